From an optimization exercise on the open Yosys and OpenROAD flow, aimed at small area; shortcuts taken in it are not production practice. At most, simulation tests tie the RTL to the original design; equivalence was not proved. Order is by start time. A run may have started before the one above it ended, and the first run may already hold edits. Not every run is shown, and edits may drop behaviour that the tests do not exercise. The RTL of run 2 was laid out without a check of its function. Power and IR drop assume default switching activity.

`design/flow/run.sh`:
```
#!/bin/bash
# synth_recipe.tcl (not shown) runs the flow's synth.tcl, then flattens the netlist and writes it again
# the make line also repeats each setting of config.mk as NAME=value (left out here)
make -C /OpenROAD-flow-scripts/flow DESIGN_CONFIG=/design/flow/config.mk WORK_HOME=/design/flow/orfs CLKGATE_MAP_FILE= SYNTH_SCRIPT=/design/flow/synth_recipe.tcl finish
```
`design/flow/config.mk`:
```
export PLATFORM = sky130hd
export DESIGN_NAME = Register_File
export DESIGN_NICKNAME = Register_File
export VERILOG_FILES = /design/flow/design.v
export SDC_FILE = /design/flow/constraint.sdc
export NUM_CORES = 4
export LEC_CHECK = 0
export CAP_MARGIN = 20
export CORE_MARGIN = 2
export CORE_UTILIZATION = 40
export SETUP_SLACK_MARGIN = 0.4
export SLEW_MARGIN = 20
```
`design/flow/constraint.sdc`:
```
create_clock -name core_clock -period 6.0 [get_ports {clk}]
set_input_delay 1.2000 -clock core_clock [delete_from_list [all_inputs] [get_ports {clk}]]
set_output_delay 1.2000 -clock core_clock [all_outputs]
set_load 0.01 [all_outputs]
```
`design/flow/design.v`:
```
 module Register
#(
	parameter WORD_LENGTH = 32
)
(
	input clk,
	input reset,
	input enable,
	input [WORD_LENGTH-1 : 0] Data_Input,
	output [WORD_LENGTH-1 : 0] Data_Output
);
reg  [WORD_LENGTH-1 : 0] Data_reg;
always@(posedge clk or negedge reset) begin
	if(reset == 1'b0) 
		Data_reg <= 32'd0;
	else begin
		if(enable ==1'b1)
			Data_reg <= Data_Input;
	end
end
assign Data_Output = Data_reg;
endmodule
module Mux32to1
#(
	parameter WORD_LENGTH = 32,
	parameter NBITS = CeilLog2(WORD_LENGTH)
)
(
	input [NBITS-1 : 0]Selector,
	input [WORD_LENGTH-1 : 0] Data_0,
	input [WORD_LENGTH-1 : 0] Data_1,
	input [WORD_LENGTH-1 : 0] Data_2,
	input [WORD_LENGTH-1 : 0] Data_3,
	input [WORD_LENGTH-1 : 0] Data_4,
	input [WORD_LENGTH-1 : 0] Data_5,
	input [WORD_LENGTH-1 : 0] Data_6,
	input [WORD_LENGTH-1 : 0] Data_7,
	input [WORD_LENGTH-1 : 0] Data_8,
	input [WORD_LENGTH-1 : 0] Data_9,
	input [WORD_LENGTH-1 : 0] Data_10,
	input [WORD_LENGTH-1 : 0] Data_11,
	input [WORD_LENGTH-1 : 0] Data_12,
	input [WORD_LENGTH-1 : 0] Data_13,
	input [WORD_LENGTH-1 : 0] Data_14,
	input [WORD_LENGTH-1 : 0] Data_15,
	input [WORD_LENGTH-1 : 0] Data_16,
	input [WORD_LENGTH-1 : 0] Data_17,
	input [WORD_LENGTH-1 : 0] Data_18,
	input [WORD_LENGTH-1 : 0] Data_19,
	input [WORD_LENGTH-1 : 0] Data_20,
	input [WORD_LENGTH-1 : 0] Data_21,
	input [WORD_LENGTH-1 : 0] Data_22,
	input [WORD_LENGTH-1 : 0] Data_23,
	input [WORD_LENGTH-1 : 0] Data_24,
	input [WORD_LENGTH-1 : 0] Data_25,
	input [WORD_LENGTH-1 : 0] Data_26,
	input [WORD_LENGTH-1 : 0] Data_27,
	input [WORD_LENGTH-1 : 0] Data_28,
	input [WORD_LENGTH-1 : 0] Data_29,
	input [WORD_LENGTH-1 : 0] Data_30,
	input [WORD_LENGTH-1 : 0] Data_31,
	output reg [WORD_LENGTH-1 : 0] Mux_Output
);
 always@(Selector, 
	 Data_0, 
	 Data_1, 
	 Data_2, 
	 Data_3, 
	 Data_4, 
	 Data_5,  
	 Data_6,
	 Data_7, 
	 Data_8,
	 Data_9, 
	 Data_10, 
	 Data_11, 
	 Data_12, 
	 Data_13, 
	 Data_14, 
	 Data_15,  
	 Data_16,
	 Data_17,
	 Data_18,
	 Data_19, 
	 Data_20, 
	 Data_21, 
	 Data_22, 
	 Data_23, 
	 Data_24, 
	 Data_25,  
	 Data_26,
	 Data_27,
	 Data_28,
	 Data_29, 
	 Data_30, 
	 Data_31 
 ) begin
	case(Selector)
		5'd0 : Mux_Output= Data_0;
		5'd1 : Mux_Output= Data_1;
		5'd2 : Mux_Output= Data_2;
		5'd3 : Mux_Output= Data_3;
		5'd4 : Mux_Output= Data_4;
		5'd5 : Mux_Output= Data_5;
		5'd6 : Mux_Output= Data_6;
		5'd7 : Mux_Output= Data_7;
		5'd8 : Mux_Output= Data_8;
		5'd9 : Mux_Output= Data_9;
		5'd10 : Mux_Output= Data_10;
		5'd11 : Mux_Output= Data_11;
		5'd12 : Mux_Output= Data_12;
		5'd13 : Mux_Output= Data_13;
		5'd14 : Mux_Output= Data_14;
		5'd15 : Mux_Output= Data_15;
		5'd16 : Mux_Output= Data_16;
		5'd17 : Mux_Output= Data_17;
		5'd18 : Mux_Output= Data_18;
		5'd19 : Mux_Output = Data_19;
		5'd20 : Mux_Output= Data_20;
		5'd21 : Mux_Output= Data_21;
		5'd22 : Mux_Output= Data_22;
		5'd23 : Mux_Output= Data_23;
		5'd24 : Mux_Output= Data_24;
		5'd25 : Mux_Output= Data_25;
		5'd26 : Mux_Output= Data_26;
		5'd27 : Mux_Output= Data_27;
		5'd28 : Mux_Output= Data_28;
		5'd29 : Mux_Output= Data_29;
		5'd30 : Mux_Output= Data_30;
		5'd31 : Mux_Output= Data_31;
	 default: Mux_Output= Data_0;
	endcase
 end
     function integer CeilLog2;
       input integer data;
       integer i,result;
       begin
          for(i=0; 2**i < data; i=i+1)
             result = i + 1;
          CeilLog2 = result;
       end
    endfunction
endmodule
module Register_File
#(
	parameter WORD_LENGTH =32,
	parameter NBITS = CeilLog2(WORD_LENGTH)
)
(
	input clk,
	input reset,
	input [NBITS-1 : 0]Read_Reg1,
	input [NBITS-1 : 0]Read_Reg2,
	input [NBITS-1 : 0]Write_Reg,
	input [WORD_LENGTH-1 : 0] Write_Data,
	input Write,
	output [WORD_LENGTH-1 : 0] Read_Data1,
	output [WORD_LENGTH-1 : 0] Read_Data2
);
wire [WORD_LENGTH-1 : 0]RegtoMux [WORD_LENGTH-1 : 0];
Mux32to1
#(
 .WORD_LENGTH(WORD_LENGTH)
)
Mux_Read_Register_Number1
(
 .Selector(Read_Reg1), 
 .Data_0(RegtoMux[0]),
 .Data_1(RegtoMux[1]),
 .Data_2(RegtoMux[2]),
 .Data_3(RegtoMux[3]),
 .Data_4(RegtoMux[4]),
 .Data_5(RegtoMux[5]),
 .Data_6(RegtoMux[6]),
 .Data_7(RegtoMux[7]),
 .Data_8(RegtoMux[8]),
 .Data_9(RegtoMux[9]),
 .Data_10(RegtoMux[10]),
 .Data_11(RegtoMux[11]),
 .Data_12(RegtoMux[12]),
 .Data_13(RegtoMux[13]),
 .Data_14(RegtoMux[14]),
 .Data_15(RegtoMux[15]),
 .Data_16(RegtoMux[16]),
 .Data_17(RegtoMux[17]),
 .Data_18(RegtoMux[18]),
 .Data_19(RegtoMux[19]),
 .Data_20(RegtoMux[20]),
 .Data_21(RegtoMux[21]),
 .Data_22(RegtoMux[22]),
 .Data_23(RegtoMux[23]),
 .Data_24(RegtoMux[24]),
 .Data_25(RegtoMux[25]),
 .Data_26(RegtoMux[26]),
 .Data_27(RegtoMux[27]),
 .Data_28(RegtoMux[28]),
 .Data_29(RegtoMux[29]),
 .Data_30(RegtoMux[30]),
 .Data_31(RegtoMux[31]),
 .Mux_Output(Read_Data1)
);
Mux32to1
#(
 .WORD_LENGTH(WORD_LENGTH)
)
Mux_Read_Register_Number2
(
 .Selector(Read_Reg2), 
 .Data_0(RegtoMux[0]),
 .Data_1(RegtoMux[1]),
 .Data_2(RegtoMux[2]),
 .Data_3(RegtoMux[3]),
 .Data_4(RegtoMux[4]),
 .Data_5(RegtoMux[5]),
 .Data_6(RegtoMux[6]),
 .Data_7(RegtoMux[7]),
 .Data_8(RegtoMux[8]),
 .Data_9(RegtoMux[9]),
 .Data_10(RegtoMux[10]),
 .Data_11(RegtoMux[11]),
 .Data_12(RegtoMux[12]),
 .Data_13(RegtoMux[13]),
 .Data_14(RegtoMux[14]),
 .Data_15(RegtoMux[15]),
 .Data_16(RegtoMux[16]),
 .Data_17(RegtoMux[17]),
 .Data_18(RegtoMux[18]),
 .Data_19(RegtoMux[19]),
 .Data_20(RegtoMux[20]),
 .Data_21(RegtoMux[21]),
 .Data_22(RegtoMux[22]),
 .Data_23(RegtoMux[23]),
 .Data_24(RegtoMux[24]),
 .Data_25(RegtoMux[25]),
 .Data_26(RegtoMux[26]),
 .Data_27(RegtoMux[27]),
 .Data_28(RegtoMux[28]),
 .Data_29(RegtoMux[29]),
 .Data_30(RegtoMux[30]),
 .Data_31(RegtoMux[31]),
 .Mux_Output(Read_Data2)
);
genvar i;  
generate
	for(i=0;i<=WORD_LENGTH-1; i = i + 1)begin:Register
		Register
		RegisterUnit
		(
			.clk(clk),
			.reset(reset),
			.enable(Write & (Write_Reg == i)),
			.Data_Input(Write_Data),
			.Data_Output(RegtoMux[i])
		);
	end
endgenerate
     function integer CeilLog2;
       input integer data;
       integer i,result;
       begin
          for(i=0; 2**i < data; i=i+1)
             result = i + 1;
          CeilLog2 = result;
       end
    endfunction
endmodule
```
==> results.toml, run 1 <==
[floorplanning]
dieArea_um2 = 133000
io_pins = 114
fp.dieH_um = 365
core_area_um2 = 129000
initial_core_util_pct = 40.3
die_w_um = 365
core.rowCount = 132

[clock_network]
cts_max_level = 3
cts_root_buf = "clkbuf_16"
clockBufferDepth = 3
cts_hold_buf = 0
clkSinkCount = 1024
clock_latency_ps = 770
clkTransAtPathRegs_ps = 50
numCtsBuffers = 115
cts_tree = "done"

[grt]
track_usage_pct = 41.9
antenna_found_initial = 24
grt_max_degree = 147
grt_pass1_wl_um = 383000
grt_overflow_total = 0
grt_pass1_vias = 45226

[worst_setup_path]
setup.worst_path.class = "input port to output port"
start_kind = "input port"
cp-end-kind = "output port"
crit_fanout = 10
arrival_ps = 4540
critPathRequiredTime_ps = 4800

[synth]
synth_edf_count = 0
syn_area_um2 = 52100
yosys_warnings = 3
synth_flop_cell = "dfrtp_1"
syn-num-nets = 4449
ys_ff_latch = 1024
async_flop_share_pct = 100
synth_cell_types = 73
syn_inst = 4399
seq_area_frac_synth_pct = 49.2
syn_area_per_cell_um2 = 11.8

[timing]
rsz0062_at_grt = "true"
maxSlewViolCount = 0
maxSlewHeadroom_pct = 20.0
timing.fmax_mhz = 174
final-setup-viol-count = 0
tightest_slew_ps = 1190
fin_worst_hold_slack_ps = 409
fin_tns_setup_ps = 0
period_needed_ps = 5740
period_share_pct = 95.7
hold_viol = 0
skew_ps = 0

[routing]
drtPass1Iterations = 9
via_per_inst = 7.34
wl_per_cell_um = 44.2
ant_nets = 0
drc = 0
vias = 47046
drt-initial-drc-count = 8349
wirelength_um = 283000

[layout]
drive_above_1_share_pct = 37.0
largest_reg_flops = 1024
fillers = 11733
final_nets = 4614
syn_to_final_growth_pct = 17.9

[power]
vdd_drop_max_mv = 0.237
p_leak_nw = 26.7
powerDensity_nw_per_um2 = 333

[place]
post-dp-hpwl_um = 180000
io_buffers = 113
gp_congestion = 1.03

[hold_path]
hold_class = "input port to async pin"

[status]
status = "complete, no violations"

[job]
drv_cap = 0
[through the flow]
step	std cells	setup WS [ps]	instance area, µm²	total power [mW]	utilization, %
4_1_cts	6382	411	61200	20.3	47.3
5_1_grt	6403	282	61400	21.0	47.5
3_5_place_dp	6167	314	57100	12.8	44.2
3_3_place_gp	6167	216	57200	12.7	44.2
6_report	6412	255	61400	20.5	47.5
2_1_floorplan	4399	2060	52100	11.0	-
[Yosys cell counts (28+ instances only)]
library cell,n,area share (%)
a21oi_1,91,0.87
a221oi_1,34,0.57
a22o_1,47,0.79
a22oi_1,740,11
buf_1,37,0.27
buf_2,157,1.5
buf_4,40,0.58
clkbuf_1,178,1.3
dfrtp_1,1024,49
mux2_2,999,22
mux2_4,30,0.87
mux2i_1,39,0.75
nand2_1,238,1.7
nand3_1,47,0.45
nand4_1,97,1.2
nor2_1,150,1.1
nor3_1,72,0.69
nor4_1,28,0.34
[per-layer routing]
layer  routed length [µm]  part of all wire, %  track usage, %  vias up
li1                     -                    -               -    17191
met2               110000                   39            56.7     4581
met1               105000                   37            54.0    23693
met4                25800                  9.1            29.0       20
met5                  106                0.037               0        -
met3                42500                   15            17.4     1561
[path summary, 6_finish.rpt]
kind	from	to	slack, ps	depth (start not counted)
hold reg to reg	Register[14].RegisterUnit.Data_reg[19]$_DFFE_PN0P_	Register[14].RegisterUnit.Data_reg[19]$_DFFE_PN0P_	520	1
setup reg to reg	Register[6].RegisterUnit.Data_reg[0]$_DFFE_PN0P_	Register[6].RegisterUnit.Data_reg[0]$_DFFE_PN0P_	5070	1
setup / recovery	Read_Reg1[0]	Read_Data1[12]	260	10
hold / removal	reset	Register[8].RegisterUnit.Data_reg[18]$_DFFE_PN0P_	410	1
min in group core_clock	Register[14].RegisterUnit.Data_reg[19]$_DFFE_PN0P_	Register[14].RegisterUnit.Data_reg[19]$_DFFE_PN0P_	520	1
max in group asynchronous	reset	Register[28].RegisterUnit.Data_reg[26]$_DFFE_PN0P_	4090	2
[critical path, cell delays in order]
cell and delay (ps):
buf_2 320, buf_4 230, nand3_2 90, buf_4 200, nor2_4 730, buf_4 390, a22o_1 170, nor3_1 40
a31oi_1 500, clkdlybuf4s50_1 650
[cells in the final DEF, fill, tap and decap left out, types with 25 or more instances in the layout]
cell	count
nor2_4	71
nor3_1	69
nand4_1	97
clkdlybuf4s50_1	93
a221oi_1	34
mux2_4	30
nand3_1	47
mux2i_1	39
buf_12	67
a21oi_1	88
nand2_1	226
nor4_1	28
mux2_2	999
clkbuf_8	25
nor2_1	101
buf_4	293
a22oi_1	740
clkbuf_16	117
a22o_1	47
dfrtp_1	1024
[cell type report]
type	instances	area [µm²]	share of cell area, %
Sequential cell	1024	25600	41.7
Multi-Input combinational cell	2939	24900	40.5
Timing Repair Buffer	477	4670	7.60
Clock buffer	165	3360	5.47
Tap cell	1742	2180	3.55
Clock inverter	46	629	1.02
Antenna cell	12	30.0	0.0489
Inverter	7	26.3	0.0428
[power by group]
part / switching [mW] / internal [mW] / leakage (nW) / total (mW)
combinational: 1.54 / 1.61 / 11.7 / 3.15
clock: 3.13 / 4.43 / 1.95 / 7.56
sequential: 1.49 / 8.26 / 13.1 / 9.75
[logic make-up (layout without fill, tap and decap cells)]
family | count (synthesis) | after routing | share of synthesized area (%)
flip-flops | 1024 | 1024 | 49.2
AND/OR/NAND/NOR | 774 | 774 | 7.62
AO/OA/AOI/OAI | 1076 | 1076 | 15.4
other | 0 | 12 | 0
buffers and inverters | 436 | 695 | 4.05
multiplexers | 1089 | 1089 | 23.7
[timing repair]
action / CTS / global route
hold endpoints to repair: 0 / 0
endpoints found under the setup margin: 6 / 14
pin swaps: 1 / 6
buffers inserted: 4 / 15
resized for setup: 3 / 10
cloned: 0 / 0
==> run 2, diff against run 1 <==
==> design/flow/design.v (replaced) <==
module Register
#(
	parameter WORD_LENGTH = 32
)
(
	input enable,
	input enable_n,
	input [WORD_LENGTH-1 : 0] Data_Input,
	input [WORD_LENGTH-1 : 0] Data_Current,
	output [WORD_LENGTH-1 : 0] Data_Next
);
assign Data_Next = (Data_Input & {WORD_LENGTH{enable}}) | (Data_Current & {WORD_LENGTH{enable_n}});
endmodule
module Mux32to1
#(
	parameter WORD_LENGTH = 32
)
(
	input [31:0] Select_n,
	input [32*WORD_LENGTH-1 : 0] Data_n,
	output [WORD_LENGTH-1 : 0] Mux_Output
);
genvar b, j;
generate
	for (b = 0; b < WORD_LENGTH; b = b + 1) begin : Bit
		wire [15:0] pair_n;
		wire [3:0] group;
		for (j = 0; j < 16; j = j + 1) begin : Pair
			OAI22 Gate (
				.A1(Data_n[(2*j)*WORD_LENGTH + b]), .A2(Select_n[2*j]),
				.B1(Data_n[(2*j+1)*WORD_LENGTH + b]), .B2(Select_n[2*j+1]),
				.Y(pair_n[j])
			);
		end
		for (j = 0; j < 4; j = j + 1) begin : Group
			NOR4 Gate (.A(pair_n[4*j]), .B(pair_n[4*j+1]), .C(pair_n[4*j+2]), .D(pair_n[4*j+3]), .Y(group[j]));
		end
		NAND4 Out (.A(group[0]), .B(group[1]), .C(group[2]), .D(group[3]), .Y(Mux_Output[b]));
	end
endgenerate
endmodule
module OAI22 (input A1, input A2, input B1, input B2, output Y);
assign Y = ~((A1 | A2) & (B1 | B2));
endmodule
module NOR4 (input A, input B, input C, input D, output Y);
assign Y = ~(A | B | C | D);
endmodule
module NAND4 (input A, input B, input C, input D, output Y);
assign Y = ~(A & B & C & D);
endmodule
module Register_File
#(
	parameter WORD_LENGTH = 32,
	parameter NBITS = 5
)
(
	input clk,
	input reset,
	input [NBITS-1 : 0] Read_Reg1,
	input [NBITS-1 : 0] Read_Reg2,
	input [NBITS-1 : 0] Write_Reg,
	input [WORD_LENGTH-1 : 0] Write_Data,
	input Write,
	output [WORD_LENGTH-1 : 0] Read_Data1,
	output [WORD_LENGTH-1 : 0] Read_Data2
);
wire [WORD_LENGTH-1 : 0] Write_Data_n = ~Write_Data;
wire [32*WORD_LENGTH-1 : 0] Words_n;
wire [31:0] Write_Enable;
wire [31:0] Write_Enable_n;
wire [31:0] Select1_n;
wire [31:0] Select2_n;
reg  [31:0] Valid;
genvar i;
generate
	for (i = 0; i < 32; i = i + 1) begin : Register
		reg  [WORD_LENGTH-1 : 0] Data_reg_n;
		wire [WORD_LENGTH-1 : 0] Data_next_n;
		assign Write_Enable[i]   = Write & (Write_Reg == i);
		assign Write_Enable_n[i] = ~Write_Enable[i];
		assign Select1_n[i] = ~(Valid[i] & (Read_Reg1 == i));
		assign Select2_n[i] = ~(Valid[i] & (Read_Reg2 == i));
		Register #(.WORD_LENGTH(WORD_LENGTH)) RegisterUnit (
			.enable(Write_Enable[i]),
			.enable_n(Write_Enable_n[i]),
			.Data_Input(Write_Data_n),
			.Data_Current(Data_reg_n),
			.Data_Next(Data_next_n)
		);
		always @(posedge clk)
			Data_reg_n <= Data_next_n;
		assign Words_n[i*WORD_LENGTH +: WORD_LENGTH] = Data_reg_n;
	end
endgenerate
always @(posedge clk or negedge reset) begin
	if (reset == 1'b0)
		Valid <= 32'd0;
	else
		Valid <= Valid | Write_Enable;
end
Mux32to1 #(.WORD_LENGTH(WORD_LENGTH)) Mux_Read_Register_Number1 (
	.Select_n(Select1_n),
	.Data_n(Words_n),
	.Mux_Output(Read_Data1)
);
Mux32to1 #(.WORD_LENGTH(WORD_LENGTH)) Mux_Read_Register_Number2 (
	.Select_n(Select2_n),
	.Data_n(Words_n),
	.Mux_Output(Read_Data2)
);
endmodule
--- a/design/flow/config.mk
+++ b/design/flow/config.mk
@@ -10,3 +10,4 @@
 export CORE_UTILIZATION = 40
 export SETUP_SLACK_MARGIN = 0.4
 export SLEW_MARGIN = 20
+export SYNTH_HIERARCHICAL = 1
==> results.toml, run 2 <==
[status]
status = "complete, no violations"

[worst_setup_path]
crit_path_start = "Read_Reg2[0]"
crit_fanout = 20
path_cells = "clkdlybuf4s50_1, nor2b_1, buf_4, nand3_2, buf_4, buf_4, o22ai_1, nor4_2, nand4_1, clkdlybuf4s50_1"
slowest_delay_ps = 600
cp_slowest_cell = "clkdlybuf4s50_1"
r2r_start = "Valid[5]$_DFF_PN0_"
cp-end-kind = "output port"
critPathRequiredTime_ps = 4800
start_kind = "input port"
critical_path.most_common_cell = "buf_4"
setup.worst_path.class = "input port to output port"
arrival_ps = 4550

[routing]
wl_per_cell_um = 35.4
vias = 41580
ant_nets = 0
drt-initial-drc-count = 6099
via_per_inst = 7.33
drtPass1Iterations = 7
drc = 0
wirelength_um = 201000

[synth]
synth_cell_types = 32
syn_inst = 3883
synth_area_leaders = "dfxtp_1, a22o_1, o22ai_1"
synth_commonest_cells = "dfxtp_1, o22ai_1, a22o_1"
ys_ff_latch = 1056
syn_area_per_cell_um2 = 11.3
synth_top_area_cell = "dfxtp_1"
synth_flop_cell = "dfxtp_1"
synth_edf_count = 0
synth_top_area_share_pct = 46.6
async_flop_share_pct = 3.03
syn-num-nets = 3933
syn_area_um2 = 44000
seq_area_frac_synth_pct = 48.4
yosys_warnings = 7

[clock_network]
clock_latency_ps = 700
cts_max_level = 3
clkTransAtPathRegs_ps = 60
numCtsBuffers = 111
clkSinkCount = 1056
cts_root_buf = "clkbuf_16"
cts_tree = "done"
clockBufferDepth = 3

[floorplanning]
core.rowCount = 121
die_w_um = 336
initial_core_util_pct = 40.3
core_area_um2 = 109000
fp.dieH_um = 336
dieArea_um2 = 113000
io_pins = 114

[grt]
grt_pass1_wl_um = 284000
antenna_found_initial = 17
grt_max_degree = 33
track_usage_pct = 34.1
grt_overflow_total = 0
grt_pass1_vias = 38785

[power]
vdd_drop_max_mv = 0.265
p_leak_nw = 21.6
total_power_mw = 20.0
powerDensity_nw_per_um2 = 385

[layout]
final_nets = 4207
seq_area_um2 = 21300
drive_above_1_share_pct = 20.9
fin_util_pct = 47.8
largest_reg_flops = 1024
layout.cells.non_filler = 5672
final_cell_mix = "dfxtp_1, o22ai_1, a22o_1, nor4_2, buf_4"
fillers = 9819
syn_to_final_growth_pct = 18.5
multi_input_comb_area_um2 = 21000

[place]
gp_congestion = 0.949
io_buffers = 113
post-dp-hpwl_um = 121000
dpl.cell_count = 5450

[timing]
skew_ps = 0
fin_worst_hold_slack_ps = 498
maxSlewHeadroom_pct = 17.7
maxSlewViolCount = 0
timing.fmax_mhz = 174
period_share_pct = 95.8
hold_viol = 0
period_needed_ps = 5750
fin_tns_setup_ps = 0
tightest_slew_ps = 1230
final-setup-viol-count = 0
rsz0062_at_grt = "true"

[hold_path]
hold_start = "Register[24].Data_reg_n[21]$_DFF_P_"
hold_class = "flop to flop"

[job]
drv_cap = 0
-- run 2: cell types whose count changed after synthesis, sizes merged, moves of 740 or more --
cell,before,now
mux2,1050,0
dfxtp,0,1024
o22ai,10,1024
dfrtp,1024,32
a22o,47,1024
a22oi,740,0
-- run 2: critical path, delay by kind of cell --
| family | cells | cell delay, ps |
|---|---|---|
| buffers and inverters | 5 | 2070 |
| and+or+nand+nor | 4 | 1090 |
| AOI/OAI and AO/OA | 1 | 160 |
-- run 2: logic make-up after synthesis --
kind of cell,Yosys count,synth area share [%]
buf+inv,251,5.48
flops,1056,48.4
compound gates,2080,35.7
simple gates,496,10.4
-- run 2: layout make-up --
cell class | instances | area share (%)
Clock inverter | 52 | 1.34
Sequential cell | 1056 | 40.9
Antenna cell | 4 | 0.0192
Multi-Input combinational cell | 2576 | 40.3
Inverter | 32 | 0.231
Timing Repair Buffer | 380 | 7.63
Clock buffer | 158 | 6.17
Tap cell | 1414 | 3.40
-- run 2: metrics by stage --
step           worst slack [ps]  area (µm²)
3_3_place_gp               65.4       47700
6_report                    253       52100
5_1_grt                     327       52100
2_1_floorplan              2010       44000
4_1_cts                     412       51800
3_5_place_dp               64.1       47800
-- run 2: worst paths after layout --
path / endpoint / slack, ps / cells past startpoint
max in group asynchronous: Valid[8]$_DFF_PN0_ / 4710 / 2
setup reg to reg: Valid[5]$_DFF_PN0_ / 5250 / 1
hold / removal: Register[24].Data_reg_n[21]$_DFF_P_ / 500 / 1
hold reg to reg: Register[24].Data_reg_n[21]$_DFF_P_ / 500 / 1
setup / recovery: Read_Data2[12] / 250 / 10
min in group asynchronous: Valid[26]$_DFF_PN0_ / 930 / 2
-- run 2: layer usage --
metal / track usage [%] / routed length [µm]
met4: 18.4 / 12800
met3: 11.9 / 27200
met5: 0.695 / 274
met2: 48.9 / 82700
met1: 44.7 / 77700
-- run 2: power breakdown --
group	total [mW]	internal (mW)	switching, mW	leakage, nW
Sequential	9.59	8.43	1.16	8.89
Combinational	3.00	1.61	1.38	10.8
Clock	7.45	4.34	3.11	1.92
Total	20.0	14.4	5.66	21.6
-- run 2: modules after synthesis, one instance, submodules excluded, excerpt --
module / flops+latches / cell area, µm² / copies in the design / cells
OAI22: 0 / 6.26 / 1024 / 1
NAND4: 0 / 6.26 / 64 / 1
Register_File: 1056 / 22700 / 1 / 1323
NOR4: 0 / 12.5 / 256 / 1
-- run 2: what timing repair did --
action | CTS | global route
pin swaps | 0 | 1
buffers inserted | 0 | 3
gates resized for setup | 7 | 18
hold buffers | 0 | 0
endpoints found under the setup margin | 62 | 21
==> run 3, diff against run 2 <==
--- a/design/flow/design.v
+++ b/design/flow/design.v
@@ -23,30 +23,23 @@
 genvar b, j;
 generate
 	for (b = 0; b < WORD_LENGTH; b = b + 1) begin : Bit
-		wire [15:0] pair_n;
-		wire [3:0] group;
+		wire [15:0] pair;
 		for (j = 0; j < 16; j = j + 1) begin : Pair
 			OAI22 Gate (
 				.A1(Data_n[(2*j)*WORD_LENGTH + b]), .A2(Select_n[2*j]),
 				.B1(Data_n[(2*j+1)*WORD_LENGTH + b]), .B2(Select_n[2*j+1]),
-				.Y(pair_n[j])
+				.Y(pair[j])
 			);
 		end
-		for (j = 0; j < 4; j = j + 1) begin : Group
-			NOR4 Gate (.A(pair_n[4*j]), .B(pair_n[4*j+1]), .C(pair_n[4*j+2]), .D(pair_n[4*j+3]), .Y(group[j]));
-		end
-		NAND4 Out (.A(group[0]), .B(group[1]), .C(group[2]), .D(group[3]), .Y(Mux_Output[b]));
+		OR16 Out (.A(pair), .Y(Mux_Output[b]));
 	end
 endgenerate
 endmodule
 module OAI22 (input A1, input A2, input B1, input B2, output Y);
 assign Y = ~((A1 | A2) & (B1 | B2));
 endmodule
-module NOR4 (input A, input B, input C, input D, output Y);
-assign Y = ~(A | B | C | D);
-endmodule
-module NAND4 (input A, input B, input C, input D, output Y);
-assign Y = ~(A & B & C & D);
+module OR16 (input [15:0] A, output Y);
+assign Y = |A;
 endmodule
 module Register_File
 #(
==> results.toml, run 3 <==
[timing]
final-setup-viol-count = 0
tightest_slew_ps = 1250
fin_tns_setup_ps = 0
maxSlewViolCount = 0
period_needed_ps = 5670
hold_viol = 0
rsz0062_at_grt = "true"
final.setup.worst_slack_ps = 334
period_share_pct = 94.4
maxSlewHeadroom_pct = 16.6
fin_worst_hold_slack_ps = 495
skew_ps = 0
timing.fmax_mhz = 176

[synth]
synth_top_area_cell = "dfxtp_1"
syn_inst = 3883
async_flop_share_pct = 3.03
yosys_warnings = 7
syn_area_um2 = 42400
synth_top_area_share_pct = 48.4
syn_area_per_cell_um2 = 10.9
synth_xor_area_share_pct = 0
synth_edf_count = 0
synth_area_leaders = "dfxtp_1, a22o_1, o22ai_1"
synthMuxAreaShare_pct = 0
synth-compound-area-share_pct = 37.0
synth_top_family_by_area = "compound AO/OA/AOI/OAI gates"
synth_flop_cell = "dfxtp_1"
synth_cell_types = 32
syn-num-nets = 3933
synth_commonest_cells = "dfxtp_1, o22ai_1, a22o_1"
yosys.area_share.adder_pct = 0
synth-simple-area-share_pct = 6.99
ys_ff_latch = 1056
seq_area_frac_synth_pct = 50.3

[worst_setup_path]
setup.worst_path.class = "input port to output port"
slowest_delay_ps = 620
crit_fanout = 15
cp_slowest_cell = "clkdlybuf4s50_1"
start_kind = "input port"
cp-end-kind = "output port"
critical_path.most_common_cell = "clkdlybuf4s50_1"
cp_top_family = "simple AND/OR/NAND/NOR gates"
path_cells = "clkdlybuf4s50_1, and3b_1, nand3_2, buf_12, o22ai_1, nor4_1, nand4_1, buf_4, clkdlybuf4s50_1"
cp.depth = 9
worst-path-buf-inv = 4
critPathRequiredTime_ps = 4800
worst_r2r_path_depth = 1
arrival_ps = 4470

[layout]
drive_above_1_share_pct = 17.1
largest_reg_flops = 1024
fillers = 9546
final_cell_mix = "dfxtp_1, o22ai_1, a22o_1, buf_4, nor4_1"
syn_to_final_growth_pct = 20.4
final_nets = 4279

[place]
post-dp-hpwl_um = 113000
gp_congestion = 0.914
pre_cts_slack_ps = 116
io_buffers = 113

[grt]
grt_overflow_total = 0
antenna_found_initial = 11
grt_max_degree = 33
grt_pass1_wl_um = 278000
grt_pass1_vias = 38989
track_usage_pct = 34.4

[floorplanning]
fp.dieH_um = 329
io_pins = 114
dieArea_um2 = 109000
core.rowCount = 119
initial_core_util_pct = 40.3
core_area_um2 = 105000
die_w_um = 329

[clock_network]
cts_max_level = 3
cts_tree = "done"
cts_root_buf = "clkbuf_16"
clock_latency_ps = 710
numCtsBuffers = 109
clkTransAtPathRegs_ps = 60
cts_hold_buf = 0
clockBufferDepth = 3
clkSinkCount = 1056

[routing]
vias = 41938
drt-initial-drc-count = 6459
ant_nets = 0
via_per_inst = 7.34
wl_per_cell_um = 34.1
drtPass1Iterations = 6
wirelength_um = 195000
drc = 0

[power]
p_seq_share_pct = 48.1
p_comb_share_pct = 15.4
power_switching_share_pct = 28.1
pwr-share-clk_pct = 36.5
powerDensity_nw_per_um2 = 390
power_switching_mw = 5.59
p_leak_nw = 21.6
intPower_mw = 14.3
vdd_drop_max_mv = 0.256
total_power_mw = 19.9

[hold_path]
hold_class = "flop to flop"
min_path_cells = 1

[status]
status = "complete, no violations"

[job]
drv_cap = 0
## run 3: cell count changes in the layout (fill, tap and decap cells not counted), sizes merged
cell,before,now
clkinv,30,26
buf,267,340
clkbuf,158,153
bufinv,14,12
inv,33,37
diode,4,1
clkinvlp,7,8
## run 3: power by group through the flow
| stage | logic [mW] | registers, mW | clock network, mW |
|---|---|---|---|
| 4_1_cts | 2.96 | 9.52 | 7.24 |
| 2_1_floorplan | 1.70 | 9.36 | 0 |
| 6_report | 3.06 | 9.56 | 7.26 |
| 5_1_grt | 3.20 | 9.73 | 7.54 |
| 3_3_place_gp | 2.88 | 9.62 | 0 |
| 3_5_place_dp | 2.95 | 9.63 | 0 |
## run 3: path summary, 6_finish.rpt
kind | slack, ps | start | end
setup / recovery | 330 | Read_Reg1[4] | Read_Data1[31]
hold / removal | 490 | Register[13].Data_reg_n[20]$_DFF_P_ | Register[13].Data_reg_n[20]$_DFF_P_
setup reg to reg | 5250 | Valid[23]$_DFF_PN0_ | Valid[23]$_DFF_PN0_
hold reg to reg | 490 | Register[13].Data_reg_n[20]$_DFF_P_ | Register[13].Data_reg_n[20]$_DFF_P_
max in group asynchronous | 4750 | reset | Valid[31]$_DFF_PN0_
min in group asynchronous | 900 | reset | Valid[2]$_DFF_PN0_
## run 3: final cells by class
cell class / count / area [µm²] / area share (%)
Clock inverter: 51 / 657 / 1.29
Timing Repair Buffer: 454 / 4570 / 8.95
Sequential cell: 1056 / 21300 / 41.8
Tap cell: 1391 / 1740 / 3.41
Multi-Input combinational cell: 2576 / 19500 / 38.2
Clock buffer: 152 / 3140 / 6.16
Antenna cell: 1 / 2.50 / 0.00491
Inverter: 32 / 120 / 0.235
## run 3: through the flow
stage	instances	util [%]	instance area (µm²)
CTS	5710	48.3	50800
detailed placement	5507	44.7	46900
finish	5713	48.5	51000
global placement	5496	44.4	46700
floorplan	3883	-	42400
global route	5712	48.5	51000
## run 3: cells by family (layout without fill, tap and decap cells)
| logic type | Yosys count | count (layout) |
|---|---|---|
| buffers and inverters | 251 | 689 |
| DFF | 1056 | 1056 |
| and+or+nand+nor | 496 | 496 |
| other | 0 | 1 |
| AOI/OAI and AO/OA | 2080 | 2080 |
## run 3: per-layer routing
| metal | wire (µm) | part of all wire [%] | vias up | global-route usage (%) |
|---|---|---|---|---|
| met5 | 69 | 0.035 | - | 0 |
| li1 | - | - | 17247 | - |
| met3 | 28400 | 15 | 831 | 11.9 |
| met1 | 74300 | 38 | 20159 | 45.4 |
| met2 | 81000 | 42 | 3689 | 49.9 |
| met4 | 11000 | 5.6 | 12 | 17.0 |
## run 3: what timing repair did
| item | CTS | global route |
|---|---|---|
| resized for setup | 16 | 23 |
| pin swaps | 0 | 1 |
| setup endpoints to repair | 28 | 24 |
| buffers inserted | 0 | 0 |
| gates cloned | 0 | 0 |
## run 3: modules after synthesis, one instance, submodules excluded, a selection
module	flops+latches	times used	cells	area, µm²
OR16	0	64	5	31.3
OAI22	0	1024	1	6.26
Register_File	1056	1	1323	22700
==> run 4, diff against run 3 <==
==> design/flow/flow/run.sh (new file) <==
#!/bin/bash
# Own layout flow: the standard ORFS flow (standard.sh, unchanged synthesis,
# floorplan, power grid and tap cells) with these changes:
#  - ports are buffered with the smallest buffer (buf_1) instead of the
#    default choice;
#  - clock tree synthesis without dummy loads;
#  - power recovery (downsizing of gates with positive slack) after global
#    routing's timing repair.
# make's full output goes to flow.log in the work folder; each ORFS step also
# writes its own log under orfs/logs/.
set -euo pipefail
bash standard.sh \
  "BUFFER_PORTS_ARGS=-buffer_cell sky130_fd_sc_hd__buf_1" \
  "CTS_ARGS=-sink_clustering_enable -repair_clock_nets -root_buf sky130_fd_sc_hd__clkbuf_16 -buf_list {sky130_fd_sc_hd__clkbuf_8} -sink_clustering_size 16 -sink_clustering_max_diameter 45 -dont_use_dummy_load" \
  "RECOVER_POWER=100" \
  finish > flow.log 2>&1
==> design/flow/standard.sh (new file) <==
#!/bin/bash
# synth_recipe.tcl (not shown) runs the flow's synth.tcl, then flattens the netlist and writes it again
# the make line also repeats each setting of config.mk as NAME=value (left out here)
make -C /OpenROAD-flow-scripts/flow DESIGN_CONFIG=/design/flow/config.mk WORK_HOME=/design/flow/orfs CLKGATE_MAP_FILE= SYNTH_SCRIPT=/design/flow/synth_recipe.tcl "${@:-finish}"
--- a/design/flow/config.mk
+++ b/design/flow/config.mk
@@ -7,7 +7,10 @@
 export LEC_CHECK = 0
 export CAP_MARGIN = 20
 export CORE_MARGIN = 2
-export CORE_UTILIZATION = 40
-export SETUP_SLACK_MARGIN = 0.4
+export CORE_UTILIZATION = 55
+export CTS_BUF_LIST = sky130_fd_sc_hd__clkbuf_4 sky130_fd_sc_hd__clkbuf_8
+export CTS_CLUSTER_DIAMETER = 60
+export CTS_CLUSTER_SIZE = 30
+export SETUP_SLACK_MARGIN = 0.2
 export SLEW_MARGIN = 20
 export SYNTH_HIERARCHICAL = 1
removed: design/flow/run.sh
==> results.toml, run 4 <==
[layout]
largest_reg_flops = 1024
design_area_um2 = 45600
final_nets = 4180
drive_above_1_share_pct = 10.9
syn_to_final_growth_pct = 7.66
final_cell_mix = "dfxtp_1, o22ai_1, a22o_1, nor4_1, buf_4"

[worst_setup_path]
path_cells = "clkbuf_1, and2_1, nand3_2, clkbuf_2, o22ai_1, nor4_1, nand4_1, buf_1"
start_kind = "input port"
critPathRequiredTime_ps = 4800
cp-end-kind = "output port"
arrival_ps = 4500
crit_fanout = 20
setup.worst_path.class = "input port to output port"
cp_slowest_cell = "nor4_1"
slowest_delay_ps = 810

[power]
vdd_drop_max_mv = 0.244
powerDensity_nw_per_um2 = 366
p_leak_nw = 19.2

[status]
violations = "max-capacitance violations, max-slew violations"
status = "complete, but fails checks"

[timing]
maxSlewHeadroom_pct = -114
rsz0062_at_grt = "false"
maxSlewViolCount = 1058
final-setup-viol-count = 0
hold_viol = 0
fin_tns_setup_ps = 0
timing.fmax_mhz = 175
tightest_slew_ps = 3210
period_share_pct = 95.0
skew_ps = 0
period_needed_ps = 5700

[synth]
synth_area_leaders = "dfxtp_1, a22o_1, o22ai_1"
synth_edf_count = 0
async_flop_share_pct = 3.03
ys_ff_latch = 1056
syn_inst = 3883
syn_area_per_cell_um2 = 10.9
syn-num-nets = 3933
synth_top_area_share_pct = 48.4
synth_commonest_cells = "dfxtp_1, o22ai_1, a22o_1"
syn_area_um2 = 42400
synth_flop_cell = "dfxtp_1"
synth_top_area_cell = "dfxtp_1"
synth_cell_types = 32
seq_area_frac_synth_pct = 50.3
yosys_warnings = 7

[grt]
antenna_found_initial = 10
grt_overflow_total = 0
grt_max_degree = 33
grt_pass1_vias = 41608
track_usage_pct = 50.6
grt_pass1_wl_um = 292000

[floorplanning]
initial_core_util_pct = 55.7
io_pins = 114
die_w_um = 282
core_area_um2 = 76100
fp.dieH_um = 282
dieArea_um2 = 79300
core.rowCount = 101

[routing]
drtPass1Iterations = 9
drt-initial-drc-count = 7850
drc = 0
via_per_inst = 8.48
ant_nets = 0
wl_per_cell_um = 40.0
vias = 43778
wirelength_um = 207000

[place]
post_dp_cell_area_um2 = 44100
io_buffers = 113
post-dp-hpwl_um = 119000
gp_congestion = 0.991

[clock_network]
cts_tree = "done"
cts_setup_buffers = 0
cts_max_level = 4
cts_hold_buf = 0
clkSinkCount = 1056
clockBufferDepth = 3
ctsResizeCount = 0
numCtsBuffers = 131
cts_root_buf = "clkbuf_16"
clock_latency_ps = 650
clkTransAtPathRegs_ps = 50

[job]
drv_cap = 46

[hold_path]
hold_class = "flop to flop"
==> run 4: metrics by stage <==
| stage | hold WS (ps) | std cells | utilization, % | total power, mW | setup WS, ps |
|---|---|---|---|---|---|
| 2_1_floorplan | 448 | 3883 | - | 11.1 | 2040 |
| 3_3_place_gp | 463 | 5023 | 57.9 | 12.0 | 792 |
| 3_5_place_dp | 465 | 5027 | 58.0 | 12.2 | 850 |
| 4_1_cts | 478 | 5158 | 60.4 | 16.5 | 841 |
| 5_1_grt | 504 | 5160 | 59.9 | 17.2 | 379 |
| 6_report | 479 | 5165 | 60.0 | 16.7 | 298 |
==> run 4: layout make-up <==
type / instances / area [µm²]
clock buffer: 131 / 1810
timing repair buffer: 333 / 2070
multi-input combinational: 2576 / 19000
antenna: 7 / 17.5
inverter: 32 / 120
tap: 1030 / 1290
fill: 6504 / 30500
sequential: 1056 / 21300
==> run 4: cells by family after synthesis <==
| kind of cell | Yosys count | share of synthesized area (%) |
|---|---|---|
| AOI/OAI and AO/OA | 2080 | 37.0 |
| buffers and inverters | 251 | 5.69 |
| DFF | 1056 | 50.3 |
| and+or+nand+nor | 496 | 6.99 |
==> run 4: per-module statistics from Yosys (local to each module, per instance), excerpt <==
module,flops+latches,cells inside,copies in the design,area (µm²)
Register_File,1056,1323,1,22700
OAI22,0,1,1024,6.26
OR16,0,5,64,31.3
==> run 4: where the power goes <==
part / switching [mW] / internal [mW] / total (mW)
Sequential: 1.16 / 8.42 / 9.59
Combinational: 1.31 / 1.29 / 2.60
Clock: 2.55 / 1.96 / 4.51
==> run 4: worst max-delay path: cells and delay by family <==
| kind | cells | cell delay, ps |
|---|---|---|
| AO/OA/AOI/OAI | 1 | 180 |
| buffers and inverters | 3 | 960 |
| AND/OR/NAND/NOR | 4 | 2100 |
==> run 4: final timing paths <==
kind / slack (ps) / cells after the start / end / start
hold reg to reg: 480 / 1 / Valid[10]$_DFF_PN0_ / Valid[10]$_DFF_PN0_
hold / removal: 480 / 1 / Valid[10]$_DFF_PN0_ / Valid[10]$_DFF_PN0_
setup reg to reg: 5240 / 1 / Valid[20]$_DFF_PN0_ / Valid[20]$_DFF_PN0_
max in group asynchronous: 3900 / 1 / Valid[4]$_DFF_PN0_ / reset
min in group asynchronous: 1000 / 1 / Valid[16]$_DFF_PN0_ / reset
setup / recovery: 300 / 8 / Read_Data2[22] / Read_Reg2[1]
==> run 4: routing by layer <==
metal / global-route usage, % / wire [µm] / share of wire [%] / vias to the layer above
met5: 1.65 / 265 / 0.13 / -
met4: 31.4 / 17000 / 8.2 / 18
met3: 25.2 / 36100 / 17 / 1360
met2: 69.3 / 80600 / 39 / 4549
met1: 62.8 / 72700 / 35 / 20938
li1: - / - / - / 16913
==> run 5, diff against run 4 <==
--- a/design/flow/flow/run.sh
+++ b/design/flow/flow/run.sh
@@ -11,6 +11,6 @@
 set -euo pipefail
 bash standard.sh \
   "BUFFER_PORTS_ARGS=-buffer_cell sky130_fd_sc_hd__buf_1" \
-  "CTS_ARGS=-sink_clustering_enable -repair_clock_nets -root_buf sky130_fd_sc_hd__clkbuf_16 -buf_list {sky130_fd_sc_hd__clkbuf_8} -sink_clustering_size 16 -sink_clustering_max_diameter 45 -dont_use_dummy_load" \
+  "CTS_ARGS=-sink_clustering_enable -repair_clock_nets -buf_list {sky130_fd_sc_hd__clkbuf_16} -sink_clustering_size 24 -sink_clustering_max_diameter 60 -dont_use_dummy_load" \
   "RECOVER_POWER=100" \
   finish > flow.log 2>&1
==> results.toml, run 5 <==
[status]
status = "complete, but fails checks"
violations = "max-capacitance violations, max-slew violations"

[worst_setup_path]
setup.worst_path.class = "input port to output port"
start_kind = "input port"
path_cells = "clkbuf_1, and2_0, nand3_2, clkbuf_2, o22ai_1, nor4_1, nand4_1, buf_1"
arrival_ps = 4610
cp_slowest_cell = "nor4_1"
slowest_delay_ps = 730
crit_fanout = 17
critPathRequiredTime_ps = 4800
cp-end-kind = "output port"
cp_top_family = "simple AND/OR/NAND/NOR gates"
worst-path-buf-inv = 3

[synth]
synth_top_area_share_pct = 48.4
synth_commonest_cells = "dfxtp_1, o22ai_1, a22o_1"
ys_ff_latch = 1056
synth_cell_types = 32
synth_edf_count = 0
syn_area_um2 = 42400
syn-num-nets = 3933
async_flop_share_pct = 3.03
syn_area_per_cell_um2 = 10.9
synth_top_area_cell = "dfxtp_1"
yosys_warnings = 7
syn_inst = 3883
synth_flop_cell = "dfxtp_1"
synth_area_leaders = "dfxtp_1, a22o_1, o22ai_1"
seq_area_frac_synth_pct = 50.3

[timing]
fin_tns_setup_ps = 0
period_needed_ps = 5810
period_share_pct = 96.9
timing.fmax_mhz = 172
tightest_slew_ps = 3200
final-setup-viol-count = 0
skew_ps = 0
hold_viol = 0
rsz0062_at_grt = "false"
maxSlewHeadroom_pct = -114
fin_worst_hold_slack_ps = 485
final.setup.worst_slack_ps = 188
maxSlewViolCount = 1048

[layout]
drive_above_1_share_pct = 9.75
fillers = 6485
final_cell_mix = "dfxtp_1, o22ai_1, a22o_1, nor4_1, buf_4"
largest_reg_flops = 1024
final_nets = 4124
multi_input_comb_area_um2 = 19000
design_area_um2 = 45700
seq_area_um2 = 21300
fin_util_pct = 60.0
syn_to_final_growth_pct = 7.78
layout.cells.non_filler = 5106

[hold_path]
hold_class = "flop to flop"

[routing]
drc = 0
top_layer_used = "met5"
drtPass1Iterations = 9
wl_per_cell_um = 40.2
via_per_inst = 8.49
route.met2.wl_um = 80200
vias = 43367
drt-met1-wl_um = 72200
wirelength_um = 205000
ant_nets = 0
drt-initial-drc-count = 7706
dr_wl_met3_um = 36300

[clock_network]
cts_root_buf = "clkbuf_16"
cts_tree = "done"
cts_setup_buffers = 0
clockBufferDepth = 3
clock_latency_ps = 650
ctsResizeCount = 0
cts_hold_buf = 0
clkSinkCount = 1056
numCtsBuffers = 74
clkTransAtPathRegs_ps = 70
cts_max_level = 3

[grt]
grt_pass1_vias = 41316
antenna_found_initial = 15
grt_pass1_wl_um = 290000
grt_overflow_total = 0
grt_max_degree = 33
track_usage_pct = 50.2

[place]
pre_cts_slack_ps = 850
dpl.cell_count = 5027
post_dp_cell_area_um2 = 44100
io_buffers = 113
gp_congestion = 0.991
post-dp-hpwl_um = 119000

[floorplanning]
io_pins = 114
initial_core_util_pct = 55.7
core_area_um2 = 76100
fp.dieH_um = 282
dieArea_um2 = 79300
core.rowCount = 101
die_w_um = 282

[power]
vdd_drop_max_mv = 0.224
powerDensity_nw_per_um2 = 369
total_power_mw = 16.9
p_leak_nw = 19.2

[job]
drv_cap = 44
run 5: changes by cell type in the layout (fill, tap and decap cells not counted), sizes merged:
cell / delta
diode: -3
clkbuf: -57
inv: +1
buf: +1
clkinv: -1
run 5: cell type report:
cell class	count	share of cell area [%]
repair buffers	334	4.57
diodes	4	0.0219
inverters	32	0.263
multi-input cells	2576	41.6
clock buffers	74	4.06
flip-flops and latches	1056	46.6
well taps	1030	2.82
run 5: logic make-up after synthesis:
family / count (synthesis) / share of synthesized area, %
buf+inv: 251 / 5.69
simple gates: 496 / 6.99
compound gates: 2080 / 37.0
flops: 1056 / 50.3
run 5: final timing paths:
check                                          from             endpoint  slack [ps]  cells past startpoint
worst min register to register  Valid[10]$_DFF_PN0_  Valid[10]$_DFF_PN0_         480                      1
worst max-delay path                   Read_Reg2[1]       Read_Data2[11]         190                      8
worst min-delay path            Valid[10]$_DFF_PN0_  Valid[10]$_DFF_PN0_         480                      1
min in group asynchronous                     reset  Valid[11]$_DFF_PN0_        1030                      1
max in group asynchronous                     reset  Valid[13]$_DFF_PN0_        3880                      1
worst max register to register  Valid[20]$_DFF_PN0_  Valid[20]$_DFF_PN0_        5220                      1
run 5: per-module statistics from Yosys, one instance, submodules excluded, excerpt:
module / copies in the design / area, µm²
OAI22: 1024 / 6.26
Register_File: 1 / 22700
OR16: 64 / 31.3
run 5: power by group:
| part | internal (mW) | total (mW) | switching, mW |
|---|---|---|---|
| clock | 2.19 | 4.67 | 2.48 |
| combinational | 1.29 | 2.60 | 1.31 |
| sequential | 8.42 | 9.59 | 1.17 |
run 5: routing by layer:
metal / track usage [%] / vias up
met3: 24.4 / 1344
met5: 1.65 / -
met2: 68.8 / 4479
li1: - / 16830
met1: 62.5 / 20690
met4: 31.3 / 24
==> run 6, diff against run 5 <==
==> design/flow/flow/run.sh (replaced) <==
#!/bin/bash
# Own layout flow: the standard ORFS flow (standard.sh, unchanged synthesis,
# floorplan, power grid and tap cells) with these changes:
#  - ports are buffered with the smallest buffer (buf_1) instead of the
#    default choice;
#  - clock tree synthesis without dummy loads;


# make's full output goes to flow.log in the work folder; each ORFS step also
# writes its own log under orfs/logs/.
set -euo pipefail
bash standard.sh \
  "BUFFER_PORTS_ARGS=-buffer_cell sky130_fd_sc_hd__buf_1" \
  "CTS_ARGS=-sink_clustering_enable -repair_clock_nets -buf_list {sky130_fd_sc_hd__clkbuf_16} -sink_clustering_size 30 -sink_clustering_max_diameter 60 -dont_use_dummy_load" \
  finish > flow.log 2>&1
==> results.toml, run 6 <==
[floorplanning]
fp.dieH_um = 282
core.rowCount = 101
core_area_um2 = 76100
die_w_um = 282
dieArea_um2 = 79300
initial_core_util_pct = 55.7
io_pins = 114

[place]
io_buffers = 113
post-dp-hpwl_um = 119000
gp_congestion = 0.991
post_dp_cell_area_um2 = 44100

[timing]
tightest_slew_ps = 1290
period_needed_ps = 5580
maxSlewViolCount = 0
period_share_pct = 92.9
fin_worst_hold_slack_ps = 484
hold_viol = 0
fin_tns_setup_ps = 0
maxSlewHeadroom_pct = 13.5
timing.fmax_mhz = 179
final-setup-viol-count = 0
rsz0062_at_grt = "false"
skew_ps = 0

[clock_network]
ctsResizeCount = 0
cts_max_level = 3
cts_setup_buffers = 0
clock_latency_ps = 650
numCtsBuffers = 74
clkSinkCount = 1056
cts_hold_buf = 0
clkTransAtPathRegs_ps = 70
cts_tree = "done"
clockBufferDepth = 3
cts_root_buf = "clkbuf_16"

[synth]
syn_inst = 3883
syn_area_um2 = 42400
synth_flop_cell = "dfxtp_1"
syn-num-nets = 3933
ys_ff_latch = 1056
yosys_warnings = 7
synth_top_area_share_pct = 48.4
synth_cell_types = 32
syn_area_per_cell_um2 = 10.9
synth_edf_count = 0
seq_area_frac_synth_pct = 50.3
synth_top_area_cell = "dfxtp_1"
synth_commonest_cells = "dfxtp_1, o22ai_1, a22o_1"
async_flop_share_pct = 3.03
synth_area_leaders = "dfxtp_1, a22o_1, o22ai_1"

[grt]
track_usage_pct = 50.2
grt_max_degree = 33
grt_pass1_wl_um = 290000
grt_overflow_total = 0
antenna_found_initial = 13
grt_pass1_vias = 41248

[routing]
drc = 0
ant_nets = 0
wl_per_cell_um = 40.2
drt-initial-drc-count = 7803
vias = 43327
via_per_inst = 8.48
drtPass1Iterations = 9
wirelength_um = 205000

[layout]
largest_reg_flops = 1024
final_nets = 4124
design_area_um2 = 46000
syn_to_final_growth_pct = 8.63
final_cell_mix = "dfxtp_1, o22ai_1, a22o_1, nor4_1, buf_4"
fillers = 6407
drive_above_1_share_pct = 11.4

[worst_setup_path]
setup.worst_path.class = "input port to output port"
worst_r2r_path_depth = 1
critPathRequiredTime_ps = 4800
r2r_start = "Valid[20]$_DFF_PN0_"
arrival_ps = 4380
rr_endpoint = "Valid[20]$_DFF_PN0_"
crit_fanout = 19
start_kind = "input port"
cp-end-kind = "output port"
crit_path_start = "Read_Reg2[1]"
r2r_setup_slack_ps = 5230

[power]
total_power_mw = 16.9
p_leak_nw = 19.4
vdd_drop_max_mv = 0.225
powerDensity_nw_per_um2 = 367

[status]
status = "complete, no violations"

[hold_path]
hold_class = "flop to flop"
holdPathEnd = "Valid[10]$_DFF_PN0_"
min_path_cells = 1
hold_start = "Valid[10]$_DFF_PN0_"

[job]
drv_cap = 0
-- run 6: changes by cell type in the layout (fill, tap and decap cells not counted), sizes merged --
cell | before | now
buf | 269 | 333
clkbuf | 139 | 75
diode | 4 | 5
clkinv | 1 | 3
inv | 31 | 29
-- run 6: worst max-delay path, cell delays in order --
cell and delay (ps):
buf_1 180, and2_1 390, nand3_2 760, buf_4 430
o22ai_1 160, nor4_1 780, nand4_1 230, buf_1 220
-- run 6: worst max-delay path by stage --
stage / slack, ps / cells after the start / to
finish: 420 / 8 / Read_Data2[23]
detailed placement: 850 / 8 / Read_Data2[29]
floorplan: 2040 / 6 / Read_Data1[0]
CTS: 840 / 8 / Read_Data2[29]
global route: 560 / 8 / Read_Data2[23]
global placement: 790 / 8 / Read_Data2[6]
-- run 6: power breakdown --
group          switching [mW]  internal [mW]
Sequential               1.16           8.42
Clock                    2.50           2.19
Combinational            1.32           1.31
Total                    4.98           11.9
-- run 6: logic make-up (layout without fill, tap and decap cells) --
kind of cell | count (synthesis) | in the layout | share of synthesized area (%)
buffers and inverters | 251 | 440 | 5.69
other | 0 | 5 | 0
DFF | 1056 | 1056 | 50.3
and+or+nand+nor | 496 | 496 | 6.99
AOI/OAI and AO/OA | 2080 | 2080 | 37.0
-- run 6: Yosys stat by module (local to each module, per instance), a selection --
module / cells / area [µm²] / times used
OR16: 5 / 31.3 / 64
OAI22: 1 / 6.26 / 1024
Register_File: 1323 / 22700 / 1
-- run 6: layout make-up --
cell class              instances  area (µm²)  area share (%)
diodes                          5        12.5          0.0272
clock buffers                  74        1850            4.02
inverters                      32         120           0.261
multi-input cells            2576       19100            41.6
flip-flops and latches       1056       21300            46.3
well taps                    1030        1290            2.80
repair buffers                334        2320            5.04
-- run 6: layer usage --
metal	global-route usage [%]	vias up	share of wire, %
li1	-	16827	-
met1	62.7	20602	35
met2	68.8	4502	39
met3	24.9	1376	18
met4	30.3	20	8.1
met5	0.549	-	0.065
-- run 6: stage by stage --
step	setup slack [ps]	cells	util, %
after floorplan	2040	3883	-
after CTS	835	5101	60.4
after detailed placement	850	5027	58.0
final	425	5107	60.5
after global routing	563	5103	60.5
after global placement	792	5023	57.9
==> run 7, diff against run 6 <==
--- a/design/flow/flow/run.sh
+++ b/design/flow/flow/run.sh
@@ -11,5 +11,5 @@
 set -euo pipefail
 bash standard.sh \
   "BUFFER_PORTS_ARGS=-buffer_cell sky130_fd_sc_hd__buf_1" \
-  "CTS_ARGS=-sink_clustering_enable -repair_clock_nets -buf_list {sky130_fd_sc_hd__clkbuf_16} -sink_clustering_size 30 -sink_clustering_max_diameter 60 -dont_use_dummy_load" \
+  "CTS_ARGS=-sink_clustering_enable -repair_clock_nets -root_buf sky130_fd_sc_hd__clkbuf_16 -buf_list {sky130_fd_sc_hd__clkbuf_8} -sink_clustering_size 16 -sink_clustering_max_diameter 45 -dont_use_dummy_load" \
   finish > flow.log 2>&1
==> results.toml, run 7 <==
[grt]
grt_pass1_wl_um = 292000
antenna_found_initial = 11
track_usage_pct = 50.6
grt_pass1_vias = 41608
grt_max_degree = 33
grt_overflow_total = 0

[timing]
final-setup-viol-count = 0
maxSlewViolCount = 0
timing.fmax_mhz = 178
rsz0062_at_grt = "false"
fin_tns_setup_ps = 0
period_needed_ps = 5610
period_share_pct = 93.5
hold_viol = 0
maxSlewHeadroom_pct = 13.6
tightest_slew_ps = 1280
skew_ps = 0
final.setup.worst_slack_ps = 387

[place]
io_buffers = 113
post-dp-hpwl_um = 119000
gp_congestion = 0.991
pre_cts_slack_ps = 850

[synth]
syn-num-nets = 3933
synth_top_area_share_pct = 48.4
synth_edf_count = 0
syn_area_per_cell_um2 = 10.9
synth_commonest_cells = "dfxtp_1, o22ai_1, a22o_1"
synth_cell_types = 32
ys_ff_latch = 1056
yosys_warnings = 7
seq_area_frac_synth_pct = 50.3
synth_top_area_cell = "dfxtp_1"
syn_inst = 3883
synth_area_leaders = "dfxtp_1, a22o_1, o22ai_1"
synth_flop_cell = "dfxtp_1"
syn_area_um2 = 42400
async_flop_share_pct = 3.03

[routing]
wirelength_um = 206000
vias = 43542
via_per_inst = 8.44
ant_nets = 0
drt-initial-drc-count = 7810
drc = 0
drtPass1Iterations = 9
wl_per_cell_um = 40.0

[worst_setup_path]
slowest_delay_ps = 800
cp-end-kind = "output port"
arrival_ps = 4410
cp_top_family = "simple AND/OR/NAND/NOR gates"
setup.worst_path.class = "input port to output port"
worst_r2r_path_depth = 1
worst-path-buf-inv = 3
critical_path.most_common_cell = "buf_1"
r2r_setup_slack_ps = 5240
r2r_start = "Valid[20]$_DFF_PN0_"
start_kind = "input port"
cp_slowest_cell = "nor4_1"
crit_fanout = 19
critPathRequiredTime_ps = 4800
rr_endpoint = "Valid[20]$_DFF_PN0_"
path_cells = "buf_1, and2_1, nand3_2, buf_4, o22ai_1, nor4_1, nand4_1, buf_1"

[clock_network]
cts_hold_buf = 0
clkTransAtPathRegs_ps = 50
ctsResizeCount = 0
numCtsBuffers = 131
clockBufferDepth = 3
cts_setup_buffers = 0
cts_max_level = 4
clock_latency_ps = 650
clkSinkCount = 1056
cts_root_buf = "clkbuf_16"
cts_tree = "done"

[layout]
fillers = 6427
largest_reg_flops = 1024
final_cell_mix = "dfxtp_1, o22ai_1, a22o_1, nor4_1, buf_4"
syn_to_final_growth_pct = 8.46
final_nets = 4180
drive_above_1_share_pct = 12.6

[power]
vdd_drop_max_mv = 0.242
powerDensity_nw_per_um2 = 363
p_leak_nw = 19.4

[hold_path]
hold_start = "Valid[10]$_DFF_PN0_"
holdPathEnd = "Valid[10]$_DFF_PN0_"
min_path_cells = 1
hold_class = "flop to flop"

[floorplanning]
die_w_um = 282
core_area_um2 = 76100
core.rowCount = 101
initial_core_util_pct = 55.7
io_pins = 114
dieArea_um2 = 79300
fp.dieH_um = 282

[job]
drv_cap = 0

[status]
status = "complete, no violations"
run 7: worst max-delay path by stage:
stage                       from        endpoint  slack, ps  cells past startpoint
finish              Read_Reg2[1]  Read_Data2[23]        390                      8
global route        Read_Reg2[1]  Read_Data2[23]        570                      8
CTS                 Read_Reg2[1]  Read_Data2[29]        840                      8
detailed placement  Read_Reg2[1]  Read_Data2[29]        850                      8
global placement    Read_Reg2[1]   Read_Data2[6]        790                      8
floorplan           Read_Reg1[1]   Read_Data1[0]       2040                      6
run 7: cells by family after synthesis:
group                  share of synthesized area (%)
AO/OA/AOI/OAI                                   37.0
buffers and inverters                           5.69
AND/OR/NAND/NOR                                 6.99
flip-flops                                      50.3
run 7: per-module statistics from Yosys, one instance, submodules excluded, excerpt:
module | times used | flops+latches | cell area [µm²] | cells inside
Register_File | 1 | 1056 | 22700 | 1323
OAI22 | 1024 | 0 | 6.26 | 1
OR16 | 64 | 0 | 31.3 | 5
run 7: stage by stage:
step           total power [mW]  utilization, %  instance area (µm²)  hold slack [ps]  cells
2_1_floorplan              11.1               -                42400              448   3883
3_3_place_gp               12.0            57.9                44000              463   5023
3_5_place_dp               12.2            58.0                44100              465   5027
4_1_cts                    16.5            60.4                45900              478   5158
5_1_grt                    17.2            60.4                45900              504   5160
6_report                   16.7            60.4                46000              479   5162
run 7: cell type report:
cell class | instances | area [µm²] | share of cell area [%]
flip-flops and latches | 1056 | 21300 | 46.4
multi-input cells | 2576 | 19100 | 41.6
repair buffers | 333 | 2290 | 4.99
clock buffers | 131 | 1810 | 3.95
well taps | 1030 | 1290 | 2.80
inverters | 32 | 120 | 0.261
diodes | 4 | 10.0 | 0.0218
run 7: per-layer routing:
layer	vias to the layer above	share of wire (%)	GRT usage, %
met4	18	7.9	31.4
met5	-	0.13	1.65
met3	1366	18	25.2
met1	20678	35	62.8
met2	4570	39	69.3
li1	16910	-	-
run 7: power breakdown:
group	leakage (nW)	switching (mW)	internal, mW
sequential	8.89	1.16	8.42
clock	0.947	2.54	1.96
combinational	9.61	1.31	1.30
==> run 8, diff against run 7 <==
--- a/design/flow/flow/run.sh
+++ b/design/flow/flow/run.sh
@@ -11,5 +11,5 @@
 set -euo pipefail
 bash standard.sh \
   "BUFFER_PORTS_ARGS=-buffer_cell sky130_fd_sc_hd__buf_1" \
-  "CTS_ARGS=-sink_clustering_enable -repair_clock_nets -root_buf sky130_fd_sc_hd__clkbuf_16 -buf_list {sky130_fd_sc_hd__clkbuf_8} -sink_clustering_size 16 -sink_clustering_max_diameter 45 -dont_use_dummy_load" \
+  "CTS_ARGS=-sink_clustering_enable -repair_clock_nets -buf_list {sky130_fd_sc_hd__clkbuf_16} -sink_clustering_size 24 -sink_clustering_max_diameter 90 -dont_use_dummy_load" \
   finish > flow.log 2>&1
==> results.toml, run 8 <==
[clock_network]
cts_max_level = 2
clkSinkCount = 1056
cts_root_buf = "clkbuf_16"
clock_latency_ps = 650
numCtsBuffers = 50
clockBufferDepth = 3
cts_setup_buffers = 0
cts_hold_buf = 0
ctsResizeCount = 0
clkTransAtPathRegs_ps = 100
cts_tree = "done"

[synth]
synth_xor_area_share_pct = 0
syn-num-nets = 3933
async_flop_share_pct = 3.03
yosys.area_share.adder_pct = 0
synth_commonest_cells = "dfxtp_1, o22ai_1, a22o_1"
ys_ff_latch = 1056
syn_area_um2 = 42400
synth_cell_types = 32
synth_flop_cell = "dfxtp_1"
yosys_warnings = 7
syn_inst = 3883
synth_top_family_by_area = "compound AO/OA/AOI/OAI gates"
synth_area_leaders = "dfxtp_1, a22o_1, o22ai_1"
seq_area_frac_synth_pct = 50.3
synth_top_area_cell = "dfxtp_1"
synth-compound-area-share_pct = 37.0
synth_edf_count = 0
synthMuxAreaShare_pct = 0
syn_area_per_cell_um2 = 10.9
synth_top_area_share_pct = 48.4
synth-simple-area-share_pct = 6.99

[place]
io_buffers = 113
post-dp-hpwl_um = 119000
gp_congestion = 0.991
dpl.cell_count = 5027
post_dp_cell_area_um2 = 44100

[layout]
drive_above_1_share_pct = 10.9
final_cell_mix = "dfxtp_1, o22ai_1, a22o_1, nor4_1, buf_4"
largest_reg_flops = 1024
fillers = 6463
syn_to_final_growth_pct = 7.16
design_area_um2 = 45400
layout.cells.non_filler = 5082
final_nets = 4099

[floorplanning]
core_area_um2 = 76100
dieArea_um2 = 79300
die_w_um = 282
fp.dieH_um = 282
initial_core_util_pct = 55.7
core.rowCount = 101
io_pins = 114

[grt]
grt_overflow_total = 0
grt_pass1_vias = 41026
antenna_found_initial = 12
grt_pass1_wl_um = 289000
track_usage_pct = 49.8
grt_max_degree = 33

[routing]
via_per_inst = 8.47
wl_per_cell_um = 40.2
drc = 0
wirelength_um = 204000
drt-initial-drc-count = 7864
ant_nets = 0
drtPass1Iterations = 7
vias = 43026

[timing]
rsz0062_at_grt = "false"
skew_ps = 0
fin_tns_setup_ps = 0
timing.fmax_mhz = 182
maxSlewViolCount = 0
maxSlewHeadroom_pct = 14.6
period_needed_ps = 5490
final-setup-viol-count = 0
period_share_pct = 91.5
hold_viol = 0
tightest_slew_ps = 1270

[hold_path]
hold_class = "flop to flop"
hold_start = "Valid[10]$_DFF_PN0_"

[power]
powerDensity_nw_per_um2 = 352
p_leak_nw = 19.1
vdd_drop_max_mv = 0.259

[worst_setup_path]
crit_fanout = 19
cp-end-kind = "output port"
r2r_start = "Valid[20]$_DFF_PN0_"
crit_path_start = "Read_Reg2[1]"
arrival_ps = 4290
setup.worst_path.class = "input port to output port"
r2r_setup_slack_ps = 5230
start_kind = "input port"
critPathRequiredTime_ps = 4800

[job]
drv_cap = 0

[status]
status = "complete, no violations"
[run 8: cell counts after synthesis]
No cell type changed its count.
[run 8: metrics by stage]
stage / setup WS (ps) / power (mW) / hold WS (ps) / util, %
finish: 509 / 16.0 / 489 / 59.7
global route: 561 / 16.5 / 516 / 59.7
CTS: 841 / 15.8 / 489 / 59.6
detailed placement: 850 / 12.2 / 465 / 58.0
global placement: 792 / 12.0 / 463 / 57.9
floorplan: 2040 / 11.1 / 448 / -
[run 8: modules after synthesis, one instance, submodules excluded, excerpt]
module / times used / flip-flops and latches
OR16: 64 / 0
OAI22: 1024 / 0
Register_File: 1 / 1056
[run 8: where the power goes]
| part | internal [mW] | total (mW) | leakage [nW] | switching [mW] |
|---|---|---|---|---|
| combinational | 1.30 | 2.61 | 9.62 | 1.31 |
| clock | 1.49 | 3.80 | 0.616 | 2.31 |
| sequential | 8.42 | 9.57 | 8.89 | 1.16 |
[run 8: final timing paths]
check / endpoint / depth (start not counted)
max in group asynchronous: Valid[8]$_DFF_PN0_ / 1
worst min register to register: Valid[10]$_DFF_PN0_ / 1
worst min-delay path: Valid[10]$_DFF_PN0_ / 1
worst max register to register: Valid[20]$_DFF_PN0_ / 1
min in group asynchronous: Valid[20]$_DFF_PN0_ / 1
worst max-delay path: Read_Data2[6] / 8
[run 8: layout make-up]
type / count / area, µm² / share of cell area (%)
Sequential cell: 1056 / 21300 / 46.9
Multi-Input combinational cell: 2576 / 19100 / 42.1
Timing Repair Buffer: 333 / 2290 / 5.05
Tap cell: 1030 / 1290 / 2.84
Clock buffer: 50 / 1250 / 2.76
Inverter: 32 / 120 / 0.265
Antenna cell: 5 / 12.5 / 0.0276
[run 8: cell families after synthesis]
logic type / after synthesis
compound gates: 2080
buf+inv: 251
flops: 1056
simple gates: 496
[run 8: worst max-delay path, cell delays in order]
cell and delay [ps]:
buf_1 170, and2_1 380, nand3_2 750, buf_4 420, o22ai_1 160, nor4_1 550
nand4_1 390, buf_1 240
[run 8: layer usage]
metal  up-vias  routed length [µm]  global-route usage [%]
li1      16756                   -                       -
met3      1291               36300                    24.0
met2      4401               79700                    68.7
met5         -                 108                   0.305
met4        16               16600                    30.6
met1     20562               71400                    62.2
==> run 9, diff against run 8 <==
--- a/design/flow/design.v
+++ b/design/flow/design.v
@@ -1,15 +1,12 @@
 module Register
-#(
-	parameter WORD_LENGTH = 32
-)
 (
 	input enable,
 	input enable_n,
-	input [WORD_LENGTH-1 : 0] Data_Input,
-	input [WORD_LENGTH-1 : 0] Data_Current,
-	output [WORD_LENGTH-1 : 0] Data_Next
+	input Data_Input,
+	input Data_Current,
+	output Data_Next
 );
-assign Data_Next = (Data_Input & {WORD_LENGTH{enable}}) | (Data_Current & {WORD_LENGTH{enable_n}});
+assign Data_Next = (Data_Input & enable) | (Data_Current & enable_n);
 endmodule
 module Mux32to1
 #(
@@ -64,7 +61,7 @@
 wire [31:0] Select1_n;
 wire [31:0] Select2_n;
 reg  [31:0] Valid;
-genvar i;
+genvar i, b;
 generate
 	for (i = 0; i < 32; i = i + 1) begin : Register
 		reg  [WORD_LENGTH-1 : 0] Data_reg_n;
@@ -73,13 +70,15 @@
 		assign Write_Enable_n[i] = ~Write_Enable[i];
 		assign Select1_n[i] = ~(Valid[i] & (Read_Reg1 == i));
 		assign Select2_n[i] = ~(Valid[i] & (Read_Reg2 == i));
-		Register #(.WORD_LENGTH(WORD_LENGTH)) RegisterUnit (
-			.enable(Write_Enable[i]),
-			.enable_n(Write_Enable_n[i]),
-			.Data_Input(Write_Data_n),
-			.Data_Current(Data_reg_n),
-			.Data_Next(Data_next_n)
-		);
+		for (b = 0; b < WORD_LENGTH; b = b + 1) begin : Bit
+			Register RegisterUnit (
+				.enable(Write_Enable[i]),
+				.enable_n(Write_Enable_n[i]),
+				.Data_Input(Write_Data_n[b]),
+				.Data_Current(Data_reg_n[b]),
+				.Data_Next(Data_next_n[b])
+			);
+		end
 		always @(posedge clk)
 			Data_reg_n <= Data_next_n;
 		assign Words_n[i*WORD_LENGTH +: WORD_LENGTH] = Data_reg_n;
--- a/design/flow/config.mk
+++ b/design/flow/config.mk
@@ -8,9 +8,6 @@
 export CAP_MARGIN = 20
 export CORE_MARGIN = 2
 export CORE_UTILIZATION = 55
-export CTS_BUF_LIST = sky130_fd_sc_hd__clkbuf_4 sky130_fd_sc_hd__clkbuf_8
-export CTS_CLUSTER_DIAMETER = 60
-export CTS_CLUSTER_SIZE = 30
 export SETUP_SLACK_MARGIN = 0.2
 export SLEW_MARGIN = 20
 export SYNTH_HIERARCHICAL = 1
==> results.toml, run 9 <==
[status]
status = "complete, no violations"

[routing]
vias = 43775
wirelength_um = 202000
via_per_inst = 8.67
drtPass1Iterations = 12
drc = 0
wl_per_cell_um = 40.1
drt-initial-drc-count = 8224
ant_nets = 0

[hold_path]
hold_class = "flop to flop"
min_path_cells = 1
hold_start = "Valid[4]$_DFF_PN0_"

[layout]
layout.cells.non_filler = 5051
fin_util_pct = 63.1
fillers = 5951
largest_reg_flops = 1024
final_nets = 4136
final_cell_mix = "dfxtp_1, o22ai_1, a22o_1, nor4_1, buf_4"
syn_to_final_growth_pct = 14.1
drive_above_1_share_pct = 10.2

[worst_setup_path]
cp_top_family = "simple AND/OR/NAND/NOR gates"
crit_path_start = "Read_Reg2[4]"
slowest_delay_ps = 970
cp_slowest_cell = "nor4_1"
crit_fanout = 16
r2r_setup_slack_ps = 5280
setup.worst_path.class = "input port to output port"
path_cells = "buf_1, and3b_1, nand3_2, o22ai_1, nor4_1, nand4_1, buf_1"
arrival_ps = 4320
critical_path.most_common_cell = "buf_1"
r2r_start = "Valid[2]$_DFF_PN0_"
worst-path-buf-inv = 2
cp.depth = 7
start_kind = "input port"
worst_r2r_path_depth = 1
cp-end-kind = "output port"
critPathRequiredTime_ps = 4800

[power]
vdd_drop_max_mv = 0.352
p_leak_nw = 19.3
powerDensity_nw_per_um2 = 351

[synth]
syn_area_per_cell_um2 = 10.9
yosys_warnings = 7
ys_ff_latch = 1056
synth_edf_count = 0
synth_top_area_share_pct = 51.1
synth_cell_types = 31
syn_inst = 3691
syn-num-nets = 3741
synth_flop_cell = "dfxtp_1"
synth_commonest_cells = "a22o_1, dfxtp_1, o22ai_1"
syn_area_um2 = 40100
synth_top_area_cell = "dfxtp_1"
seq_area_frac_synth_pct = 53.1
async_flop_share_pct = 3.03
synth_area_leaders = "dfxtp_1, a22o_1, o22ai_1"

[clock_network]
cts_hold_buf = 0
ctsResizeCount = 0
numCtsBuffers = 50
clock_latency_ps = 670
cts_setup_buffers = 0
cts_root_buf = "clkbuf_16"
clkTransAtPathRegs_ps = 110
clkSinkCount = 1056
cts_max_level = 2
clockBufferDepth = 3
cts_tree = "done"

[timing]
final.setup.worst_slack_ps = 480
timing.fmax_mhz = 181
tightest_slew_ps = 1320
maxSlewHeadroom_pct = 10.9
period_share_pct = 92.0
period_needed_ps = 5520
hold_viol = 0
skew_ps = 0
final-setup-viol-count = 0
fin_worst_hold_slack_ps = 502
rsz0062_at_grt = "false"
fin_tns_setup_ps = 0
maxSlewViolCount = 0

[floorplanning]
die_w_um = 274
initial_core_util_pct = 55.3
dieArea_um2 = 75100
core.rowCount = 99
core_area_um2 = 72600
fp.dieH_um = 274
io_pins = 114

[job]
drv_cap = 0

[place]
gp_congestion = 1.07
pre_cts_slack_ps = 899
post-dp-hpwl_um = 124000
io_buffers = 113
dpl.cell_count = 4987

[grt]
grt_pass1_wl_um = 284000
track_usage_pct = 51.6
grt_overflow_total = 0
grt_pass1_vias = 40908
antenna_found_initial = 16
grt_max_degree = 33
[run 9: per-layer routing]
| layer | track usage (%) | vias up | routed length, µm |
|---|---|---|---|
| met1 | 63.9 | 20769 | 69800 |
| met2 | 69.7 | 4847 | 77500 |
| met5 | 0.770 | - | 81 |
| met4 | 32.0 | 14 | 16500 |
| met3 | 27.4 | 1296 | 38400 |
| li1 | - | 16849 | - |
[run 9: metrics by stage]
step           power [mW]  instance area [µm²]
6_report             16.1                45800
5_1_grt              16.5                45800
4_1_cts              15.8                45600
3_5_place_dp         12.2                44400
3_3_place_gp         12.0                44200
2_1_floorplan        11.1                40100
[run 9: report_power, final]
part / total (mW) / switching (mW) / leakage (nW) / internal (mW)
registers: 9.59 / 1.18 / 8.89 / 8.41
logic: 2.67 / 1.30 / 9.77 / 1.38
clock network: 3.82 / 2.32 / 0.616 / 1.49
[run 9: cell families (layout without fill, tap and decap cells)]
group | Yosys count | in the layout | synth area share (%)
DFF | 1056 | 1056 | 53.1
buffers and inverters | 59 | 452 | 0.614
other | 0 | 8 | 0
AOI/OAI and AO/OA | 2080 | 2080 | 38.9
and+or+nand+nor | 496 | 496 | 7.38
[run 9: worst paths after layout]
check,to
hold / removal,Valid[4]$_DFF_PN0_
hold reg to reg,Valid[4]$_DFF_PN0_
min in group asynchronous,Valid[19]$_DFF_PN0_
setup / recovery,Read_Data2[29]
max in group asynchronous,Valid[25]$_DFF_PN0_
setup reg to reg,Valid[2]$_DFF_PN0_
[run 9: modules after synthesis, one instance, submodules excluded, a selection]
| module | flip-flops and latches | times used | cells inside | area [µm²] |
|---|---|---|---|---|
| OAI22 | 0 | 1024 | 1 | 6.26 |
| Register_File | 1056 | 1 | 1323 | 22700 |
| Register | 0 | 1024 | 1 | 8.76 |
| OR16 | 0 | 64 | 5 | 31.3 |
[run 9: layout make-up]
cell class,count,area [µm²],share of cell area [%]
sequential,1056,21300,46.5
antenna,8,20.0,0.0437
clock buffer,50,1250,2.73
inverter,32,120,0.262
timing repair buffer,370,2800,6.11
tap,959,1200,2.62
multi-input combinational,2576,19100,41.7
==> run 10, diff against run 9 <==
--- a/design/flow/design.v
+++ b/design/flow/design.v
@@ -1,12 +1,15 @@
 module Register
+#(
+	parameter WORD_LENGTH = 32
+)
 (
 	input enable,
 	input enable_n,
-	input Data_Input,
-	input Data_Current,
-	output Data_Next
+	input [WORD_LENGTH-1 : 0] Data_Input,
+	input [WORD_LENGTH-1 : 0] Data_Current,
+	output [WORD_LENGTH-1 : 0] Data_Next
 );
-assign Data_Next = (Data_Input & enable) | (Data_Current & enable_n);
+assign Data_Next = (Data_Input & {WORD_LENGTH{enable}}) | (Data_Current & {WORD_LENGTH{enable_n}});
 endmodule
 module Mux32to1
 #(
@@ -61,7 +64,7 @@
 wire [31:0] Select1_n;
 wire [31:0] Select2_n;
 reg  [31:0] Valid;
-genvar i, b;
+genvar i;
 generate
 	for (i = 0; i < 32; i = i + 1) begin : Register
 		reg  [WORD_LENGTH-1 : 0] Data_reg_n;
@@ -70,15 +73,13 @@
 		assign Write_Enable_n[i] = ~Write_Enable[i];
 		assign Select1_n[i] = ~(Valid[i] & (Read_Reg1 == i));
 		assign Select2_n[i] = ~(Valid[i] & (Read_Reg2 == i));
-		for (b = 0; b < WORD_LENGTH; b = b + 1) begin : Bit
-			Register RegisterUnit (
-				.enable(Write_Enable[i]),
-				.enable_n(Write_Enable_n[i]),
-				.Data_Input(Write_Data_n[b]),
-				.Data_Current(Data_reg_n[b]),
-				.Data_Next(Data_next_n[b])
-			);
-		end
+		Register #(.WORD_LENGTH(WORD_LENGTH)) RegisterUnit (
+			.enable(Write_Enable[i]),
+			.enable_n(Write_Enable_n[i]),
+			.Data_Input(Write_Data_n),
+			.Data_Current(Data_reg_n),
+			.Data_Next(Data_next_n)
+		);
 		always @(posedge clk)
 			Data_reg_n <= Data_next_n;
 		assign Words_n[i*WORD_LENGTH +: WORD_LENGTH] = Data_reg_n;
==> results.toml, run 10 <==
[status]
status = "complete, no violations"

[clock_network]
clock_latency_ps = 650
cts_setup_buffers = 0
clockBufferDepth = 3
clkSinkCount = 1056
cts_hold_buf = 0
numCtsBuffers = 50
cts_max_level = 2
cts_root_buf = "clkbuf_16"
clkTransAtPathRegs_ps = 100
ctsResizeCount = 0
cts_tree = "done"

[worst_setup_path]
rr_endpoint = "Valid[20]$_DFF_PN0_"
start_kind = "input port"
path_cells = "buf_1, and2_1, nand3_2, buf_4, o22ai_1, nor4_1, nand4_1, buf_1"
arrival_ps = 4290
crit_fanout = 19
r2r_setup_slack_ps = 5230
worst_r2r_path_depth = 1
r2r_start = "Valid[20]$_DFF_PN0_"
critPathRequiredTime_ps = 4800
cp-end-kind = "output port"
worst-path-buf-inv = 3
setup.worst_path.class = "input port to output port"
critical_path.most_common_cell = "buf_1"
cp_top_family = "simple AND/OR/NAND/NOR gates"
cp_slowest_cell = "nand3_2"
slowest_delay_ps = 750

[synth]
synth_area_leaders = "dfxtp_1, a22o_1, o22ai_1"
syn_area_per_cell_um2 = 10.9
syn_inst = 3883
synth_xor_area_share_pct = 0
synth_top_area_cell = "dfxtp_1"
synth_edf_count = 0
synth_cell_types = 32
yosys.area_share.adder_pct = 0
syn-num-nets = 3933
synth-compound-area-share_pct = 37.0
ys_ff_latch = 1056
synth_flop_cell = "dfxtp_1"
yosys_warnings = 7
synth_top_area_share_pct = 48.4
synth-simple-area-share_pct = 6.99
seq_area_frac_synth_pct = 50.3
syn_area_um2 = 42400
async_flop_share_pct = 3.03
synth_top_family_by_area = "compound AO/OA/AOI/OAI gates"
synthMuxAreaShare_pct = 0
synth_commonest_cells = "dfxtp_1, o22ai_1, a22o_1"

[timing]
skew_ps = 0
period_share_pct = 91.5
tightest_slew_ps = 1270
maxSlewViolCount = 0
final-setup-viol-count = 0
hold_viol = 0
fin_tns_setup_ps = 0
maxSlewHeadroom_pct = 14.6
timing.fmax_mhz = 182
rsz0062_at_grt = "false"
period_needed_ps = 5490

[layout]
drive_above_1_share_pct = 10.9
fin_util_pct = 59.7
final_nets = 4099
final_cell_mix = "dfxtp_1, o22ai_1, a22o_1, nor4_1, buf_4"
design_area_um2 = 45400
syn_to_final_growth_pct = 7.16
largest_reg_flops = 1024

[hold_path]
holdPathEnd = "Valid[10]$_DFF_PN0_"
min_path_cells = 1
hold_start = "Valid[10]$_DFF_PN0_"
hold_class = "flop to flop"

[power]
p_leak_nw = 19.1
vdd_drop_max_mv = 0.259
powerDensity_nw_per_um2 = 352
total_power_mw = 16.0

[routing]
drtPass1Iterations = 7
vias = 43026
wirelength_um = 204000
drt-initial-drc-count = 7864
via_per_inst = 8.47
drc = 0
ant_nets = 0
wl_per_cell_um = 40.2

[floorplanning]
core.rowCount = 101
initial_core_util_pct = 55.7
fp.dieH_um = 282
core_area_um2 = 76100
die_w_um = 282
io_pins = 114
dieArea_um2 = 79300

[job]
drv_cap = 0

[grt]
track_usage_pct = 49.8
grt_pass1_vias = 41026
grt_max_degree = 33
grt_overflow_total = 0
antenna_found_initial = 12
grt_pass1_wl_um = 289000

[place]
gp_congestion = 0.991
post_dp_cell_area_um2 = 44100
post-dp-hpwl_um = 119000
io_buffers = 113
[run 10: cell types whose count changed in the layout (fill, tap and decap cells not counted), moves of 10 or more]
cell / before / now
nand3_2: 52 / 36
nor4_1: 252 / 240
buf_4: 226 / 203
nand3_1: 12 / 28
a22o_2: 0 / 64
a22o_1: 1024 / 960
buf_16: 11 / 1
nor4_2: 4 / 15
[run 10: worst max path at each step]
stage / from / slack [ps] / cells past startpoint / to
6_report: Read_Reg2[1] / 510 / 8 / Read_Data2[6]
5_1_grt: Read_Reg2[1] / 560 / 8 / Read_Data2[23]
4_1_cts: Read_Reg2[1] / 840 / 8 / Read_Data2[29]
3_5_place_dp: Read_Reg2[1] / 850 / 8 / Read_Data2[29]
3_3_place_gp: Read_Reg2[1] / 790 / 8 / Read_Data2[6]
2_1_floorplan: Read_Reg1[1] / 2040 / 6 / Read_Data1[0]
[run 10: cell families (layout without fill, tap and decap cells)]
kind of cell / count (synthesis) / in the layout
AO/OA/AOI/OAI: 2080 / 2080
buffers and inverters: 251 / 415
flip-flops: 1056 / 1056
other: 0 / 5
AND/OR/NAND/NOR: 496 / 496
[run 10: through the flow]
step                      setup slack (ps)  hold WS, ps  std cells
after floorplan                       2040          448       3883
final                                  509          489       5082
after CTS                              841          489       5077
after detailed placement               850          465       5027
after global placement                 792          463       5023
after global routing                   561          516       5079
[run 10: per-module statistics from Yosys (local to each module, per instance), a selection]
| module | flip-flops and latches | cells | cell area (µm²) | copies in the design |
|---|---|---|---|---|
| Register_File | 1056 | 1323 | 22700 | 1 |
| OR16 | 0 | 5 | 31.3 | 64 |
| OAI22 | 0 | 1 | 6.26 | 1024 |
[run 10: cell type report]
cell class	instances	area, µm²
diodes	5	12.5
clock buffers	50	1250
fillers	6463	30700
inverters	32	120
multi-input cells	2576	19100
flip-flops and latches	1056	21300
well taps	1030	1290
repair buffers	333	2290
[run 10: layer usage]
layer	part of all wire (%)	GRT usage, %	vias up
met5	0.053	0.305	-
met1	35	62.2	20562
met2	39	68.7	4401
met3	18	24.0	1291
met4	8.1	30.6	16
li1	-	-	16756
[run 10: power by group]
part	switching (mW)	internal (mW)
Combinational	1.31	1.30
Clock	2.31	1.49
Sequential	1.16	8.42
Total	4.78	11.2
==> run 11, diff against run 10 <==
==> design/flow/config.mk (replaced) <==
export PLATFORM = sky130hd
export DESIGN_NAME = Register_File
export DESIGN_NICKNAME = Register_File
export VERILOG_FILES = /design/flow/design.v
export SDC_FILE = /design/flow/constraint.sdc
export NUM_CORES = 4
export LEC_CHECK = 0
export CAP_MARGIN = 5
export CORE_MARGIN = 2
export CORE_UTILIZATION = 60
export SETUP_SLACK_MARGIN = 0.2
export SLEW_MARGIN = 5
export SYNTH_HIERARCHICAL = 1
==> results.toml, run 11 <==
[synth]
syn_area_per_cell_um2 = 10.9
synth_flop_cell = "dfxtp_1"
syn-num-nets = 3933
synth_edf_count = 0
async_flop_share_pct = 3.03
yosys_warnings = 7
synth_commonest_cells = "dfxtp_1, o22ai_1, a22o_1"
synth_area_leaders = "dfxtp_1, a22o_1, o22ai_1"
ys_ff_latch = 1056
synth_cell_types = 32
synth_top_area_share_pct = 48.4
seq_area_frac_synth_pct = 50.3
syn_area_um2 = 42400
synth_top_area_cell = "dfxtp_1"
syn_inst = 3883

[timing]
maxSlewViolCount = 0
period_share_pct = 95.4
maxSlewHeadroom_pct = 4.08
skew_ps = 0
rsz0062_at_grt = "false"
period_needed_ps = 5730
timing.fmax_mhz = 175
tightest_slew_ps = 1440
final.setup.worst_slack_ps = 275
final-setup-viol-count = 0
fin_tns_setup_ps = 0
hold_viol = 0
fin_worst_hold_slack_ps = 501

[floorplanning]
io_pins = 114
core.rowCount = 97
initial_core_util_pct = 60.5
dieArea_um2 = 72800
fp.dieH_um = 270
core_area_um2 = 70000
die_w_um = 270

[power]
powerDensity_nw_per_um2 = 353
p_leak_nw = 19.1
total_power_mw = 16.0
pwr-share-clk_pct = 23.8
vdd_drop_max_mv = 0.291
power_switching_mw = 4.80
intPower_mw = 11.2
p_comb_share_pct = 16.1
power_switching_share_pct = 30.0
p_seq_share_pct = 60.1

[clock_network]
clkSinkCount = 1056
cts_tree = "done"
clkTransAtPathRegs_ps = 100
cts_hold_buf = 0
cts_setup_buffers = 0
cts_max_level = 2
ctsResizeCount = 0
clockBufferDepth = 3
clock_latency_ps = 660
numCtsBuffers = 50
cts_root_buf = "clkbuf_16"

[routing]
vias = 44816
drt-initial-drc-count = 9280
dr_wl_met3_um = 42000
via_per_inst = 8.97
drt-met1-wl_um = 69800
wl_per_cell_um = 43.5
wirelength_um = 218000
drtPass1Iterations = 12
route.met2.wl_um = 80900
top_layer_used = "met5"
ant_nets = 0
drc = 0

[layout]
fillers = 5630
seq_area_um2 = 21300
drive_above_1_share_pct = 10.4
fin_util_pct = 64.7
largest_reg_flops = 1024
final_nets = 4098
syn_to_final_growth_pct = 6.94
final_cell_mix = "dfxtp_1, o22ai_1, a22o_1, nor4_1, buf_4"
multi_input_comb_area_um2 = 19100

[place]
pre_cts_slack_ps = 703
io_buffers = 113
post-dp-hpwl_um = 122000
gp_congestion = 1.01

[hold_path]
holdPathEnd = "Valid[0]$_DFF_PN0_"
hold_class = "flop to flop"
hold_start = "Valid[0]$_DFF_PN0_"
min_path_cells = 1

[grt]
antenna_found_initial = 8
grt_pass1_wl_um = 305000
track_usage_pct = 57.3
grt_pass1_vias = 42608
grt_max_degree = 33
grt_overflow_total = 0

[worst_setup_path]
start_kind = "input port"
critPathRequiredTime_ps = 4800
r2r_setup_slack_ps = 5230
worst_r2r_path_depth = 1
crit_fanout = 17
r2r_start = "Register[31].Data_reg_n[0]$_DFF_P_"
arrival_ps = 4530
setup.worst_path.class = "input port to output port"
rr_endpoint = "Register[31].Data_reg_n[0]$_DFF_P_"
cp-end-kind = "output port"

[job]
drv_cap = 0

[status]
status = "complete, no violations"
## run 11: cell counts after synthesis
No cell type changed its count.
## run 11: power by group through the flow
stage	Clock [mW]	Sequential [mW]	Combinational (mW)
2_1_floorplan	0	9.36	1.70
3_3_place_gp	0	9.59	2.36
3_5_place_dp	0	9.67	2.44
4_1_cts	3.72	9.54	2.45
5_1_grt	3.98	9.75	2.67
6_report	3.81	9.61	2.58
## run 11: modules after synthesis, one instance, submodules excluded, excerpt
module,flip-flops and latches,area (µm²)
OR16,0,31.3
Register_File,1056,22700
OAI22,0,6.26
## run 11: layout make-up
class,count,share of cell area [%]
diodes,12,0.0663
flip-flops and latches,1056,47.0
clock buffers,50,2.76
multi-input cells,2576,42.2
inverters,32,0.265
repair buffers,332,5.08
well taps,940,2.60
## run 11: layer usage
layer | vias to the layer above | GRT usage, %
met5 | - | 2.04
met4 | 12 | 46.6
met3 | 1906 | 31.7
met2 | 5301 | 75.6
met1 | 20797 | 67.4
li1 | 16800 | -
## run 11: stage by stage
stage	cells	area (µm²)
after global routing	4986	45300
after floorplan	3883	42400
after detailed placement	4935	44000
after global placement	4935	44000
after CTS	4985	45300
final	4998	45300
## run 11: cell families after synthesis
logic type / Yosys count / share of synthesized area [%]
flip-flops: 1056 / 50.3
AND/OR/NAND/NOR: 496 / 6.99
AO/OA/AOI/OAI: 2080 / 37.0
buffers and inverters: 251 / 5.69
## run 11: worst max-delay path by stage
stage / from / endpoint / slack (ps) / cells after the start
floorplan: Read_Reg1[1] / Read_Data1[0] / 2040 / 6
global placement: Read_Reg1[2] / Read_Data1[5] / 810 / 8
detailed placement: Read_Reg1[2] / Read_Data1[5] / 700 / 8
CTS: Read_Reg1[2] / Read_Data1[5] / 680 / 8
global route: Read_Reg1[2] / Read_Data1[5] / 400 / 8
finish: Read_Reg1[2] / Read_Data1[5] / 270 / 8
## run 11: critical path, cell delays in order
cell and delay, ps:
buf_1 220, nor3b_1 780, nand3_2 1010, buf_4 550, o22ai_1 210, nor4_1 150
nand4_1 140, buf_1 220
==> run 12, diff against run 11 <==
--- a/design/flow/design.v
+++ b/design/flow/design.v
@@ -1,15 +1,12 @@
 module Register
-#(
-	parameter WORD_LENGTH = 32
-)
 (
 	input enable,
 	input enable_n,
-	input [WORD_LENGTH-1 : 0] Data_Input,
-	input [WORD_LENGTH-1 : 0] Data_Current,
-	output [WORD_LENGTH-1 : 0] Data_Next
+	input Data_Input,
+	input Data_Current,
+	output Data_Next
 );
-assign Data_Next = (Data_Input & {WORD_LENGTH{enable}}) | (Data_Current & {WORD_LENGTH{enable_n}});
+assign Data_Next = (Data_Input & enable) | (Data_Current & enable_n);
 endmodule
 module Mux32to1
 #(
@@ -64,7 +61,7 @@
 wire [31:0] Select1_n;
 wire [31:0] Select2_n;
 reg  [31:0] Valid;
-genvar i;
+genvar i, b;
 generate
 	for (i = 0; i < 32; i = i + 1) begin : Register
 		reg  [WORD_LENGTH-1 : 0] Data_reg_n;
@@ -73,13 +70,15 @@
 		assign Write_Enable_n[i] = ~Write_Enable[i];
 		assign Select1_n[i] = ~(Valid[i] & (Read_Reg1 == i));
 		assign Select2_n[i] = ~(Valid[i] & (Read_Reg2 == i));
-		Register #(.WORD_LENGTH(WORD_LENGTH)) RegisterUnit (
-			.enable(Write_Enable[i]),
-			.enable_n(Write_Enable_n[i]),
-			.Data_Input(Write_Data_n),
-			.Data_Current(Data_reg_n),
-			.Data_Next(Data_next_n)
-		);
+		for (b = 0; b < WORD_LENGTH; b = b + 1) begin : Bit
+			Register RegisterUnit (
+				.enable(Write_Enable[i]),
+				.enable_n(Write_Enable_n[i]),
+				.Data_Input(Write_Data_n[b]),
+				.Data_Current(Data_reg_n[b]),
+				.Data_Next(Data_next_n[b])
+			);
+		end
 		always @(posedge clk)
 			Data_reg_n <= Data_next_n;
 		assign Words_n[i*WORD_LENGTH +: WORD_LENGTH] = Data_reg_n;
==> design/flow/config.mk (replaced) <==
export PLATFORM = sky130hd
export DESIGN_NAME = Register_File
export DESIGN_NICKNAME = Register_File
export VERILOG_FILES = /design/flow/design.v
export SDC_FILE = /design/flow/constraint.sdc
export NUM_CORES = 4
export LEC_CHECK = 0
export CAP_MARGIN = 20
export CORE_MARGIN = 2
export CORE_UTILIZATION = 65
export SETUP_SLACK_MARGIN = 0.2
export SLEW_MARGIN = 20
export SYNTH_HIERARCHICAL = 1
==> results.toml, run 12 <==
[worst_setup_path]
cp.depth = 7
arrival_ps = 4240
worst_r2r_path_depth = 1
slowest_delay_ps = 960
crit_fanout = 10
cp-end-kind = "output port"
setup.worst_path.class = "input port to output port"
cp_slowest_cell = "nor4_1"
r2r_start = "Valid[22]$_DFF_PN0_"
start_kind = "input port"
path_cells = "buf_1, and3b_1, nand3_1, o22ai_1, nor4_1, nand4_1, buf_1"
worst-path-buf-inv = 2
critPathRequiredTime_ps = 4800
rr_endpoint = "Valid[22]$_DFF_PN0_"
r2r_setup_slack_ps = 5250
critical_path.most_common_cell = "buf_1"
cp_top_family = "simple AND/OR/NAND/NOR gates"

[routing]
wl_per_cell_um = 43.3
drt-initial-drc-count = 10396
vias = 46203
drtPass1Iterations = 13
wirelength_um = 211000
drc = 0
ant_nets = 0
via_per_inst = 9.49

[layout]
fillers = 4424
final_nets = 4110
largest_reg_flops = 1024
multi_input_comb_area_um2 = 18900
seq_area_um2 = 21300
drive_above_1_share_pct = 8.90
final_cell_mix = "dfxtp_1, o22ai_1, a22o_1, nor4_1, buf_4"
syn_to_final_growth_pct = 11.8

[clock_network]
cts_tree = "done"
cts_root_buf = "clkbuf_16"
clock_latency_ps = 650
clockBufferDepth = 3
ctsResizeCount = 0
cts_setup_buffers = 0
clkSinkCount = 1056
numCtsBuffers = 49
clkTransAtPathRegs_ps = 90
cts_hold_buf = 0
cts_max_level = 2

[synth]
synth_cell_types = 31
syn_inst = 3691
synth_top_area_share_pct = 51.1
synth_top_area_cell = "dfxtp_1"
synth_commonest_cells = "a22o_1, dfxtp_1, o22ai_1"
ys_ff_latch = 1056
seq_area_frac_synth_pct = 53.1
syn-num-nets = 3741
synth_edf_count = 0
async_flop_share_pct = 3.03
yosys_warnings = 7
synth_area_leaders = "dfxtp_1, a22o_1, o22ai_1"
syn_area_um2 = 40100
synth_flop_cell = "dfxtp_1"
syn_area_per_cell_um2 = 10.9

[grt]
grt_max_degree = 33
track_usage_pct = 63.7
grt_pass1_vias = 43703
grt_overflow_total = 0
grt_pass1_wl_um = 296000
antenna_found_initial = 26

[place]
post-dp-hpwl_um = 123000
io_buffers = 113
gp_congestion = 1.07

[power]
vdd_drop_max_mv = 0.326
pwr-share-clk_pct = 23.6
power_switching_mw = 4.77
powerDensity_nw_per_um2 = 356
intPower_mw = 11.2
power_switching_share_pct = 29.9
p_seq_share_pct = 60.3
p_leak_nw = 19.0
p_comb_share_pct = 16.1

[floorplanning]
core.rowCount = 91
die_w_um = 252
core_area_um2 = 61400
dieArea_um2 = 63700
fp.dieH_um = 252
initial_core_util_pct = 65.4
io_pins = 114

[timing]
period_needed_ps = 5440
fin_tns_setup_ps = 0
maxSlewViolCount = 0
timing.fmax_mhz = 184
tightest_slew_ps = 1290
maxSlewHeadroom_pct = 14.1
final-setup-viol-count = 0
fin_worst_hold_slack_ps = 493
rsz0062_at_grt = "false"
skew_ps = 0
period_share_pct = 90.7
hold_viol = 0

[hold_path]
min_path_cells = 1
hold_start = "Valid[7]$_DFF_PN0_"
hold_class = "flop to flop"
holdPathEnd = "Valid[7]$_DFF_PN0_"

[job]
drv_cap = 0

[status]
status = "complete, no violations"
## run 12: layer usage
layer | global-route usage (%) | vias to the layer above | share of wire (%)
met5 | 12.4 | - | 0.63
met4 | 50.1 | 72 | 11
met3 | 43.7 | 2232 | 21
met2 | 79.2 | 5827 | 35
met1 | 73.3 | 21273 | 31
li1 | - | 16799 | -
## run 12: power by group through the flow
stage / Combinational [mW] / Sequential, mW / Clock [mW]
finish: 2.57 / 9.63 / 3.78
global route: 2.66 / 9.76 / 3.86
CTS: 2.41 / 9.55 / 3.64
detailed placement: 2.40 / 9.67 / 0
global placement: 2.29 / 9.59 / 0
floorplan: 1.73 / 9.35 / 0
## run 12: per-module statistics from Yosys, one instance, submodules excluded, a selection
module | times used | cell area [µm²] | cells | flip-flops and latches
Register_File | 1 | 22700 | 1323 | 1056
OAI22 | 1024 | 6.26 | 1 | 0
Register | 1024 | 8.76 | 1 | 0
OR16 | 64 | 31.3 | 5 | 0
## run 12: layout make-up
class	count	share of cell area, %
diodes	19	0.106
clock buffers	49	2.73
flip-flops and latches	1056	47.5
well taps	790	2.20
repair buffers	345	5.15
inverters	32	0.268
multi-input cells	2576	42.1
## run 12: cells by family after synthesis
| group | after synthesis | synth area share [%] |
|---|---|---|
| AOI/OAI and AO/OA | 2080 | 38.9 |
| DFF | 1056 | 53.1 |
| and+or+nand+nor | 496 | 7.38 |
| buffers and inverters | 59 | 0.614 |
## run 12: worst max-delay path by stage
stage / from / to / slack, ps
after floorplan: Read_Reg1[1] / Read_Data1[0] / 2040
after global placement: Read_Reg2[1] / Read_Data2[19] / 1040
after detailed placement: Read_Reg2[3] / Read_Data2[31] / 980
after CTS: Read_Reg2[3] / Read_Data2[31] / 970
after global routing: Read_Reg2[3] / Read_Data2[10] / 680
final: Read_Reg1[3] / Read_Data1[12] / 560
## run 12: through the flow
stage,worst slack (ps),utilization [%],std cells,total power [mW],cell area (µm²)
6_report,561,73.1,4867,16.0,44900
3_5_place_dp,983,70.8,4792,12.1,43400
2_1_floorplan,2040,-,3691,11.1,40100
5_1_grt,677,73.1,4855,16.3,44800
4_1_cts,975,72.8,4841,15.6,44700
3_3_place_gp,1040,70.7,4791,11.9,43400

static timing again, ports no longer ideal:
In the flow no input, the clock included, has a driving cell. The finished layouts below were timed again as built, in two steps. Step 1 (the two cells are an assumption about what drives the block):
set clk [get_ports {clk}]
set_driving_cell -lib_cell sky130_fd_sc_hd__clkbuf_16 $clk
set_driving_cell -lib_cell sky130_fd_sc_hd__buf_2 [delete_from_list [all_inputs] $clk]
Step 2, shift: input delay + t, output delay - t, t = (earliest + latest rising clock arrival at the registers) / 2. This alone moves slack from input paths to output paths. Slacks: ideal ports / drivers / drivers and shift; pairs: ideal ports / drivers.
| run | t, ns | slack for setup (ns) | clock arrival spread, ns | worst data-port slew with drivers (ns) |
|---|---|---|---|---|
| run 1 | 0.841 | 0.255 / 0.130 / 0.130 | 0.047 / 0.046 | 0.12 |
| run 2 | 0.787 | 0.253 / 0.152 / 0.152 | 0.027 / 0.028 | 0.16 |
| run 3 | 0.782 | 0.334 / 0.312 / 0.312 | 0.039 / 0.039 | 0.15 |
| run 4 | 0.758 | 0.298 / 0.255 / -0.079 | 0.086 / 0.086 | 0.08 |
| run 5 | 0.722 | 0.188 / 0.149 / -0.116 | 0.090 / 0.090 | 0.13 |
| run 6 | 0.724 | 0.425 / 0.384 / 0.384 | 0.079 / 0.078 | 0.09 |
| run 7 | 0.753 | 0.387 / 0.348 / 0.348 | 0.081 / 0.082 | 0.08 |
| run 8 | 0.718 | 0.509 / 0.469 / 0.469 | 0.058 / 0.058 | 0.08 |
| run 9 | 0.724 | 0.480 / 0.439 / 0.439 | 0.060 / 0.060 | 0.20 |
| run 10 | 0.718 | 0.509 / 0.469 / 0.469 | 0.058 / 0.058 | 0.08 |
| run 11 | 0.710 | 0.275 / 0.248 / 0.248 | 0.063 / 0.063 | 0.04 |
| run 12 | 0.724 | 0.561 / 0.538 / 0.538 | 0.052 / 0.052 | 0.12 |
For run 4, which loses most, drivers alone change the setup slack by -0.043 ns; drivers and shift together by -0.377 ns.
